This is an optimization exercise on Yosys and OpenROAD, whose aim is a short achievable clock period and few clock cycles, not a production implementation. Only simulation tests tie the RTL to the original design; equivalence was not proved. Order is by start time. A run may have started before the one above it ended, and the first run may already hold edits. The series may have gaps, and a smaller design here may also do less where the tests do not look. Power is estimated from default activity; no workload was simulated.

### design/flow/config.mk
export PLATFORM = sky130hd
export DESIGN_NAME = multi_cpu
export DESIGN_NICKNAME = multi_cpu
export VERILOG_FILES = /design/flow/design.v
export SDC_FILE = /design/flow/constraint.sdc
export NUM_CORES = 4
export LEC_CHECK = 0
export CAP_MARGIN = 20
export CORE_MARGIN = 2
export CORE_UTILIZATION = 30
export SLEW_MARGIN = 20
### design/flow/constraint.sdc
create_clock -name core_clock -period 8.0 [get_ports {clk}]
set_input_delay 1.6000 -clock core_clock [delete_from_list [all_inputs] [get_ports {clk}]]
set_output_delay 1.6000 -clock core_clock [all_outputs]
set_load 0.01 [all_outputs]
### design/flow/design.v
module ALU32(
	input wire [2:0] ALUopcode,
	input wire [31:0] rega,
	input wire [31:0] regb,
	output wire zero,
	output wire sign,
	output reg [31:0] result
	);
assign zero = (result==0)? 1:0;
assign sign = result[31];
always @(ALUopcode or rega or regb) begin
	case(ALUopcode)
		3'b000: result = rega + regb;
		3'b001: result = rega - regb;
		3'b010: result = (rega < regb)? 1:0;
        3'b011:begin
        if(rega < regb && (rega[31] == regb[31]))
            result = 1;
        else if(rega[31] == 1 && regb[31] == 0) result =  1;
        else result = 0;
        end
        3'b100: result = regb << rega;
		3'b101: result = rega | regb;
		3'b110: result = rega & regb;
		3'b111: result = (~rega & regb) | (rega & ~regb);
		default: begin
			result = 0;
		end
		endcase
end
endmodule
module Extend(
	input ExtSel, 
	input [15:0] OriData,
	output reg [31:0] ExtData
	);
always @(ExtSel or OriData) begin
	if(0 == ExtSel)
		ExtData <= {16'b0, OriData};
	 else if(1 == OriData[15])
	 	ExtData <= {16'hffff, OriData};
	 else ExtData <= {16'h0000, OriData}; 
end
endmodule
module Selector_Dst(
    input wire [4:0] In0,
    input wire [4:0] In1,
    input wire [4:0] In2,
    input wire [1:0] Selector,
    output reg [4:0] Out
    );
always @(Selector or In0 or In1 or In2) begin
        case(Selector)
        2'b00: Out <= In0;    
        2'b01: Out <= In1;    
        2'b10: Out <= In2;    
        default: Out <= 32'b0;
        endcase
    end   
endmodule
module Four_Way_Selector(
	input [31:0] In0,
	input [31:0] In1,
	input [31:0] In2,
	input [31:0] In3,
	input [1:0] Selector,
	output reg [31:0] Out
	);
always @(Selector or In0 or In1 or In2 or In3) begin
	case(Selector)
	2'b00: Out <= In0;	
	2'b01: Out <= In1;	
	2'b10: Out <= In2;	
	2'b11: Out <= In3;	
	default: Out <= 32'b0;
	endcase
end
endmodule
module PC(
	input CLK,
	input Reset, 
	input PCWre,  
	input [31:0] IAddrIn,
	output [31:0] IAddrOut
	);
reg [31:0] IAddrOut_reg; 
assign IAddrOut = IAddrOut_reg;
always @(posedge CLK or posedge Reset) begin
    if(Reset == 1)begin
        IAddrOut_reg <= 32'b0;
    end
    else begin
        if (PCWre == 1) begin
            IAddrOut_reg <= IAddrIn;
        end
        else begin 
            IAddrOut_reg <= IAddrOut_reg;
        end
    end
end
endmodule
module IR(
    input wire [31:0] in,
    input wire CLK,
    input wire IRWre,
    output reg [31:0] out
);
always @(posedge CLK) begin
    if (1 == IRWre)
        out <= in;
    else out <= out;
end
endmodule
module D_latch(
    input wire CLK,
    input wire [31:0] in,
    output reg [31:0] out
);
always @(posedge CLK) begin
    out <= in;
end 
endmodule
module RegisterFile(
    input wire Reset,
	input [4:0] Read_reg1, 
	input [4:0] Read_reg2, 
	input WE, 
	input CLK, 
	input [4:0] Write_reg, 
	input [31:0] Write_data, 
	output [31:0] Read_data1,
	output [31:0] Read_data2
	);
reg [31:0] regFile[1:31]; 
integer i;
assign Read_data1 = (Read_reg1 == 5'b0)? 0:regFile[Read_reg1];
assign Read_data2 = (Read_reg2 == 5'b0)? 0:regFile[Read_reg2];
always @(posedge CLK or posedge Reset) begin
    if (1 == Reset) begin 
        for(i = 1; i < 32; i=i+1)
        begin
            regFile[i] <= 32'b0;
        end
    end
    else begin
        if (1 == WE && Write_reg != 0) begin
            regFile[Write_reg] <= Write_data;
        end
    end
end
endmodule
module ControlUnit(
	input wire Reset, sign, zero, CLK,
	input wire [5:0] opcode,
	output reg PCWre, ALUSrcA, ALUSrcB, DBDataSrc, RegWre, 
		WrRegDSrc, InsMemRW, RD, WR, IRWre, ExtSel,
	output reg [1:0] PCSrc, RegDst,
	output reg [2:0] ALUOp,
	output reg Halted
	);
parameter [3:0] sIF = 4'b0000,
                sID = 4'b0001,
                EAL = 4'b1000,
                EBR = 4'b0100,
                ELS = 4'b0010,
                MLD = 4'b0011,
                MST = 4'b0101,
                WAL = 4'b1001,
                WLD = 4'b0110;
reg [3:0] state_now, state_next;
wire addop, subop, addiop, orop, andop, oriop, sllop,
	sltop, sltiop, swop, lwop, beqop, bneop, bgtzop, jop, jrop,
	jalop, haltop;
assign addop = (opcode == 6'b000000);
assign subop = (opcode == 6'b000001);
assign addiop = (opcode == 6'b000010);
assign orop = (opcode == 6'b010000);
assign andop = (opcode == 6'b010001);
assign oriop = (opcode == 6'b010010);
assign sllop = (opcode == 6'b011000);
assign sltop = (opcode == 6'b100110);
assign sltiop = (opcode == 6'b100111);
assign swop = (opcode == 6'b110000);
assign lwop = (opcode == 6'b110001);
assign beqop = (opcode == 6'b110100);
assign bneop = (opcode == 6'b110101);
assign bgtzop = (opcode == 6'b110110);
assign jop = (opcode == 6'b111000);
assign jrop = (opcode == 6'b111001);
assign jalop = (opcode == 6'b111010);
assign haltop = (opcode == 6'b111111);
always @(posedge CLK or posedge Reset) begin
	if(1 == Reset)
		state_now <= sIF;
	else 
		state_now <= state_next;
end
always @(posedge CLK or posedge Reset) begin
	if(1 == Reset)
		Halted <= 1'b0;
	else if (state_now == sID && haltop)
		Halted <= 1'b1;
end
always @(state_now or opcode) begin
	case(state_now)
		sIF: state_next = sID;
		sID: begin
			if (jop || jalop || jrop || haltop) begin
				state_next = sIF;
			end
			else if (addop || addiop || orop || oriop || subop ||
				sltop || sllop || sltiop || andop) begin
				state_next = EAL;	
			end
			else if (beqop || bneop || bgtzop) begin
				state_next = EBR;
			end
			else begin
				state_next = ELS;
			end
		end
		EAL: begin
			state_next = WAL;
		end
		EBR: begin
			state_next = sIF;
		end
		ELS: begin
			if (lwop) begin
				state_next = MLD;
			end
			else begin
				state_next = MST;
			end
		end
		MLD: begin
			state_next = WLD;
		end
		MST: begin
			state_next = sIF;
		end
		WLD: begin
			state_next = sIF;
		end
		WAL: begin
			state_next = sIF;
		end
		default: begin
			state_next = sIF;
		end
	endcase
end
always @(state_now or opcode or zero or sign) begin
	if ((state_now == sID &&  (jalop || jop || jrop)) || state_now == EBR ||
		state_now == MST || state_now == WLD || 
		state_now == WAL)
		PCWre = 1;
	else 
		PCWre = 0;
	if (state_now == EAL && sllop)
		ALUSrcA = 1;
	else 
	    ALUSrcA = 0;	
	if (state_now == EAL) begin
	   if (addiop || oriop || sltiop)
	       ALUSrcB = 1;
	   else ALUSrcB = 0;
	end
	else if (state_now == ELS)
	    ALUSrcB = 1;
	else 
		ALUSrcB = 0;
	if (state_now == MLD && lwop)
		DBDataSrc = 1;
	else 
		DBDataSrc = 0;
	if ((state_now == sID && jalop) || state_now == WLD ||
		state_now == WAL)
		RegWre = 1;
	else 
		RegWre = 0;
	if (state_now == WLD || state_now == WAL)
		WrRegDSrc = 1;
	else 
		WrRegDSrc = 0;
	if (state_now == sIF)
		InsMemRW = 1;
	else 
		InsMemRW = 0;
	RD = 0;
	if (state_now == MST)
		WR = 0;
	else 
		WR = 1;
	if (state_now == sIF)
		IRWre = 1;
	else 
		IRWre = 0;
	if (state_now == EAL && (addiop || sltiop) ||
		state_now == ELS || state_now == EBR)
		ExtSel = 1;
	else 
		ExtSel = 0;
	if (state_now == sID) begin
		if (jop || jalop)
			PCSrc = 2'b11;
		else if (jrop)
			PCSrc = 2'b10;
		else 
			PCSrc = 2'b00;
	end
	else if (state_now == EBR) begin
		if ((beqop && zero == 1) || (bneop && zero == 0) || (bgtzop && zero==0 && sign == 0))
			PCSrc = 2'b01;
		else PCSrc = 2'b00;
	end
	else
		PCSrc = 2'b00;
	if (state_now == sID && jalop)
		RegDst = 2'b00;
	else if (state_now == WLD)
		RegDst = 2'b01;
	else if (state_now == WAL) begin
		if (addiop || oriop || sltiop)
			RegDst = 2'b01;
		else 
			RegDst = 2'b10;
	end
	else 
		RegDst = 2'b00;
	if (state_now == EAL) begin
		if (addop) ALUOp = 3'b000;
		else if (subop) ALUOp = 3'b001;
		else if (addiop) ALUOp = 3'b000;
		else if (orop) ALUOp = 3'b101;
		else if (andop) ALUOp = 3'b110;
		else if (oriop) ALUOp = 3'b101;
		else if (sllop) ALUOp = 3'b100;
		else ALUOp = 3'b011;
	end
	else if (state_now == ELS)
		ALUOp = 3'b000;
	else if (state_now == EBR)
		ALUOp = 3'b001;
	else ALUOp = 3'b000;
end
endmodule
module multi_cpu(
    input wire clk,
    input wire reset,
    output wire [31:0] imem_addr,
    input wire [31:0] imem_rdata,
    output wire [31:0] dmem_addr,
    output wire [31:0] dmem_wdata,
    output wire dmem_we,
    input wire [31:0] dmem_rdata,
    output wire halted
    );
wire CLK;
wire Reset;
assign CLK = clk;
assign Reset = reset;
wire PCWre;
wire ALUSrcA;
wire ALUSrcB;
wire DBDataSrc;
wire RegWre;
wire WrRegDSrc;
wire InsMemRW;
wire RD;
wire WR;
wire IRWre;
wire ExtSel;
wire [1:0] RegDst;
wire [1:0] PCSrc;
wire [2:0] ALUOp;
wire [31:0] IAddrIn;  
wire [31:0] IAddrOut;
wire [31:0] IDataOut_IM;
wire [31:0] IDataOut;
PC pc_inst(
    .CLK(CLK),
    .Reset(Reset),
    .PCWre(PCWre),
    .IAddrIn(IAddrIn),
    .IAddrOut(IAddrOut)
);
wire [31:0] PCAddedFour;
assign PCAddedFour = IAddrOut + 4;
assign imem_addr = IAddrOut;
assign IDataOut_IM = imem_rdata;
IR ir_inst(
    .in(IDataOut_IM),
    .CLK(CLK),
    .IRWre(IRWre),
    .out(IDataOut)
);
wire [5:0] op;
wire [4:0] rs;
wire [4:0] rt;
wire [4:0] rd;
wire [4:0] sa;
wire [31:0] Ext_sa;
wire [15:0] immediate;
wire [31:0] Ext_immediate;
wire [25:0] address;
assign op = IDataOut[31:26]; 
assign rs = IDataOut[25:21]; 
assign rt = IDataOut[20:16]; 
assign rd = IDataOut[15:11];
assign sa = IDataOut[10:6]; 
assign Ext_sa = {27'b0000_0000_0000_0000_0000_0000_000,sa}; 
assign immediate = IDataOut[15:0]; 
assign address = IDataOut[25:0];
Extend ext_imm(
	.ExtSel(ExtSel),
	.OriData(immediate),
	.ExtData(Ext_immediate)
	);
wire [4:0] Write_reg;
parameter [4:0] thirty_one = 5'b11111;
Selector_Dst select_write_reg(
    .In0(thirty_one),
    .In1(rt),
    .In2(rd),
    .Selector(RegDst),
    .Out(Write_reg)
);
wire [31:0] Read_data1;
wire [31:0] Read_data2;
wire [31:0] Read_data1_Reg;
wire [31:0] Read_data2_Reg;
wire [31:0] DBData;  
wire [31:0] DBData_ram;
wire [31:0] Write_Data;
assign Write_Data = (WrRegDSrc == 0? PCAddedFour:DBData);
RegisterFile regFile(
    .Reset(Reset),
	.Read_reg1(rs),
	.Read_reg2(rt),
	.WE(RegWre),
	.CLK(CLK),
	.Write_reg(Write_reg),
	.Write_data(Write_Data),
	.Read_data1(Read_data1_Reg),
	.Read_data2(Read_data2_Reg)
	);
D_latch ADR(
    .CLK(CLK),
    .in(Read_data1_Reg),
    .out(Read_data1)
);
D_latch BDR(
    .CLK(CLK),
    .in(Read_data2_Reg),
    .out(Read_data2)
);
wire [31:0] result_alu;  
wire [31:0] result;
wire [31:0] DataOutFromRAM;
D_latch ALUoutDR(
    .CLK(CLK),
    .in(result_alu),
    .out(result)
);
assign dmem_addr = result;
assign dmem_wdata = Read_data2;
assign dmem_we = ~WR;
assign DataOutFromRAM = dmem_rdata;
assign DBData_ram = (0 == DBDataSrc)? result_alu:DataOutFromRAM;
D_latch DBDR(
    .CLK(CLK),
    .in(DBData_ram),
    .out(DBData)
);
wire [31:0] InALU_A;
wire [31:0] InALU_B;
assign InALU_A = (0 == ALUSrcA)? Read_data1:Ext_sa;
assign InALU_B = (0 == ALUSrcB)? Read_data2:Ext_immediate;
wire zero;
wire sign;
ALU32 alu32(
	.ALUopcode(ALUOp),
	.rega(InALU_A),
	.regb(InALU_B),
	.zero(zero),
	.sign(sign),
	.result(result_alu)
	);
ControlUnit control_unit(
    .CLK(CLK),
    .Reset(Reset),
	.opcode(op),
	.zero(zero),
	.sign(sign),
	.PCWre(PCWre),
	.ALUSrcA(ALUSrcA),
	.ALUSrcB(ALUSrcB),
	.DBDataSrc(DBDataSrc),
	.RegWre(RegWre),
	.WrRegDSrc(WrRegDSrc),
	.InsMemRW(InsMemRW),
	.RD(RD),
	.WR(WR),
	.IRWre(IRWre),
	.ExtSel(ExtSel),
	.RegDst(RegDst),
	.PCSrc(PCSrc),
	.ALUOp(ALUOp),
	.Halted(halted)
	);
wire [31:0] PCFromJIns;
wire [31:0] PCFromBranch;
assign PCFromBranch = (Ext_immediate << 2) + PCAddedFour;
assign PCFromJIns = {PCAddedFour[31:28], address, 1'b0, 1'b0};
Four_Way_Selector PCSel(
	.In0(PCAddedFour),
	.In1(PCFromBranch),
	.In2(Read_data1_Reg),
	.In3(PCFromJIns),
	.Selector(PCSrc),
	.Out(IAddrIn)
	);
endmodule
### design/flow/run.sh
#!/bin/bash
# synth_recipe.tcl (not shown) runs the flow's synth.tcl, then flattens the netlist and writes it again
# the make line also repeats each setting of config.mk as NAME=value (left out here)
make -C /OpenROAD-flow-scripts/flow DESIGN_CONFIG=/design/flow/config.mk WORK_HOME=/design/flow/orfs CLKGATE_MAP_FILE= SYNTH_SCRIPT=/design/flow/synth_recipe.tcl finish
==> results_tabular.tex, run 1 <==
\begin{tabular}{lr}
\hline
Metric & Value \\
\hline
\multicolumn{2}{l}{\textbf{Setup path}} \\
\quad Depth of the most critical reg-to-reg path & 28 \\
\quad Type of the setup path with the least slack & reg -> reg \\
\quad Delay of the slowest critical-path stage & 0.55 ns \\
\quad Delay-heaviest family, CP & compound AO/OA/AOI/OAI gates \\
\quad Total stage count of the critical path & 28 \\
\quad Slowest library cell on the worst path & sky130\_fd\_sc\_hd\_\_edfxtp\_1 \\
\quad Crit path DAT & 8.43 ns \\
\quad Endpoint of the most critical register-to-register path & pc\_inst.IAddrOut\_reg[22] \\
\quad Type of origin of the critical path & flip-flop \\
\quad Crit path buf inv count & 7 \\
\quad Largest fanout on the critical path & 25 \\
\quad Worst reg2reg path startpoint & ir\_inst.out[26] \\
\quad Crit path to & pc\_inst.IAddrOut\_reg[22] \\
\quad Required time reported for the critical path endpoint & 8.67 ns \\
\quad Crit end category & flip-flop \\
\quad Setup slack, reg-to-reg & 0.24 ns \\
\quad Most frequent CP cell & sky130\_fd\_sc\_hd\_\_buf\_4 \\
\quad Launch point of the worst path & ir\_inst.out[26] \\
\multicolumn{2}{l}{\textbf{Global route}} \\
\quad Maximum number of pins on one net before global-route repair & 159 \\
\quad Vias in the first global route & 61000 \\
\quad GRT Total Usage & 31.1\% \\
\quad First-pass GRT wire length & 473000 um \\
\quad Number of antenna violations at the first check in global routing & 26 \\
\quad Aggregate global routing overflow & 0 \\
\multicolumn{2}{l}{\textbf{Clocking}} \\
\quad CTS tree & done \\
\quad Quantity of hold-fixing buffers added after cts & 0 \\
\quad Max clock buf depth & 3 \\
\quad Clock buffers created by TritonCTS & 135 \\
\quad Clock edge transition at the registers on the reported setup and hold paths & 0.06 ns \\
\quad H-tree levels & 4 \\
\quad Total clock sinks & 1189 \\
\quad Buffer cell driving the clock tree root & sky130\_fd\_sc\_hd\_\_clkbuf\_16 \\
\quad Source-to-sink clock delay at the later pin of the worst-skew pair & 0.83 ns \\
\multicolumn{2}{l}{\textbf{Placement}} \\
\quad Routability Congestion & 1.01 \\
\quad Number of placed instances with taps included & 9757 \\
\quad Port bufs & 163 \\
\quad Estimated wirelength of the detail-placed design & 212000 um \\
\quad Post-DP Area & 0.0684 mm\^{}2 \\
\multicolumn{2}{l}{\textbf{Floorplanning}} \\
\quad Boundary Pins & 164 \\
\quad Area of the die & 0.213 mm\^{}2 \\
\quad Core region area & 0.207 mm\^{}2 \\
\quad FP Rows & 167 \\
\quad Starting density of the core & 30.2\% \\
\quad Die Wd & 461 um \\
\quad Die boundary height & 461 um \\
\multicolumn{2}{l}{\textbf{Timing}} \\
\quad Final worst path period need & 7.76 ns \\
\quad Headroom to the max-slew limit & 10.8\% \\
\quad RSZ-0062 raised after global routing & no \\
\quad Worst clock skew on the final layout & 0.0538 ns \\
\quad Endpoints failing setup & 0 \\
\quad Slew of the pin with the lowest slew margin & 1.33 ns \\
\quad Fin. max-slew vios & 0 \\
\quad Ratio of final minimum period to clock period & 97.0\% \\
\quad Worst hold slack after final layout & 0.498 ns \\
\quad Highest attainable clock frequency & 0.129 GHz \\
\quad Fin. Hold Viols & 0 \\
\multicolumn{2}{l}{\textbf{Drt}} \\
\quad Number of iterations in the first detailed-routing pass & 12 \\
\quad Vias per cell & 6.48 \\
\quad Count of routing violations after the opening detailed-route iteration & 12500 \\
\quad DR DRC count & 0 \\
\quad Vias after detailed routing & 64900 \\
\quad Number of routed nets with antenna violations & 0 \\
\quad Routed length per instance & 34.1 um \\
\quad Post-Route WL & 341000 um \\
\multicolumn{2}{l}{\textbf{Cells and area}} \\
\quad Final std cell area, no fill & 0.0733 mm\^{}2 \\
\quad Fraction of layout cells with a size suffix above 1 & 9.64\% \\
\quad Most flop-heavy register & regFile.regFile \\
\quad Net count of the finished layout & 7306 \\
\quad Final cell count without fillers & 10000 \\
\quad Area Overhead vs Synth & 16.8\% \\
\quad Number of filler instances in the final layout & 21100 \\
\quad Area used by multi-input combinational logic & 0.0315 mm\^{}2 \\
\quad Storage cell area & 0.0293 mm\^{}2 \\
\quad Utilization after layout & 35.3\% \\
\quad Largest register FFs & 992 \\
\multicolumn{2}{l}{\textbf{Synthesis}} \\
\quad Synth top area cells & sky130\_fd\_sc\_hd\_\_dfrtp\_1 41\%, sky130\_fd\_sc\_hd\_\_o21ai\_0 9.1\%, sky130\_fd\_sc\_hd\_\_nand2\_1 7.7\% \\
\quad Most frequently used flop master after synthesis & sky130\_fd\_sc\_hd\_\_dfrtp\_1 \\
\quad EDFF count, synth & 32 \\
\quad Portion of the post-synthesis area used by sequential elements & 46.6\% \\
\quad Count of warnings emitted by yosys & 10 \\
\quad Cell taking the most area after synthesis & sky130\_fd\_sc\_hd\_\_dfrtp\_1 \\
\quad Most instantiated library cell after synthesis & sky130\_fd\_sc\_hd\_\_nand2\_1 \\
\quad Number of distinct library cells after synthesis & 103 \\
\quad Fraction of synthesized cell area taken by the top area cell type & 41.0\% \\
\quad Area of the mapped netlist & 0.0628 mm\^{}2 \\
\quad Mean area per synthesized cell & 8.75 um\^{}2 \\
\quad Cells after synthesis & 7174 \\
\quad Flip-flop and latch count after synthesis & 1189 \\
\quad Share of flip-flops with an asynchronous set or reset after synthesis & 86.5\% \\
\quad Top cell types by occurrence after synthesis & 1289 x sky130\_fd\_sc\_hd\_\_nand2\_1, 1141 x sky130\_fd\_sc\_hd\_\_o21ai\_0, 1029 x sky130\_fd\_sc\_hd\_\_dfrtp\_1, 579 x sky130\_fd\_sc\_hd\_\_clkbuf\_1, 361 x sky130\_fd\_sc\_hd\_\_a22oi\_1 \\
\quad Net Count, Synth & 7369 \\
\multicolumn{2}{l}{\textbf{Hold path}} \\
\quad Worst min-delay path category & reg -> reg \\
\multicolumn{2}{l}{\textbf{Pwr}} \\
\quad Maximum resistive drop on vdd & 260 uV \\
\quad Cell leakage power & 30.4 nW \\
\quad Ratio of total power to cell area & 334 mW/mm\^{}2 \\
\multicolumn{2}{l}{\textbf{Flow run}} \\
\quad Max cap viols & 0 \\
\multicolumn{2}{l}{\textbf{Status}} \\
\quad Run status & no timing/DRC/antenna violations \\
\hline
\end{tabular}
-- metal layers --
layer  GRT usage (%)  vias up  share of wire (%)  wire, um
met5            1.33        -               0.27       912
met4            17.8       44                7.2     24400
met3            13.1     1629                 15     51000
li1                -    26300                  -         -
met1            38.6    31400                 37    125000
met2            44.8     5593                 41    140000
-- through the flow --
stage	power, mW	TNS (ns)	setup WS [ns]
2_1_floorplan	12.5	-8009.60	-7.78
3_5_place_dp	17.4	-1.29	-0.246
5_1_grt	25.1	0	0.00683
4_1_cts	23.9	0	0.102
3_3_place_gp	17.4	-4.40	-0.387
6_report	24.5	0	0.240
-- logic make-up after synthesis --
family,synth area share [%]
fa+ha+maj,2.62
simple gates,15.6
xor+xnor,1.03
flops,46.6
compound gates,28.6
buf+inv,4.75
mux,0.807
-- how the worst min path moves through the flow --
stage / from / to / slack [ns] / cells after the start
floorplan: regFile.regFile[1][0] / regFile.regFile[1][0] / 0.47 / 2
global placement: regFile.regFile[1][23] / regFile.regFile[1][23] / 0.48 / 2
detailed placement: regFile.regFile[1][1] / regFile.regFile[1][1] / 0.49 / 2
CTS: regFile.regFile[1][24] / regFile.regFile[1][24] / 0.50 / 2
global route: regFile.regFile[20][4] / regFile.regFile[20][4] / 0.53 / 2
finish: regFile.regFile[1][1] / regFile.regFile[1][1] / 0.50 / 2
-- worst min-delay path, stage by stage (launching register included) --
cell and delay (ns):
sky130_fd_sc_hd__dfrtp_1 0.35, sky130_fd_sc_hd__nand2_1 0.05, sky130_fd_sc_hd__o21ai_0 0.06
-- what timing repair did --
action / CTS / global route
buffers inserted: 0 / 3
endpoints found under the setup margin: 23 / 30
pin swaps: 0 / 1
endpoints found under the hold margin: 0 / 0
resized for setup: 2 / 5
-- final cells by class --
cell class / count / share of cell area (%)
well taps: 2788 / 4.76
diodes: 11 / 0.0375
clock buffers: 193 / 5.43
flip-flops and latches: 1189 / 39.9
multi-input cells: 5206 / 43.0
inverters: 149 / 0.775
repair buffers: 430 / 5.16
clock inverters: 50 / 0.945
-- power breakdown --
group,total (mW),leakage [nW],switching [mW],internal (mW)
logic,10.2,12.5,7.33,2.85
registers,7.74,15.7,0.987,6.75
clock network,6.60,2.28,2.82,3.77
-- cell usage in the layout (no fill, tap or decap), drive strengths merged, types with 32 or more instances in the layout --
| master | n |
|---|---|
| edfxtp | 32 |
| dfrtp | 1029 |
| a222oi | 72 |
| dfxtp | 128 |
| clkbuf | 193 |
| a21oi | 261 |
| nand3 | 198 |
| xnor2 | 46 |
| a22oi | 361 |
| o21ai | 1163 |
| buf | 266 |
| nand2 | 1290 |
| nor4 | 33 |
| a221oi | 266 |
| mux2i | 36 |
| inv | 155 |
| ha | 126 |
| nor3 | 118 |
| o211ai | 42 |
| nor2 | 308 |
| nand4 | 139 |
| clkdlybuf4s50 | 163 |
| a22o | 256 |
Testbench counts, summed over its fixed seeds: cycles 86,557.
==> run 2, diff against run 1 <==
==> design/flow/design.v (replaced) <==
module multi_cpu(
    input wire clk,
    input wire reset,
    output wire [31:0] imem_addr,
    input wire [31:0] imem_rdata,
    output wire [31:0] dmem_addr,
    output wire [31:0] dmem_wdata,
    output wire dmem_we,
    input wire [31:0] dmem_rdata,
    output wire halted
    );
localparam R_ADD = 3'd0, R_OR = 3'd1, R_AND = 3'd2, R_SLL = 3'd3,
           R_SLT = 3'd4, R_IMM = 3'd5;
reg [31:0] pc;
reg        halt_r;
reg        x_valid;
reg [4:0]  x_dest;       
reg [31:0] x_a, x_b;     
reg        x_fam, x_faw, x_fbm, x_fbw;   
reg        x_lu;         
reg [31:0] x_imm;        
reg        x_bimm;       
reg        x_sub;
reg [2:0]  x_rsel;
reg [4:0]  x_sa;
reg [31:0] x_pc4;
reg        x_beq, x_bne, x_bgtz, x_jr, x_sw, x_lw, x_halt;
reg [4:0]  m_dest;
reg [31:0] m_res;
reg [31:0] m_wdata;
reg        m_we;
reg        m_lw;
reg [4:0]  w_dest;
reg [31:0] w_val;
reg [31:0] rf [1:31];
assign imem_addr  = pc;
assign dmem_addr  = m_res;
assign dmem_wdata = m_wdata;
assign dmem_we    = m_we;
assign halted     = halt_r;
wire [31:0] ins = imem_rdata;
wire [5:0] op = ins[31:26];
wire [4:0] f_rs = ins[25:21];
wire [4:0] f_rt = ins[20:16];
wire [4:0] f_rd = ins[15:11];
wire op_add  = (op == 6'b000000);
wire op_sub  = (op == 6'b000001);
wire op_addi = (op == 6'b000010);
wire op_or   = (op == 6'b010000);
wire op_and  = (op == 6'b010001);
wire op_ori  = (op == 6'b010010);
wire op_sll  = (op == 6'b011000);
wire op_slt  = (op == 6'b100110);
wire op_slti = (op == 6'b100111);
wire op_sw   = (op == 6'b110000);
wire op_lw   = (op == 6'b110001);
wire op_beq  = (op == 6'b110100);
wire op_bne  = (op == 6'b110101);
wire op_bgtz = (op == 6'b110110);
wire op_j    = (op == 6'b111000);
wire op_jr   = (op == 6'b111001);
wire op_jal  = (op == 6'b111010);
wire op_halt = (op == 6'b111111);
wire f_rtype = op_add | op_sub | op_or | op_and | op_slt | op_sll;
wire f_itype = op_addi | op_ori | op_slti | op_lw;
wire f_br    = op_beq | op_bne | op_bgtz;
wire [4:0] f_dest = f_rtype ? f_rd : f_itype ? f_rt : op_jal ? 5'd31 : 5'd0;
wire f_use_rs = (f_rtype & ~op_sll) | f_itype | op_sw | f_br | op_jr;
wire f_use_rt = f_rtype | op_sw | f_br;
wire [31:0] pc4 = pc + 32'd4;
wire [31:0] f_sext = {{16{ins[15]}}, ins[15:0]};
wire [31:0] f_imm  = op_jal ? pc4 : op_ori ? {16'b0, ins[15:0]} : f_sext;
wire [31:0] f_a = (f_rs == 5'd0) ? 32'd0 : rf[f_rs];
wire [31:0] f_b = (f_rt == 5'd0) ? 32'd0 : rf[f_rt];
wire stall = x_valid & x_lu;
wire [31:0] a = x_fam ? m_res : x_faw ? w_val : x_a;
wire [31:0] b = x_fbm ? m_res : x_fbw ? w_val : x_b;
wire [31:0] bop = x_bimm ? x_imm : b;
wire [31:0] sum = a + (x_sub ? ~bop : bop) + {31'b0, x_sub};
wire lt = (a[31] ^ bop[31]) ? a[31] : sum[31];
wire eq = (a == b);
reg [31:0] res;
always @(*) begin
    case (x_rsel)
        R_ADD:   res = sum;
        R_OR:    res = a | bop;
        R_AND:   res = a & bop;
        R_SLL:   res = b << x_sa;
        R_SLT:   res = {31'b0, lt};
        default: res = x_imm;
    endcase
end
wire br_taken = (x_beq & eq) | (x_bne & ~eq) | (x_bgtz & ~eq & ~sum[31]);
wire redirect = x_valid & ~x_lu & (br_taken | x_jr);
wire [31:0] br_target = x_pc4 + {x_imm[29:0], 2'b00};
wire [31:0] redir_pc = x_jr ? a : br_target;
wire x_go = x_valid & ~x_lu;           
wire kill_f = redirect | (x_valid & x_halt) | halt_r;
wire f_go = ~stall & ~kill_f;          
always @(posedge clk or posedge reset) begin
    if (reset)
        pc <= 32'd0;
    else if (redirect)
        pc <= redir_pc;
    else if (stall)
        pc <= pc;
    else if (op_j | op_jal)
        pc <= {pc4[31:28], ins[25:0], 2'b00};
    else
        pc <= pc4;
end
always @(posedge clk or posedge reset) begin
    if (reset)
        halt_r <= 1'b0;
    else if (x_valid & x_halt)
        halt_r <= 1'b1;
end
always @(posedge clk or posedge reset) begin
    if (reset)
        x_valid <= 1'b0;
    else if (stall)
        x_valid <= 1'b1;
    else
        x_valid <= f_go;
end
always @(posedge clk) begin
    if (stall) begin
        x_a   <= a;
        x_b   <= b;
        x_faw <= x_fam;
        x_fbw <= x_fbm;
        x_fam <= 1'b0;
        x_fbm <= 1'b0;
        x_lu  <= 1'b0;
    end else begin
        x_dest <= f_go ? f_dest : 5'd0;
        x_a    <= f_a;
        x_b    <= f_b;
        x_fam  <= (f_rs != 5'd0) & (f_rs == x_dest) & x_go;
        x_fbm  <= (f_rt != 5'd0) & (f_rt == x_dest) & x_go;
        x_faw  <= (f_rs != 5'd0) & (f_rs == m_dest);
        x_fbw  <= (f_rt != 5'd0) & (f_rt == m_dest);
        x_lu   <= x_go & x_lw & (x_dest != 5'd0) &
                  ((f_use_rs & (f_rs == x_dest)) | (f_use_rt & (f_rt == x_dest)));
        x_imm  <= f_imm;
        x_bimm <= f_itype | op_sw;
        x_sub  <= op_sub | op_slt | op_slti | f_br;
        x_rsel <= (op_or | op_ori) ? R_OR : op_and ? R_AND : op_sll ? R_SLL :
                  (op_slt | op_slti) ? R_SLT : op_jal ? R_IMM : R_ADD;
        x_sa   <= ins[10:6];
        x_pc4  <= pc4;
        x_beq  <= op_beq;
        x_bne  <= op_bne;
        x_bgtz <= op_bgtz;
        x_jr   <= op_jr;
        x_sw   <= op_sw;
        x_lw   <= op_lw;
        x_halt <= op_halt;
    end
end
always @(posedge clk or posedge reset) begin
    if (reset) begin
        m_we   <= 1'b0;
        m_dest <= 5'd0;
    end else begin
        m_we   <= x_go & x_sw;
        m_dest <= x_go ? x_dest : 5'd0;
    end
end
always @(posedge clk) begin
    m_res   <= res;
    m_wdata <= b;
    m_lw    <= x_lw;
end
wire [31:0] wb = m_lw ? dmem_rdata : m_res;
always @(posedge clk) begin
    w_dest <= m_dest;
    w_val  <= wb;
end
integer i;
always @(posedge clk or posedge reset) begin
    if (reset) begin
        for (i = 1; i < 32; i = i + 1)
            rf[i] <= 32'd0;
    end else if (m_dest != 5'd0) begin
        rf[m_dest] <= wb;
    end
end
endmodule
==> run 2 against run 1 <==
Against the previous run:
- sequential share of layout area up 1.7 points
- clock power up about 10%
- core utilization down 0.12 points
- first-iteration DRC count down 2.3%
- critical endpoint is now pc[12]
- largest power group is now registers
==> results_tabular.tex, run 2 <==
\begin{tabular}{lr}
\hline
Metric & Value \\
\hline
\multicolumn{2}{l}{\textbf{Status}} \\
\quad Run status & no timing/DRC/antenna violations \\
\multicolumn{2}{l}{\textbf{Timing}} \\
\quad Worst clock skew on the final layout & 0.0472 ns \\
\quad Final worst path period need & 6.42 ns \\
\quad Ratio of final minimum period to clock period & 80.2\% \\
\quad Accumulated negative setup slack & 0 ns \\
\quad Highest attainable clock frequency & 0.156 GHz \\
\quad Worst hold slack after final layout & 0.395 ns \\
\quad Fin. max-slew vios & 0 \\
\quad RSZ-0062 raised after global routing & no \\
\quad Fin. Hold Viols & 0 \\
\quad Slew of the pin with the lowest slew margin & 1.35 ns \\
\quad Worst Slack Setup Final & 1.58 ns \\
\quad Endpoints failing setup & 0 \\
\quad Headroom to the max-slew limit & 9.71\% \\
\multicolumn{2}{l}{\textbf{Clocking}} \\
\quad Number of gates given a new drive strength after cts & 0 \\
\quad Post-CTS setup buffer count & 0 \\
\quad Clock buffers created by TritonCTS & 147 \\
\quad Source-to-sink clock delay at the later pin of the worst-skew pair & 0.86 ns \\
\quad Buffer cell driving the clock tree root & sky130\_fd\_sc\_hd\_\_clkbuf\_16 \\
\quad Quantity of hold-fixing buffers added after cts & 0 \\
\quad H-tree levels & 4 \\
\quad Max clock buf depth & 3 \\
\quad Clock edge transition at the registers on the reported setup and hold paths & 0.06 ns \\
\quad CTS tree & done \\
\quad Total clock sinks & 1284 \\
\multicolumn{2}{l}{\textbf{Global route}} \\
\quad First-pass GRT wire length & 475000 um \\
\quad GRT Total Usage & 29.9\% \\
\quad Busiest metal layer after global routing & met2 \\
\quad Vias in the first global route & 60800 \\
\quad Maximum number of pins on one net before global-route repair & 178 \\
\quad GR met2 Demand/Resource & 42.9\% \\
\quad Number of antenna violations at the first check in global routing & 18 \\
\quad Aggregate global routing overflow & 0 \\
\quad Met1 Use GR & 37.5\% \\
\quad Global routing met3 resource utilization & 12.6\% \\
\multicolumn{2}{l}{\textbf{Pwr}} \\
\quad Maximum resistive drop on vdd & 261 uV \\
\quad Cell leakage power & 28.9 nW \\
\quad Ratio of total power to cell area & 310 mW/mm\^{}2 \\
\quad Sum of internal, switching and leakage power & 23.6 mW \\
\multicolumn{2}{l}{\textbf{Cells and area}} \\
\quad Most common cell after layout, fill and taps aside & sky130\_fd\_sc\_hd\_\_dfrtp\_1 \\
\quad Largest register FFs & 992 \\
\quad Area Overhead vs Synth & 16.9\% \\
\quad Net count of the finished layout & 7237 \\
\quad Utilization after layout & 35.2\% \\
\quad Final cell count without fillers & 10100 \\
\quad Fraction of layout cells with a size suffix above 1 & 9.97\% \\
\quad Final std cell area, no fill & 0.0763 mm\^{}2 \\
\quad Most flop-heavy register & rf \\
\quad Commonest cells after routing, fill and taps aside & 1032 x sky130\_fd\_sc\_hd\_\_dfrtp\_1, 921 x sky130\_fd\_sc\_hd\_\_a21oi\_1, 771 x sky130\_fd\_sc\_hd\_\_nor2\_1 \\
\multicolumn{2}{l}{\textbf{Synthesis}} \\
\quad Most instantiated library cell after synthesis & sky130\_fd\_sc\_hd\_\_dfrtp\_1 \\
\quad Cell taking the most area after synthesis & sky130\_fd\_sc\_hd\_\_dfrtp\_1 \\
\quad Top cell types by occurrence after synthesis & 1032 x sky130\_fd\_sc\_hd\_\_dfrtp\_1, 921 x sky130\_fd\_sc\_hd\_\_a21oi\_1, 844 x sky130\_fd\_sc\_hd\_\_nor2\_1, 609 x sky130\_fd\_sc\_hd\_\_nand2\_1, 595 x sky130\_fd\_sc\_hd\_\_clkbuf\_1 \\
\quad Fraction of synthesized cell area taken by the top area cell type & 39.6\% \\
\quad EDFF count, synth & 86 \\
\quad Share of flip-flops with an asynchronous set or reset after synthesis & 80.4\% \\
\quad Flip-flop and latch count after synthesis & 1284 \\
\quad Synth Area in Compound Gates & 26.2\% \\
\quad Portion of the post-synthesis area used by sequential elements & 48.6\% \\
\quad XOR/XNOR share of the synthesized area & 2.16\% \\
\quad Simple-gate share of the synthesized area & 13.3\% \\
\quad Area of the mapped netlist & 0.0653 mm\^{}2 \\
\quad Count of warnings emitted by yosys & 2 \\
\quad Adder-cell share of the synthesized area & 1.29\% \\
\quad Number of distinct library cells after synthesis & 85 \\
\quad Cells after synthesis & 7211 \\
\quad Largest family of logic cells by synthesized area & compound AO/OA/AOI/OAI gates \\
\quad Multiplexer area fraction after synthesis & 3.64\% \\
\quad Net Count, Synth & 7343 \\
\quad Mean area per synthesized cell & 9.05 um\^{}2 \\
\quad Most frequently used flop master after synthesis & sky130\_fd\_sc\_hd\_\_dfrtp\_1 \\
\quad Synth top area cells & sky130\_fd\_sc\_hd\_\_dfrtp\_1 40\%, sky130\_fd\_sc\_hd\_\_a21oi\_1 7.1\%, sky130\_fd\_sc\_hd\_\_a22oi\_1 5.6\% \\
\multicolumn{2}{l}{\textbf{Hold path}} \\
\quad Worst min-delay path category & reg -> reg \\
\quad Count of cells along the worst hold path & 0 \\
\multicolumn{2}{l}{\textbf{Setup path}} \\
\quad Type of origin of the critical path & flip-flop \\
\quad Crit path buf inv count & 2 \\
\quad Delay-heaviest family, CP & compound AO/OA/AOI/OAI gates \\
\quad Depth of the most critical reg-to-reg path & 17 \\
\quad Type of the setup path with the least slack & reg -> reg \\
\quad Setup slack, reg-to-reg & 1.58 ns \\
\quad Total stage count of the critical path & 17 \\
\quad Required time reported for the critical path endpoint & 8.71 ns \\
\quad Crit path DAT & 7.13 ns \\
\quad Slowest library cell on the worst path & sky130\_fd\_sc\_hd\_\_dfxtp\_2 \\
\quad Crit end category & flip-flop \\
\quad Delay of the slowest critical-path stage & 1.03 ns \\
\quad Critical path cell sequence & buf\_4 > mux2i\_1 > nor2\_1 > a21oi\_1 > xnor2\_1 > ha\_1 > a21oi\_1 > o21ai\_0 > a31oi\_1 > o21ai\_0 > o2111ai\_1 > nand2\_1 > o2111ai\_1 > o311a\_2 > buf\_4 > nor4\_1 > a221o\_1 \\
\quad Largest fanout on the critical path & 35 \\
\multicolumn{2}{l}{\textbf{Placement}} \\
\quad Estimated wirelength of the detail-placed design & 215000 um \\
\quad Port bufs & 163 \\
\quad Post-DP Area & 0.0709 mm\^{}2 \\
\quad Routability Congestion & 1.00 \\
\quad DP Worst Slack & 1.77 ns \\
\quad Number of placed instances with taps included & 9804 \\
\multicolumn{2}{l}{\textbf{Floorplanning}} \\
\quad Boundary Pins & 164 \\
\quad FP Rows & 171 \\
\quad Starting density of the core & 30.1\% \\
\quad Core region area & 0.217 mm\^{}2 \\
\quad Die boundary height & 471 um \\
\quad Area of the die & 0.221 mm\^{}2 \\
\quad Die Wd & 471 um \\
\multicolumn{2}{l}{\textbf{Flow run}} \\
\quad Max cap viols & 0 \\
\multicolumn{2}{l}{\textbf{Drt}} \\
\quad Vias after detailed routing & 65300 \\
\quad Routed length per instance & 34.0 um \\
\quad Count of routing violations after the opening detailed-route iteration & 12200 \\
\quad Number of iterations in the first detailed-routing pass & 14 \\
\quad Vias per cell & 6.47 \\
\quad DR DRC count & 0 \\
\quad Number of routed nets with antenna violations & 0 \\
\quad Post-Route WL & 343000 um \\
\hline
\end{tabular}
## run 2: cell types whose count changed after synthesis, moves of 62 or more
cell                       previous run  this run
sky130_fd_sc_hd__a21oi_1            261       921
sky130_fd_sc_hd__nand2_1           1289       609
sky130_fd_sc_hd__nor2_1             306       844
sky130_fd_sc_hd__o21ai_0           1141       589
sky130_fd_sc_hd__xnor2_1             46       108
sky130_fd_sc_hd__nand3_1            197        89
sky130_fd_sc_hd__a221oi_1           258       183
sky130_fd_sc_hd__mux2i_1             36       151
sky130_fd_sc_hd__a22o_1             256       180
sky130_fd_sc_hd__ha_1               126        64
sky130_fd_sc_hd__a22oi_1            361       483
## run 2: routing by layer
layer | vias up | routed length (um)
li1 | 26200 | -
met1 | 31800 | 128000
met2 | 5653 | 140000
met3 | 1619 | 51000
met4 | 20 | 23700
met5 | - | 300
## run 2: where the power goes
group	internal, mW	switching [mW]	total [mW]
combinational	2.50	4.57	7.07
sequential	7.82	1.47	9.29
clock	4.24	3.05	7.29
total	14.6	9.08	23.6
## run 2: path summary, 6_finish.rpt
kind                       startpoint        end
min in group asynchronous       reset  rf[6][13]
hold / removal                   x_lw       m_lw
setup / recovery                x_fbm     pc[12]
max in group asynchronous       reset     pc[14]
setup reg to reg                x_fbm     pc[12]
hold reg to reg                  x_lw       m_lw
## run 2: kinds of logic (layout without fill, tap and decap cells)
family,Yosys count,in the layout
and+or+nand+nor,2001,2001
AOI/OAI and AO/OA,2682,2682
muxes,216,216
xor gates and xnor gates,161,161
adders and majority gates,66,66
buffers and inverters,801,812
other,0,17
DFF,1284,1284
## run 2: worst register-to-register path: cells and delay by family (launching register included)
family	cells	cell delay (ns)
AOI/OAI and AO/OA	9	2.86
xor gates and xnor gates	1	0.20
adders and majority gates	1	0.31
buffers and inverters	2	0.95
DFF	1	1.03
muxes	1	0.58
and+or+nand+nor	3	0.39
## run 2: layout make-up
type | count | area [um^2]
clock inverters | 60 | 1020
flip-flops and latches | 1284 | 31700
clock buffers | 206 | 4160
inverters | 138 | 527
repair buffers | 408 | 3800
fillers | 22000 | 140000
multi-input cells | 5126 | 31500
diodes | 17 | 42.5
well taps | 2854 | 3570
Testbench counts for the RTL of run 2, summed over its fixed seeds: cycles 24,648.
==> run 3, diff against run 2 <==
==> design/flow/design.v (replaced) <==
module multi_cpu(
    input wire clk,
    input wire reset,
    output wire [31:0] imem_addr,
    input wire [31:0] imem_rdata,
    output wire [31:0] dmem_addr,
    output wire [31:0] dmem_wdata,
    output wire dmem_we,
    input wire [31:0] dmem_rdata,
    output wire halted
    );
reg [31:0] pc;
reg        halt_r;
reg        x_valid;
reg [4:0]  x_dest;       
reg [31:0] x_a;          
reg [31:0] x_op2;        
reg [31:0] x_sd;         
reg        x_sub;
reg        x_rsum, x_ror, x_rand, x_rsll, x_rslt;
reg [4:0]  x_sa;
reg [31:0] x_pc4;
reg [31:0] x_bt;         
reg        x_beq, x_bne, x_bgtz, x_jr, x_sw, x_lw, x_halt;
reg        x_pred;       
reg [31:0] x_jrpred;     
reg [4:0]  m_dest;
reg [31:0] m_res;
reg [31:0] m_sd;
reg        m_we;
reg        m_lw;
reg [31:0] rf [1:31];
assign imem_addr  = pc;
assign dmem_addr  = m_res;
assign dmem_wdata = m_sd;
assign dmem_we    = m_we;
assign halted     = halt_r;
wire [31:0] wb = m_lw ? dmem_rdata : m_res;    
wire [32:0] sum33 = {x_a, 1'b1} + {x_op2, x_sub};
wire [31:0] sum = sum33[32:1];
wire [31:0] bx = x_sub ? ~x_op2 : x_op2;       
wire lt = (x_a[31] ^ bx[31]) ? x_a[31] : sum[31];
wire eq = (x_a == bx);
wire [31:0] c31 = {1'b0, x_a[30:0]} + {1'b0, x_op2[30:0]} + 32'd1;
wire dneg = x_a[31] ^ x_op2[31] ^ c31[31];
wire [31:0] res_other = ({32{x_ror}}  & (x_a | bx)) |
                        ({32{x_rand}} & (x_a & bx)) |
                        ({32{x_rsll}} & (bx << x_sa)) |
                        {31'b0, x_rslt & lt};
wire [31:0] res = x_rsum ? sum : res_other;
wire br_taken = (x_beq & eq) | (x_bne & ~eq) | (x_bgtz & ~eq & ~dneg);
wire br_miss = (x_beq | x_bne | x_bgtz) & (br_taken ^ x_pred);
wire jr_miss = x_jr & (x_a != x_jrpred);
wire redirect = x_valid & (br_miss | jr_miss);
wire [31:0] redir_pc = x_jr ? x_a : x_pred ? x_pc4 : x_bt;
wire [31:0] ins = imem_rdata;
wire [5:0] op = ins[31:26];
wire [4:0] f_rs = ins[25:21];
wire [4:0] f_rt = ins[20:16];
wire [4:0] f_rd = ins[15:11];
wire op_add  = (op == 6'b000000);
wire op_sub  = (op == 6'b000001);
wire op_addi = (op == 6'b000010);
wire op_or   = (op == 6'b010000);
wire op_and  = (op == 6'b010001);
wire op_ori  = (op == 6'b010010);
wire op_sll  = (op == 6'b011000);
wire op_slt  = (op == 6'b100110);
wire op_slti = (op == 6'b100111);
wire op_sw   = (op == 6'b110000);
wire op_lw   = (op == 6'b110001);
wire op_beq  = (op == 6'b110100);
wire op_bne  = (op == 6'b110101);
wire op_bgtz = (op == 6'b110110);
wire op_j    = (op == 6'b111000);
wire op_jr   = (op == 6'b111001);
wire op_jal  = (op == 6'b111010);
wire op_halt = (op == 6'b111111);
wire f_rtype = op_add | op_sub | op_or | op_and | op_slt | op_sll;
wire f_itype = op_addi | op_ori | op_slti | op_lw;
wire f_br    = op_beq | op_bne | op_bgtz;
wire [4:0] f_dest = f_rtype ? f_rd : f_itype ? f_rt : op_jal ? 5'd31 : 5'd0;
wire f_use_rs = (f_rtype & ~op_sll) | f_itype | op_sw | f_br | op_jr;
wire f_use_rt = f_rtype | op_sw | f_br;
wire f_sub  = op_sub | op_slt | op_slti | f_br;
wire f_bimm = f_itype | op_sw;
wire [31:0] pc4 = pc + 32'd4;
wire [31:0] f_sext = {{16{ins[15]}}, ins[15:0]};
wire [31:0] f_imm  = op_jal ? pc4 : op_ori ? {16'b0, ins[15:0]} : f_sext;
wire [13:0] pc_hi = pc[31:18];
wire [13:0] pc_hi_inc = pc_hi + 14'd1;
wire [13:0] pc_hi_dec = pc_hi - 14'd1;
wire [17:0] bt_s = {1'b0, pc[17:2], 1'b1} + {1'b0, ins[15:0], 1'b1};
wire bt_c = bt_s[17];
wire [13:0] bt_hi = ins[15] ? (bt_c ? pc_hi : pc_hi_dec)
                            : (bt_c ? pc_hi_inc : pc_hi);
wire [31:0] f_bt = {bt_hi, bt_s[16:1], pc[1:0]};
wire dep_xa = x_valid & (x_dest != 5'd0) & (f_rs == x_dest);
wire dep_xb = x_valid & (x_dest != 5'd0) & (f_rt == x_dest);
wire dep_ma = (m_dest != 5'd0) & (f_rs == m_dest);
wire dep_mb = (m_dest != 5'd0) & (f_rt == m_dest);
wire [31:0] rf_a = (f_rs == 5'd0) ? 32'd0 : rf[f_rs];
wire [31:0] rf_b = (f_rt == 5'd0) ? 32'd0 : rf[f_rt];
wire [31:0] f_a = dep_xa ? res : dep_ma ? wb : rf_a;
wire [31:0] f_b = dep_xb ? res : dep_mb ? wb : rf_b;
wire f_stall = x_valid & x_lw & ((f_use_rs & dep_xa) | (f_use_rt & dep_xb));
wire f_pred = f_br & ins[15];
wire [31:0] f_jrpred = dep_xa ? sum : dep_ma ? wb : rf[31];
wire kill_f = redirect | (x_valid & x_halt) | halt_r;
wire f_go = ~kill_f & ~f_stall;
always @(posedge clk or posedge reset) begin
    if (reset)
        pc <= 32'd0;
    else if (redirect)
        pc <= redir_pc;
    else if (f_stall)
        pc <= pc;
    else if (op_j | op_jal)
        pc <= {pc4[31:28], ins[25:0], 2'b00};
    else if (f_pred)
        pc <= f_bt;
    else if (op_jr)
        pc <= f_jrpred;
    else
        pc <= pc4;
end
always @(posedge clk or posedge reset) begin
    if (reset)
        halt_r <= 1'b0;
    else if (x_valid & x_halt)
        halt_r <= 1'b1;
end
always @(posedge clk or posedge reset) begin
    if (reset)
        x_valid <= 1'b0;
    else
        x_valid <= f_go;
end
wire [31:0] f_op2v = f_bimm ? f_imm : f_b;
always @(posedge clk) begin
    x_dest <= f_dest;
    x_a    <= op_jal ? 32'd0 : f_a;
    x_op2  <= op_jal ? pc4 : (f_sub ? ~f_op2v : f_op2v);
    x_sd   <= f_b;
    x_sub  <= f_sub;
    x_rsum <= op_add | op_sub | op_addi | op_lw | op_sw | op_jal;
    x_ror  <= op_or | op_ori;
    x_rand <= op_and;
    x_rsll <= op_sll;
    x_rslt <= op_slt | op_slti;
    x_sa   <= ins[10:6];
    x_pc4  <= pc4;
    x_bt   <= f_bt;
    x_beq  <= op_beq;
    x_bne  <= op_bne;
    x_bgtz <= op_bgtz;
    x_jr   <= op_jr;
    x_sw   <= op_sw;
    x_lw   <= op_lw;
    x_halt <= op_halt;
    x_pred <= f_pred;
    x_jrpred <= f_jrpred;
end
always @(posedge clk or posedge reset) begin
    if (reset) begin
        m_we   <= 1'b0;
        m_dest <= 5'd0;
    end else begin
        m_we   <= x_valid & x_sw;
        m_dest <= x_valid ? x_dest : 5'd0;
    end
end
always @(posedge clk) begin
    m_res <= res;
    m_sd  <= x_sd;
    m_lw  <= x_lw;
end
integer i;
always @(posedge clk or posedge reset) begin
    if (reset) begin
        for (i = 1; i < 32; i = i + 1)
            rf[i] <= 32'd0;
    end else if (m_dest != 5'd0) begin
        rf[m_dest] <= wb;
    end
end
endmodule
--- a/design/flow/config.mk
+++ b/design/flow/config.mk
@@ -7,2 +7,3 @@
 export LEC_CHECK = 0
+export ABC_CLOCK_PERIOD_IN_PS = 2800
 export CAP_MARGIN = 20
@@ -10,2 +11,3 @@
 export CORE_UTILIZATION = 30
+export SETUP_SLACK_MARGIN = 5
 export SLEW_MARGIN = 20
==> run 3 against run 2 <==
Against the previous run:
- via count increased by 13%
- synthesized cell count increased by 6.0%
- total power increased by 1.4%
- critical path type is now in -> reg
- wire length increased by 23%
- hold slack got worse by 0.069 ns
- area after synthesis increased by 3.2%
- core utilization increased by 6.0 points
- cell area increased by 20%
- largest cell class is now multi-input combinational cells
- global-route usage increased by 5.5 points
- critical path depth decreased by 2
==> results_tabular.tex, run 3 <==
\begin{tabular}{lr}
\hline
Metric & Value \\
\hline
\multicolumn{2}{l}{\textbf{Synthesis}} \\
\quad EDFF count, synth & 0 \\
\quad Cells after synthesis & 7645 \\
\quad Most frequently used flop master after synthesis & sky130\_fd\_sc\_hd\_\_dfrtp\_1 \\
\quad Synth top area cells & sky130\_fd\_sc\_hd\_\_dfrtp\_1 38\%, sky130\_fd\_sc\_hd\_\_a22oi\_1 8.4\%, sky130\_fd\_sc\_hd\_\_dfxtp\_1 8.3\% \\
\quad Fraction of synthesized cell area taken by the top area cell type & 38.3\% \\
\quad Net Count, Synth & 7828 \\
\quad Top cell types by occurrence after synthesis & 1032 x sky130\_fd\_sc\_hd\_\_dfrtp\_1, 909 x sky130\_fd\_sc\_hd\_\_a21oi\_1, 881 x sky130\_fd\_sc\_hd\_\_nor2\_1, 752 x sky130\_fd\_sc\_hd\_\_a22oi\_1, 716 x sky130\_fd\_sc\_hd\_\_nand2\_1 \\
\quad Most instantiated library cell after synthesis & sky130\_fd\_sc\_hd\_\_dfrtp\_1 \\
\quad Share of flip-flops with an asynchronous set or reset after synthesis & 78.7\% \\
\quad Flip-flop and latch count after synthesis & 1311 \\
\quad Area of the mapped netlist & 0.0674 mm\^{}2 \\
\quad Count of warnings emitted by yosys & 2 \\
\quad Cell taking the most area after synthesis & sky130\_fd\_sc\_hd\_\_dfrtp\_1 \\
\quad Number of distinct library cells after synthesis & 100 \\
\quad Mean area per synthesized cell & 8.82 um\^{}2 \\
\quad Portion of the post-synthesis area used by sequential elements & 46.6\% \\
\multicolumn{2}{l}{\textbf{Cells and area}} \\
\quad Number of filler instances in the final layout & 21400 \\
\quad Commonest cells after routing, fill and taps aside & 999 x sky130\_fd\_sc\_hd\_\_dfrtp\_1, 839 x sky130\_fd\_sc\_hd\_\_a21oi\_1, 800 x sky130\_fd\_sc\_hd\_\_nor2\_1 \\
\quad Largest register FFs & 992 \\
\quad Area used by multi-input combinational logic & 0.0388 mm\^{}2 \\
\quad Final cell count without fillers & 11300 \\
\quad Most flop-heavy register & rf \\
\quad Net count of the finished layout & 8408 \\
\quad Storage cell area & 0.0317 mm\^{}2 \\
\quad Utilization after layout & 41.2\% \\
\quad Fraction of layout cells with a size suffix above 1 & 27.4\% \\
\quad Final std cell area, no fill & 0.0917 mm\^{}2 \\
\quad Most common cell after layout, fill and taps aside & sky130\_fd\_sc\_hd\_\_dfrtp\_1 \\
\quad Area Overhead vs Synth & 36.1\% \\
\multicolumn{2}{l}{\textbf{Timing}} \\
\quad Highest attainable clock frequency & 0.254 GHz \\
\quad Accumulated negative setup slack & 0 ns \\
\quad Final worst path period need & 3.93 ns \\
\quad RSZ-0062 raised after global routing & yes \\
\quad Ratio of final minimum period to clock period & 49.1\% \\
\quad Worst hold slack after final layout & 0.326 ns \\
\quad Worst clock skew on the final layout & 0.0501 ns \\
\quad Slew of the pin with the lowest slew margin & 1.27 ns \\
\quad Worst Slack Setup Final & 4.07 ns \\
\quad Fin. max-slew vios & 0 \\
\quad Headroom to the max-slew limit & 15.5\% \\
\quad Fin. Hold Viols & 0 \\
\quad Endpoints failing setup & 0 \\
\multicolumn{2}{l}{\textbf{Placement}} \\
\quad DP Worst Slack & 1.71 ns \\
\quad Estimated wirelength of the detail-placed design & 259000 um \\
\quad Port bufs & 163 \\
\quad Number of placed instances with taps included & 10400 \\
\quad Post-DP Area & 0.0733 mm\^{}2 \\
\quad Routability Congestion & 1.04 \\
\multicolumn{2}{l}{\textbf{Setup path}} \\
\quad Required time reported for the critical path endpoint & 8.71 ns \\
\quad Most frequent CP cell & sky130\_fd\_sc\_hd\_\_buf\_6 \\
\quad Crit path DAT & 4.64 ns \\
\quad Largest fanout on the critical path & 5 \\
\quad Launch point of the worst path & imem\_rdata[9] \\
\quad Worst reg2reg path startpoint & pc[11] \\
\quad Critical path cell sequence & clkdlybuf4s50\_1 > buf\_6 > ha\_4 > a21o\_1 > a21oi\_1 > nor2b\_1 > a21o\_4 > o311ai\_4 > buf\_6 > buf\_12 > or4\_4 > o21ai\_4 > xnor2\_2 > a2111oi\_4 > a221oi\_2 \\
\quad Slowest library cell on the worst path & sky130\_fd\_sc\_hd\_\_or4\_4 \\
\quad Delay of the slowest critical-path stage & 0.48 ns \\
\quad Type of the setup path with the least slack & in -> reg \\
\quad Crit end category & flip-flop \\
\quad Type of origin of the critical path & primary input \\
\quad Setup slack, reg-to-reg & 4.16 ns \\
\multicolumn{2}{l}{\textbf{Global route}} \\
\quad First-pass GRT wire length & 572000 um \\
\quad GRT Total Usage & 35.4\% \\
\quad Maximum number of pins on one net before global-route repair & 159 \\
\quad Vias in the first global route & 69000 \\
\quad Aggregate global routing overflow & 0 \\
\quad Number of antenna violations at the first check in global routing & 33 \\
\multicolumn{2}{l}{\textbf{Status}} \\
\quad Run status & no timing/DRC/antenna violations \\
\multicolumn{2}{l}{\textbf{Hold path}} \\
\quad Worst min-delay path category & reg -> reg \\
\quad Min-Delay Startpoint & x\_sd[29] \\
\multicolumn{2}{l}{\textbf{Pwr}} \\
\quad Reported net switching power & 8.93 mW \\
\quad Relative contribution of combinational cells to total power & 31.2\% \\
\quad Ratio of total power to cell area & 261 mW/mm\^{}2 \\
\quad Sw frac & 37.2\% \\
\quad Cell leakage power & 36.5 nW \\
\quad Internal power component & 15.0 mW \\
\quad Sum of internal, switching and leakage power & 24.0 mW \\
\quad Clk network pwr share & 30.0\% \\
\quad Maximum resistive drop on vdd & 205 uV \\
\quad Proportion of power drawn by flip-flops and latches & 38.8\% \\
\multicolumn{2}{l}{\textbf{Floorplanning}} \\
\quad Die boundary height & 478 um \\
\quad Core region area & 0.223 mm\^{}2 \\
\quad Die Wd & 478 um \\
\quad Starting density of the core & 30.3\% \\
\quad FP Rows & 173 \\
\quad Boundary Pins & 164 \\
\quad Area of the die & 0.228 mm\^{}2 \\
\multicolumn{2}{l}{\textbf{Clocking}} \\
\quad Clock edge transition at the registers on the reported setup and hold paths & 0.06 ns \\
\quad Source-to-sink clock delay at the later pin of the worst-skew pair & 0.87 ns \\
\quad Clock buffers created by TritonCTS & 149 \\
\quad H-tree levels & 4 \\
\quad Max clock buf depth & 3 \\
\quad Total clock sinks & 1311 \\
\quad Buffer cell driving the clock tree root & sky130\_fd\_sc\_hd\_\_clkbuf\_16 \\
\quad Quantity of hold-fixing buffers added after cts & 0 \\
\quad CTS tree & done \\
\multicolumn{2}{l}{\textbf{Drt}} \\
\quad Number of routed nets with antenna violations & 0 \\
\quad Vias after detailed routing & 73900 \\
\quad Routed length per instance & 37.3 um \\
\quad DR DRC count & 0 \\
\quad Post-Route WL & 423000 um \\
\quad Count of routing violations after the opening detailed-route iteration & 14400 \\
\quad Number of iterations in the first detailed-routing pass & 14 \\
\quad Vias per cell & 6.51 \\
\multicolumn{2}{l}{\textbf{Flow run}} \\
\quad Max cap viols & 0 \\
\hline
\end{tabular}
-- run 3: timing repair --
action                     in CTS  in global routing
resized for setup            1696                388
setup endpoints to repair     556                456
gates cloned                   24                  8
setup buffers                 541                115
pin swaps                     356                291
-- run 3: cell families (layout without fill, tap and decap cells) --
family	after synthesis	after routing	share of synthesized area [%]
DFF	1311	1311	46.6
AOI/OAI and AO/OA	2702	2702	25.2
other	0	23	0
and+or+nand+nor	2319	2326	15.2
buffers and inverters	805	1494	4.71
muxes	175	177	3.24
xor gates and xnor gates	216	216	2.81
adders and majority gates	117	117	2.19
-- run 3: layout make-up --
cell class,instances,area share (%)
Timing Repair inverter,1,0.00546
Timing Repair Buffer,1103,13.0
Sequential cell,1311,34.5
Tap cell,2975,4.06
Multi-Input combinational cell,5538,42.3
Antenna cell,23,0.0627
Clock inverter,61,0.908
Clock buffer,208,4.55
Inverter,121,0.524
-- run 3: worst paths after layout --
| path | cells past startpoint | to |
|---|---|---|
| setup / recovery | 15 | pc[29] |
| hold / removal | 0 | m_sd[29] |
| setup reg to reg | 9 | pc[29] |
| hold reg to reg | 0 | m_sd[29] |
| max in group asynchronous | 5 | rf[21][23] |
| min in group asynchronous | 2 | rf[1][14] |
-- run 3: metal layers --
metal | GRT usage (%) | vias to the layer above | share of wire, %
met4 | 27.8 | 16 | 10
met2 | 50.9 | 6972 | 41
li1 | - | 29000 | -
met1 | 42.2 | 35600 | 34
met5 | 0.147 | - | 0.071
met3 | 13.6 | 2335 | 15
-- run 3: power groups by stage --
stage                     Sequential (mW)  Combinational, mW  Clock, mW
after global placement               9.27               5.12          0
after detailed placement             9.26               5.19          0
final                                9.29               7.48       7.20
after CTS                            9.13               6.71       7.20
after floorplan                      8.60               3.25          0
after global routing                 9.30               7.82       7.48
-- run 3: critical path: cells and delay by family --
kind	cells	cell delay, ns
AO/OA/AOI/OAI	7	1.06
buffers and inverters	4	0.89
XOR/XNOR	1	0.12
AND/OR/NAND/NOR	2	0.64
adder cells (fa/ha/maj)	1	0.30
Testbench counts for the RTL of run 3, summed over its fixed seeds: cycles 23,293.
==> run 4, diff against run 3 <==
--- a/design/flow/design.v
+++ b/design/flow/design.v
@@ -17,2 +17,3 @@
 reg [31:0] x_op2;        
+reg [31:0] x_opn;        
 reg [31:0] x_sd;         
@@ -22,3 +23,4 @@
 reg [31:0] x_pc4;
-reg [31:0] x_bt;         
+reg [31:0] x_imm;        
+reg [31:0] x_pc;
 reg        x_beq, x_bne, x_bgtz, x_jr, x_sw, x_lw, x_halt;
@@ -26,3 +28,6 @@
 reg [31:0] x_jrpred;     
+reg        btb_v;
+reg [31:0] btb_pc, btb_tgt;
 reg [4:0]  m_dest;
+reg [31:1] m_wen;        
 reg [31:0] m_res;
@@ -38,12 +43,11 @@
 wire [31:0] wb = m_lw ? dmem_rdata : m_res;    
-wire [32:0] sum33 = {x_a, 1'b1} + {x_op2, x_sub};
+wire [32:0] sum33 = {x_a, 1'b1} + {x_opn, x_sub};
 wire [31:0] sum = sum33[32:1];
-wire [31:0] bx = x_sub ? ~x_op2 : x_op2;       
-wire lt = (x_a[31] ^ bx[31]) ? x_a[31] : sum[31];
-wire eq = (x_a == bx);
-wire [31:0] c31 = {1'b0, x_a[30:0]} + {1'b0, x_op2[30:0]} + 32'd1;
-wire dneg = x_a[31] ^ x_op2[31] ^ c31[31];
-wire [31:0] res_other = ({32{x_ror}}  & (x_a | bx)) |
-                        ({32{x_rand}} & (x_a & bx)) |
-                        ({32{x_rsll}} & (bx << x_sa)) |
+wire lt = (x_a[31] ^ x_op2[31]) ? x_a[31] : sum[31];
+wire eq = (x_a == x_op2);
+wire [31:0] c31 = {1'b0, x_a[30:0]} + {1'b0, x_opn[30:0]} + 32'd1;
+wire dneg = x_a[31] ^ x_opn[31] ^ c31[31];
+wire [31:0] res_other = ({32{x_ror}}  & (x_a | x_op2)) |
+                        ({32{x_rand}} & (x_a & x_op2)) |
+                        ({32{x_rsll}} & (x_op2 << x_sa)) |
                         {31'b0, x_rslt & lt};
@@ -54,2 +58,3 @@
 wire redirect = x_valid & (br_miss | jr_miss);
+wire [31:0] x_bt = x_pc4 + {x_imm[29:0], 2'b00};
 wire [31:0] redir_pc = x_jr ? x_a : x_pred ? x_pc4 : x_bt;
@@ -85,3 +90,3 @@
 wire f_sub  = op_sub | op_slt | op_slti | f_br;
-wire f_bimm = f_itype | op_sw;
+wire f_bimm = f_itype | op_sw | op_jal;
 wire [31:0] pc4 = pc + 32'd4;
@@ -89,10 +94,2 @@
 wire [31:0] f_imm  = op_jal ? pc4 : op_ori ? {16'b0, ins[15:0]} : f_sext;
-wire [13:0] pc_hi = pc[31:18];
-wire [13:0] pc_hi_inc = pc_hi + 14'd1;
-wire [13:0] pc_hi_dec = pc_hi - 14'd1;
-wire [17:0] bt_s = {1'b0, pc[17:2], 1'b1} + {1'b0, ins[15:0], 1'b1};
-wire bt_c = bt_s[17];
-wire [13:0] bt_hi = ins[15] ? (bt_c ? pc_hi : pc_hi_dec)
-                            : (bt_c ? pc_hi_inc : pc_hi);
-wire [31:0] f_bt = {bt_hi, bt_s[16:1], pc[1:0]};
 wire dep_xa = x_valid & (x_dest != 5'd0) & (f_rs == x_dest);
@@ -101,8 +98,37 @@
 wire dep_mb = (m_dest != 5'd0) & (f_rt == m_dest);
-wire [31:0] rf_a = (f_rs == 5'd0) ? 32'd0 : rf[f_rs];
-wire [31:0] rf_b = (f_rt == 5'd0) ? 32'd0 : rf[f_rt];
-wire [31:0] f_a = dep_xa ? res : dep_ma ? wb : rf_a;
+wire [31:0] rfz [0:31];            
+assign rfz[0] = 32'd0;
+genvar g;
+generate
+    for (g = 1; g < 32; g = g + 1) begin : rd
+        assign rfz[g] = rf[g];
+    end
+endgenerate
+wire [31:0] rf_a = rfz[f_rs];
+wire [31:0] rf_b = rfz[f_rt];
 wire [31:0] f_b = dep_xb ? res : dep_mb ? wb : rf_b;
+wire a_res = ~op_jal & dep_xa;
+wire a_wb  = ~op_jal & ~dep_xa & dep_ma;
+wire a_rf  = ~op_jal & ~dep_xa & ~dep_ma;
+wire b_imm = f_bimm;
+wire b_res = ~f_bimm & dep_xb;
+wire a_rs = a_res & x_rsum;
+wire a_ro = a_res & ~x_rsum;
+wire b_rs = b_res & x_rsum;
+wire b_ro = b_res & ~x_rsum;
+wire b_wb  = ~f_bimm & ~dep_xb & dep_mb;
+wire b_rf  = ~f_bimm & ~dep_xb & ~dep_mb;
+wire [31:0] f_a   = ({32{a_rs}} & sum) | ({32{a_ro}} & res_other) |
+                    ({32{a_wb}} & wb) | ({32{a_rf}} & rf_a);
+wire [31:0] f_op2 = ({32{b_imm}} & f_imm) | ({32{b_rs}} & sum) | ({32{b_ro}} & res_other) |
+                    ({32{b_wb}} & wb) | ({32{b_rf}} & rf_b);
+wire bp = ~f_sub;
+wire bn = f_sub;
+wire [31:0] f_opn = ({32{b_imm & bp}} & f_imm)     | ({32{b_imm & bn}} & ~f_imm) |
+                    ({32{b_rs & bp}} & sum)        | ({32{b_rs & bn}} & ~sum) |
+                    ({32{b_ro & bp}} & res_other)  | ({32{b_ro & bn}} & ~res_other) |
+                    ({32{b_wb & bp}} & wb)         | ({32{b_wb & bn}} & ~wb) |
+                    ({32{b_rf & bp}} & rf_b)       | ({32{b_rf & bn}} & ~rf_b);
 wire f_stall = x_valid & x_lw & ((f_use_rs & dep_xa) | (f_use_rt & dep_xb));
-wire f_pred = f_br & ins[15];
+wire f_pred = btb_v & (pc == btb_pc);
 wire [31:0] f_jrpred = dep_xa ? sum : dep_ma ? wb : rf[31];
@@ -120,3 +146,3 @@
     else if (f_pred)
-        pc <= f_bt;
+        pc <= btb_tgt;
     else if (op_jr)
@@ -128,2 +154,14 @@
     if (reset)
+        btb_v <= 1'b0;
+    else if (x_valid & br_taken & ~x_pred & x_imm[31])
+        btb_v <= 1'b1;
+end
+always @(posedge clk) begin
+    if (x_valid & br_taken & ~x_pred & x_imm[31]) begin
+        btb_pc  <= x_pc;
+        btb_tgt <= x_bt;
+    end
+end
+always @(posedge clk or posedge reset) begin
+    if (reset)
         halt_r <= 1'b0;
@@ -138,7 +176,8 @@
 end
-wire [31:0] f_op2v = f_bimm ? f_imm : f_b;
 always @(posedge clk) begin
     x_dest <= f_dest;
-    x_a    <= op_jal ? 32'd0 : f_a;
-    x_op2  <= op_jal ? pc4 : (f_sub ? ~f_op2v : f_op2v);
+    x_a    <= f_a;
+    x_op2  <= f_op2;
+    x_opn  <= f_opn;
+    x_imm  <= f_sext;
     x_sd   <= f_b;
@@ -152,3 +191,2 @@
     x_pc4  <= pc4;
-    x_bt   <= f_bt;
     x_beq  <= op_beq;
@@ -161,4 +199,6 @@
     x_pred <= f_pred;
+    x_pc   <= pc;
     x_jrpred <= f_jrpred;
 end
+integer i, j;
 always @(posedge clk or posedge reset) begin
@@ -167,2 +207,3 @@
         m_dest <= 5'd0;
+        m_wen  <= 31'd0;
     end else begin
@@ -170,2 +211,4 @@
         m_dest <= x_valid ? x_dest : 5'd0;
+        for (i = 1; i < 32; i = i + 1)
+            m_wen[i] <= x_valid & (x_dest == i);
     end
@@ -177,9 +220,10 @@
 end
-integer i;
 always @(posedge clk or posedge reset) begin
     if (reset) begin
-        for (i = 1; i < 32; i = i + 1)
-            rf[i] <= 32'd0;
-    end else if (m_dest != 5'd0) begin
-        rf[m_dest] <= wb;
+        for (j = 1; j < 32; j = j + 1)
+            rf[j] <= 32'd0;
+    end else begin
+        for (j = 1; j < 32; j = j + 1)
+            if (m_wen[j])
+                rf[j] <= wb;
     end
==> run 4 against run 3 <==
Against the previous run:
- clock power rose by 13%
- critical endpoint is now x_opn[31]
- sequential share of layout area increased by 1.6 points
- sequential cell count is 137 higher
- die area up 7.6%
- hold slack improved by 0.0086 ns
- still clean
- maximum frequency is 3.4% higher
- largest power group unchanged
- count of clock-buffer cells in the layout up 9
==> results_tabular.tex, run 4 <==
\begin{tabular}{lr}
\hline
Metric & Value \\
\hline
\multicolumn{2}{l}{\textbf{Timing}} \\
\quad Fin. Hold Viols & 0 \\
\quad Endpoints failing setup & 0 \\
\quad Accumulated negative setup slack & 0 ns \\
\quad Worst hold slack after final layout & 0.334 ns \\
\quad Ratio of final minimum period to clock period & 47.5\% \\
\quad Slew of the pin with the lowest slew margin & 1.20 ns \\
\quad Final worst path period need & 3.80 ns \\
\quad Highest attainable clock frequency & 0.263 GHz \\
\quad Fin. max-slew vios & 0 \\
\quad Worst clock skew on the final layout & 0.0769 ns \\
\quad RSZ-0062 raised after global routing & yes \\
\quad Headroom to the max-slew limit & 20.1\% \\
\multicolumn{2}{l}{\textbf{Setup path}} \\
\quad Delay of the slowest critical-path stage & 0.58 ns \\
\quad Most frequent CP cell & sky130\_fd\_sc\_hd\_\_buf\_4 \\
\quad Crit end category & flip-flop \\
\quad Depth of the most critical reg-to-reg path & 13 \\
\quad Required time reported for the critical path endpoint & 8.72 ns \\
\quad Launch point of the worst path & imem\_rdata[18] \\
\quad Type of the setup path with the least slack & in -> reg \\
\quad Crit path buf inv count & 4 \\
\quad Crit path DAT & 4.53 ns \\
\quad Critical path cell sequence & buf\_16 > buf\_4 > nand3\_2 > nor2\_4 > buf\_8 > a22oi\_2 > nand4\_1 > nor4\_4 > buf\_4 > mux2i\_1 > mux2\_4 > o21ba\_4 > a211o\_1 \\
\quad Worst reg2reg path startpoint & x\_a[4] \\
\quad Slowest library cell on the worst path & sky130\_fd\_sc\_hd\_\_nor4\_4 \\
\quad Total stage count of the critical path & 13 \\
\quad Largest fanout on the critical path & 13 \\
\quad Delay-heaviest family, CP & simple AND/OR/NAND/NOR gates \\
\quad Type of origin of the critical path & primary input \\
\multicolumn{2}{l}{\textbf{Drt}} \\
\quad Vias per cell & 6.76 \\
\quad Routed length per instance & 37.9 um \\
\quad Post-Route WL & 449000 um \\
\quad DR DRC count & 0 \\
\quad Number of routed nets with antenna violations & 0 \\
\quad Count of routing violations after the opening detailed-route iteration & 15700 \\
\quad Number of iterations in the first detailed-routing pass & 15 \\
\quad Vias after detailed routing & 80000 \\
\multicolumn{2}{l}{\textbf{Clocking}} \\
\quad Quantity of hold-fixing buffers added after cts & 0 \\
\quad Max clock buf depth & 3 \\
\quad H-tree levels & 4 \\
\quad Clock buffers created by TritonCTS & 163 \\
\quad Clock edge transition at the registers on the reported setup and hold paths & 0.07 ns \\
\quad Total clock sinks & 1448 \\
\quad CTS tree & done \\
\quad Source-to-sink clock delay at the later pin of the worst-skew pair & 0.89 ns \\
\quad Buffer cell driving the clock tree root & sky130\_fd\_sc\_hd\_\_clkbuf\_16 \\
\multicolumn{2}{l}{\textbf{Placement}} \\
\quad Estimated wirelength of the detail-placed design & 268000 um \\
\quad Routability Congestion & 1.02 \\
\quad Port bufs & 163 \\
\quad Post-DP Area & 0.0785 mm\^{}2 \\
\multicolumn{2}{l}{\textbf{Floorplanning}} \\
\quad Die Wd & 496 um \\
\quad FP Rows & 180 \\
\quad Area of the die & 0.246 mm\^{}2 \\
\quad Boundary Pins & 164 \\
\quad Core region area & 0.241 mm\^{}2 \\
\quad Starting density of the core & 30.2\% \\
\quad Die boundary height & 496 um \\
\multicolumn{2}{l}{\textbf{Flow run}} \\
\quad Max cap viols & 0 \\
\multicolumn{2}{l}{\textbf{Pwr}} \\
\quad Ratio of total power to cell area & 272 mW/mm\^{}2 \\
\quad Cell leakage power & 38.1 nW \\
\quad Maximum resistive drop on vdd & 264 uV \\
\multicolumn{2}{l}{\textbf{Cells and area}} \\
\quad Area Overhead vs Synth & 34.6\% \\
\quad Fraction of layout cells with a size suffix above 1 & 26.2\% \\
\quad Final std cell area, no fill & 0.0977 mm\^{}2 \\
\quad Most flop-heavy register & rf \\
\quad Most common cell after layout, fill and taps aside & sky130\_fd\_sc\_hd\_\_nor2\_1 \\
\quad Utilization after layout & 40.6\% \\
\quad Net count of the finished layout & 8664 \\
\quad Commonest cells after routing, fill and taps aside & 1176 x sky130\_fd\_sc\_hd\_\_nor2\_1, 1134 x sky130\_fd\_sc\_hd\_\_a21oi\_1, 999 x sky130\_fd\_sc\_hd\_\_dfrtp\_1 \\
\quad Number of filler instances in the final layout & 23100 \\
\quad Largest register FFs & 992 \\
\multicolumn{2}{l}{\textbf{Synthesis}} \\
\quad Cell taking the most area after synthesis & sky130\_fd\_sc\_hd\_\_dfrtp\_1 \\
\quad Cells after synthesis & 7980 \\
\quad Most frequently used flop master after synthesis & sky130\_fd\_sc\_hd\_\_dfrtp\_1 \\
\quad Net Count, Synth & 8174 \\
\quad Share of flip-flops with an asynchronous set or reset after synthesis & 73.5\% \\
\quad EDFF count, synth & 62 \\
\quad Portion of the post-synthesis area used by sequential elements & 48.1\% \\
\quad Flip-flop and latch count after synthesis & 1448 \\
\quad Mean area per synthesized cell & 9.10 um\^{}2 \\
\quad Synth top area cells & sky130\_fd\_sc\_hd\_\_dfrtp\_1 37\%, sky130\_fd\_sc\_hd\_\_dfxtp\_1 8.9\%, sky130\_fd\_sc\_hd\_\_a21oi\_1 8.1\% \\
\quad Top cell types by occurrence after synthesis & 1261 x sky130\_fd\_sc\_hd\_\_nor2\_1, 1170 x sky130\_fd\_sc\_hd\_\_a21oi\_1, 1064 x sky130\_fd\_sc\_hd\_\_dfrtp\_1, 613 x sky130\_fd\_sc\_hd\_\_clkbuf\_1, 419 x sky130\_fd\_sc\_hd\_\_a22oi\_1 \\
\quad Fraction of synthesized cell area taken by the top area cell type & 36.7\% \\
\quad Most instantiated library cell after synthesis & sky130\_fd\_sc\_hd\_\_nor2\_1 \\
\quad Count of warnings emitted by yosys & 2 \\
\quad Area of the mapped netlist & 0.0726 mm\^{}2 \\
\quad Number of distinct library cells after synthesis & 98 \\
\multicolumn{2}{l}{\textbf{Global route}} \\
\quad Vias in the first global route & 72600 \\
\quad First-pass GRT wire length & 597000 um \\
\quad GRT Total Usage & 34.6\% \\
\quad Aggregate global routing overflow & 0 \\
\quad Number of antenna violations at the first check in global routing & 50 \\
\quad Maximum number of pins on one net before global-route repair & 160 \\
\multicolumn{2}{l}{\textbf{Hold path}} \\
\quad Count of cells along the worst hold path & 0 \\
\quad Min-Delay Startpoint & x\_sd[8] \\
\quad Worst min-delay path category & reg -> reg \\
\multicolumn{2}{l}{\textbf{Status}} \\
\quad Run status & no timing/DRC/antenna violations \\
\hline
\end{tabular}
run 4: area by class of cell:
cell class              count  area (um^2)  share of cell area [%]
multi-input cells        5665        39900                    40.8
flip-flops and latches   1448        35300                    36.1
repair buffers           1046        12200                    12.4
clock buffers             217         4630                    4.74
well taps                3185         3990                    4.08
clock inverters            89         1080                    1.11
inverters                 146          577                   0.590
diodes                     48          120                   0.123
run 4: power breakdown:
group / switching, mW / total (mW) / internal, mW
Sequential: 1.73 / 10.6 / 8.83
Clock: 3.52 / 8.16 / 4.64
Combinational: 4.74 / 7.89 / 3.15
Total: 9.99 / 26.6 / 16.6
run 4: per-layer routing:
layer | GRT usage, % | up-vias | wire [um]
met5 | 2.61 | - | 1130
met1 | 40.3 | 38500 | 152000
met3 | 16.4 | 2955 | 69600
met4 | 27.4 | 41 | 49200
li1 | - | 30500 | -
met2 | 48.3 | 8114 | 177000
run 4: repair_timing:
action | in CTS | in global routing
resized for setup | 1655 | 425
gates cloned | 52 | 15
pin swaps | 292 | 261
setup buffers | 428 | 146
endpoints found under the setup margin | 396 | 343
run 4: final timing paths:
check	endpoint	slack, ns
setup / recovery	x_opn[31]	4.20
hold / removal	m_sd[8]	0.33
setup reg to reg	pc[1]	4.45
hold reg to reg	m_sd[8]	0.33
max in group asynchronous	rf[27][8]	5.16
min in group asynchronous	rf[30][6]	1.07
run 4: metrics by stage:
stage	total power, mW	cells	setup slack [ns]
3_3_place_gp	16.4	10800	1.29
4_1_cts	25.6	11600	4.33
6_report	26.6	11800	4.20
3_5_place_dp	16.4	10800	1.55
2_1_floorplan	13.7	7980	-8.27
5_1_grt	27.3	11800	4.15
run 4: kinds of logic after synthesis:
group,after synthesis,share of synthesized area (%)
AND/OR/NAND/NOR,2537,15.9
XOR/XNOR,170,2.05
buffers and inverters,877,4.77
adder cells (fa/ha/maj),128,2.23
flip-flops,1448,48.1
multiplexers,147,2.66
AO/OA/AOI/OAI,2673,24.3
Testbench counts for the RTL of run 4, summed over its fixed seeds: cycles 23,578.
==> run 5, diff against run 4 <==
--- a/design/flow/design.v
+++ b/design/flow/design.v
@@ -17,4 +17,2 @@
 reg [31:0] x_op2;        
-reg [31:0] x_opn;        
-reg [31:0] x_sd;         
 reg        x_sub;
@@ -27,2 +25,3 @@
 reg        x_pred;       
+reg        x_meq, x_mne, x_mgt, x_mgf;
 reg [31:0] x_jrpred;     
@@ -43,2 +42,3 @@
 wire [31:0] wb = m_lw ? dmem_rdata : m_res;    
+wire [31:0] x_opn = x_sub ? ~x_op2 : x_op2;
 wire [32:0] sum33 = {x_a, 1'b1} + {x_opn, x_sub};
@@ -47,4 +47,4 @@
 wire eq = (x_a == x_op2);
-wire [31:0] c31 = {1'b0, x_a[30:0]} + {1'b0, x_opn[30:0]} + 32'd1;
-wire dneg = x_a[31] ^ x_opn[31] ^ c31[31];
+wire [31:0] c31 = {1'b0, x_a[30:0]} + {1'b0, ~x_op2[30:0]} + 32'd1;
+wire dneg = x_a[31] ^ ~x_op2[31] ^ c31[31];
 wire [31:0] res_other = ({32{x_ror}}  & (x_a | x_op2)) |
@@ -54,6 +54,7 @@
 wire [31:0] res = x_rsum ? sum : res_other;
+wire [31:0] maddr = x_a + x_imm;               
 wire br_taken = (x_beq & eq) | (x_bne & ~eq) | (x_bgtz & ~eq & ~dneg);
-wire br_miss = (x_beq | x_bne | x_bgtz) & (br_taken ^ x_pred);
 wire jr_miss = x_jr & (x_a != x_jrpred);
-wire redirect = x_valid & (br_miss | jr_miss);
+wire redirect = x_valid & ((eq & x_meq) | (~eq & x_mne) | (~eq & ~dneg & x_mgt) |
+                           (~eq & dneg & x_mgf) | jr_miss);
 wire [31:0] x_bt = x_pc4 + {x_imm[29:0], 2'b00};
@@ -90,3 +91,3 @@
 wire f_sub  = op_sub | op_slt | op_slti | f_br;
-wire f_bimm = f_itype | op_sw | op_jal;
+wire f_bimm = f_itype | op_jal;
 wire [31:0] pc4 = pc + 32'd4;
@@ -108,3 +109,2 @@
 wire [31:0] rf_b = rfz[f_rt];
-wire [31:0] f_b = dep_xb ? res : dep_mb ? wb : rf_b;
 wire a_res = ~op_jal & dep_xa;
@@ -124,11 +124,4 @@
                     ({32{b_wb}} & wb) | ({32{b_rf}} & rf_b);
-wire bp = ~f_sub;
-wire bn = f_sub;
-wire [31:0] f_opn = ({32{b_imm & bp}} & f_imm)     | ({32{b_imm & bn}} & ~f_imm) |
-                    ({32{b_rs & bp}} & sum)        | ({32{b_rs & bn}} & ~sum) |
-                    ({32{b_ro & bp}} & res_other)  | ({32{b_ro & bn}} & ~res_other) |
-                    ({32{b_wb & bp}} & wb)         | ({32{b_wb & bn}} & ~wb) |
-                    ({32{b_rf & bp}} & rf_b)       | ({32{b_rf & bn}} & ~rf_b);
 wire f_stall = x_valid & x_lw & ((f_use_rs & dep_xa) | (f_use_rt & dep_xb));
-wire f_pred = btb_v & (pc == btb_pc);
+wire f_pred = btb_v & (pc == btb_pc) & f_br;
 wire [31:0] f_jrpred = dep_xa ? sum : dep_ma ? wb : rf[31];
@@ -180,7 +173,5 @@
     x_op2  <= f_op2;
-    x_opn  <= f_opn;
     x_imm  <= f_sext;
-    x_sd   <= f_b;
     x_sub  <= f_sub;
-    x_rsum <= op_add | op_sub | op_addi | op_lw | op_sw | op_jal;
+    x_rsum <= op_add | op_sub | op_addi | op_jal;
     x_ror  <= op_or | op_ori;
@@ -199,2 +190,6 @@
     x_pred <= f_pred;
+    x_meq  <= (op_beq & ~f_pred) | (op_bne & f_pred) | (op_bgtz & f_pred);
+    x_mne  <= (op_bne & ~f_pred) | (op_beq & f_pred);
+    x_mgt  <= op_bgtz & ~f_pred;
+    x_mgf  <= op_bgtz & f_pred;
     x_pc   <= pc;
@@ -216,4 +211,4 @@
 always @(posedge clk) begin
-    m_res <= res;
-    m_sd  <= x_sd;
+    m_res <= (x_lw | x_sw) ? maddr : res;
+    m_sd  <= x_op2;
     m_lw  <= x_lw;
==> run 5 against run 4 <==
Against the previous run:
- clock power is 9.3% lower
- combinational power is 16% higher
- wire length is 3.9% lower
- sequential share of layout area hardly changed
- final cell count is 3.0% lower
- global-route usage is 0.60 points lower
- largest power group unchanged
- worst setup slack worse by 0.062 ns
- still clean on timing, DRC and antenna
- non-clock buffer count is 62 lower
==> results_tabular.tex, run 5 <==
\begin{tabular}{lr}
\hline
Metric & Value \\
\hline
\multicolumn{2}{l}{\textbf{Timing}} \\
\quad Fin. Hold Viols & 0 \\
\quad Fin. max-slew vios & 0 \\
\quad Highest attainable clock frequency & 0.259 GHz \\
\quad Slew of the pin with the lowest slew margin & 1.35 ns \\
\quad Worst hold slack after final layout & 0.381 ns \\
\quad RSZ-0062 raised after global routing & yes \\
\quad Final worst path period need & 3.86 ns \\
\quad Headroom to the max-slew limit & 9.99\% \\
\quad Endpoints failing setup & 0 \\
\quad Worst clock skew on the final layout & 0.0681 ns \\
\quad Ratio of final minimum period to clock period & 48.3\% \\
\multicolumn{2}{l}{\textbf{Hold path}} \\
\quad Count of cells along the worst hold path & 0 \\
\quad Worst min-delay path category & reg -> reg \\
\quad End of the worst hold path & btb\_pc[3] \\
\quad Min-Delay Startpoint & x\_pc[3] \\
\multicolumn{2}{l}{\textbf{Synthesis}} \\
\quad Most frequently used flop master after synthesis & sky130\_fd\_sc\_hd\_\_dfrtp\_1 \\
\quad Mean area per synthesized cell & 9.21 um\^{}2 \\
\quad Cells after synthesis & 7730 \\
\quad Net Count, Synth & 7985 \\
\quad Most instantiated library cell after synthesis & sky130\_fd\_sc\_hd\_\_nor2\_1 \\
\quad Fraction of synthesized cell area taken by the top area cell type & 37.4\% \\
\quad Count of warnings emitted by yosys & 2 \\
\quad Top cell types by occurrence after synthesis & 1301 x sky130\_fd\_sc\_hd\_\_nor2\_1, 1180 x sky130\_fd\_sc\_hd\_\_a21oi\_1, 1064 x sky130\_fd\_sc\_hd\_\_dfrtp\_1, 626 x sky130\_fd\_sc\_hd\_\_clkbuf\_1, 351 x sky130\_fd\_sc\_hd\_\_a221oi\_1 \\
\quad Area of the mapped netlist & 0.0712 mm\^{}2 \\
\quad EDFF count, synth & 62 \\
\quad Number of distinct library cells after synthesis & 94 \\
\quad Cell taking the most area after synthesis & sky130\_fd\_sc\_hd\_\_dfrtp\_1 \\
\quad Flip-flop and latch count after synthesis & 1388 \\
\quad Portion of the post-synthesis area used by sequential elements & 47.4\% \\
\quad Share of flip-flops with an asynchronous set or reset after synthesis & 76.7\% \\
\quad Synth top area cells & sky130\_fd\_sc\_hd\_\_dfrtp\_1 37\%, sky130\_fd\_sc\_hd\_\_a21oi\_1 8.3\%, sky130\_fd\_sc\_hd\_\_dfxtp\_1 7.4\% \\
\multicolumn{2}{l}{\textbf{Global route}} \\
\quad Maximum number of pins on one net before global-route repair & 159 \\
\quad Aggregate global routing overflow & 0 \\
\quad GRT Total Usage & 34.0\% \\
\quad Vias in the first global route & 71100 \\
\quad First-pass GRT wire length & 581000 um \\
\quad Number of antenna violations at the first check in global routing & 34 \\
\multicolumn{2}{l}{\textbf{Drt}} \\
\quad Uppermost layer routed & met5 \\
\quad Vias per cell & 6.77 \\
\quad Met2 Wirelength & 166000 um \\
\quad Post-Route WL & 431000 um \\
\quad Vias after detailed routing & 77700 \\
\quad Count of routing violations after the opening detailed-route iteration & 17100 \\
\quad Routed length per instance & 37.6 um \\
\quad Number of routed nets with antenna violations & 0 \\
\quad Wire length on met1 & 148000 um \\
\quad DR DRC count & 0 \\
\quad Number of iterations in the first detailed-routing pass & 18 \\
\quad Routed length on met3 & 71500 um \\
\multicolumn{2}{l}{\textbf{Clocking}} \\
\quad H-tree levels & 4 \\
\quad Source-to-sink clock delay at the later pin of the worst-skew pair & 0.87 ns \\
\quad Clock buffers created by TritonCTS & 148 \\
\quad Buffer cell driving the clock tree root & sky130\_fd\_sc\_hd\_\_clkbuf\_16 \\
\quad Clock edge transition at the registers on the reported setup and hold paths & 0.06 ns \\
\quad CTS tree & done \\
\quad Max clock buf depth & 3 \\
\quad Total clock sinks & 1388 \\
\multicolumn{2}{l}{\textbf{Setup path}} \\
\quad Critical path cell sequence & inv\_1 > ha\_1 > nor4\_4 > o31a\_1 > o31ai\_2 > a31oi\_4 > buf\_12 > nand4b\_1 > nand3\_4 > o31ai\_4 > buf\_4 > buf\_8 > buf\_16 > a21oi\_2 > a211o\_1 \\
\quad Largest fanout on the critical path & 8 \\
\quad Crit end category & flip-flop \\
\quad Type of origin of the critical path & flip-flop \\
\quad Setup slack, reg-to-reg & 4.14 ns \\
\quad Worst reg2reg path startpoint & x\_a[6] \\
\quad Required time reported for the critical path endpoint & 8.72 ns \\
\quad Delay-heaviest family, CP & compound AO/OA/AOI/OAI gates \\
\quad Crit path buf inv count & 5 \\
\quad Depth of the most critical reg-to-reg path & 15 \\
\quad Crit path DAT & 4.59 ns \\
\quad Type of the setup path with the least slack & reg -> reg \\
\quad Slowest library cell on the worst path & sky130\_fd\_sc\_hd\_\_dfxtp\_2 \\
\quad Endpoint of the most critical register-to-register path & pc[26] \\
\quad Delay of the slowest critical-path stage & 0.57 ns \\
\multicolumn{2}{l}{\textbf{Floorplanning}} \\
\quad Die Wd & 491 um \\
\quad Starting density of the core & 30.2\% \\
\quad Area of the die & 0.241 mm\^{}2 \\
\quad Boundary Pins & 164 \\
\quad Core region area & 0.236 mm\^{}2 \\
\quad Die boundary height & 491 um \\
\quad FP Rows & 178 \\
\multicolumn{2}{l}{\textbf{Pwr}} \\
\quad Maximum resistive drop on vdd & 258 uV \\
\quad Ratio of total power to cell area & 284 mW/mm\^{}2 \\
\quad Cell leakage power & 36.6 nW \\
\multicolumn{2}{l}{\textbf{Placement}} \\
\quad Port bufs & 163 \\
\quad Post-DP Area & 0.0774 mm\^{}2 \\
\quad Estimated wirelength of the detail-placed design & 255000 um \\
\quad Routability Congestion & 1.07 \\
\multicolumn{2}{l}{\textbf{Cells and area}} \\
\quad Commonest cells after routing, fill and taps aside & 1220 x sky130\_fd\_sc\_hd\_\_nor2\_1, 1129 x sky130\_fd\_sc\_hd\_\_a21oi\_1, 1004 x sky130\_fd\_sc\_hd\_\_dfrtp\_1 \\
\quad Most common cell after layout, fill and taps aside & sky130\_fd\_sc\_hd\_\_nor2\_1 \\
\quad Net count of the finished layout & 8439 \\
\quad Final std cell area, no fill & 0.0946 mm\^{}2 \\
\quad Largest register FFs & 992 \\
\quad Fraction of layout cells with a size suffix above 1 & 25.4\% \\
\quad Most flop-heavy register & rf \\
\quad Utilization after layout & 40.2\% \\
\quad Area Overhead vs Synth & 32.8\% \\
\multicolumn{2}{l}{\textbf{Status}} \\
\quad Run status & no timing/DRC/antenna violations \\
\multicolumn{2}{l}{\textbf{Flow run}} \\
\quad Max cap viols & 0 \\
\hline
\end{tabular}
[run 5: cell families after synthesis]
| group | synth area share [%] |
|---|---|
| simple gates | 13.5 |
| compound gates | 26.4 |
| flops | 47.4 |
| fa+ha+maj | 3.34 |
| buf+inv | 4.32 |
| mux | 2.45 |
| xor+xnor | 2.66 |
[run 5: layout make-up]
type	count	area (um^2)
multi-input cells	5543	39800
clock buffers	202	4150
inverters	119	467
diodes	26	65.1
fillers	22800	141000
clock inverters	71	972
repair buffers	984	11100
flip-flops and latches	1388	34100
well taps	3150	3940
[run 5: worst register-to-register path: stages, from the launching register on]
cell                       delay, ns
sky130_fd_sc_hd__dfxtp_2        0.57
sky130_fd_sc_hd__inv_1          0.09
sky130_fd_sc_hd__ha_1           0.35
sky130_fd_sc_hd__nor4_4         0.49
sky130_fd_sc_hd__o31a_1         0.30
sky130_fd_sc_hd__o31ai_2        0.13
sky130_fd_sc_hd__a31oi_4        0.20
sky130_fd_sc_hd__buf_12         0.16
sky130_fd_sc_hd__nand4b_1       0.19
sky130_fd_sc_hd__nand3_4        0.16
sky130_fd_sc_hd__o31ai_4        0.34
sky130_fd_sc_hd__buf_4          0.17
sky130_fd_sc_hd__buf_8          0.12
sky130_fd_sc_hd__buf_16         0.16
sky130_fd_sc_hd__a21oi_2        0.05
sky130_fd_sc_hd__a211o_1        0.27
[run 5: timing repair]
action | in CTS | in global routing
setup buffers | 411 | 110
endpoints found under the setup margin | 369 | 286
resized for setup | 1576 | 325
hold buffers | 0 | 0
pin swaps | 276 | 228
cloned | 44 | 10
[run 5: routing by layer]
layer	GRT usage, %	vias up
met5	1.69	-
met4	25.1	42
met3	17.2	2724
met2	46.2	8100
met1	40.8	37200
li1	-	29600
[run 5: per-stage QoR]
step	worst slack [ns]	cells	power [mW]	setup TNS [ns]
after floorplan	-8.27	7730	13.6	-8802.94
after global placement	1.88	10600	16.7	0
after detailed placement	2.02	10600	16.8	0
after CTS	4.17	11300	25.9	0
after global routing	4.05	11500	27.5	0
final	4.14	11500	26.9	0
[run 5: worst max-delay path by stage]
stage	from	to	slack (ns)	cells past startpoint
CTS	x_a[25]	pc[14]	4.17	13
detailed placement	imem_rdata[20]	x_op2[19]	2.02	11
global route	x_op2[28]	pc[27]	4.05	15
finish	x_a[6]	pc[26]	4.14	15
global placement	imem_rdata[20]	x_op2[27]	1.88	12
floorplan	reset	btb_v	-8.27	1
[run 5: report_power, final]
part / total, mW / switching (mW) / internal, mW
Clock: 7.40 / 3.25 / 4.15
Combinational: 9.17 / 5.47 / 3.70
Sequential: 10.3 / 1.81 / 8.48
Total: 26.9 / 10.5 / 16.3
Testbench counts for the RTL of run 5, summed over its fixed seeds: cycles 23,578.

-- static timing again, ports no longer ideal --
No port has a modelled driver above. Below, the same layouts with a new extraction and two added sets of constraints.
Step 1 sets driving cells, clkbuf_16 on the clock port and buf_2 on the other inputs (assumed; they add their load-dependent delay and slew).
Step 2 adds t to the input delays and takes it off the output delays; t is the mean of the earliest and latest rising clock arrival at the registers after step 1. Input paths then give back, and output paths get back, about the clock's delay inside the block.
Slacks: ideal / step 1 / step 2; pairs: ideal / step 1.
run | shift t [ns] | setup WS [ns] | worst hold slack (ns) | worst setup path after step 2
run 1 | 0.885 | 0.240 / 0.240 / 0.240 | 0.498 / 0.498 / 0.498 | register to register
run 2 | 0.920 | 1.585 / 1.585 / 1.585 | 0.395 / 0.395 / 0.395 | register to register
run 3 | 0.932 | 4.069 / 4.059 / 3.126 | 0.326 / 0.326 / 0.326 | input to register
run 4 | 0.941 | 4.197 / 4.062 / 3.121 | 0.334 / 0.334 / 0.334 | input to register
run 5 | 0.938 | 4.135 / 4.135 / 3.253 | 0.381 / 0.381 / 0.381 | input to register
After both steps setup and hold are still met in every run listed. For run 4, which loses most, drivers alone change the setup slack by -0.135 ns; drivers and shift together by -1.076 ns.
